Source: an optimization exercise on an open RTL-to-GDS flow (aim: small area, a short achievable clock period and few clock cycles per item). Production flows keep margins and buffers that such runs may drop.
At most, simulation tests tie the RTL to the original design; equivalence was not proved.
The runs stand in the order in which they began. Some may have run side by side, so a run need not build on the results above it, and the first need not be the original design.
The series may have gaps, and a smaller design here may also do less where the tests do not look.
The RTL of runs 3, 4 and 6 to 10 was laid out without a check of its function.
Power and IR drop assume default switching activity.

`flow/run.sh`:
```
#!/bin/bash
# synth_recipe.tcl (not shown) runs the flow's synth.tcl, then flattens the netlist and writes it again
# the make line also repeats each setting of config.mk as NAME=value (left out here)
make -C /OpenROAD-flow-scripts/flow DESIGN_CONFIG=/design/flow/config.mk WORK_HOME=/design/flow/orfs CLKGATE_MAP_FILE= SYNTH_SCRIPT=/design/flow/synth_recipe.tcl finish
```
`flow/config.mk`:
```
export PLATFORM = sky130hd
export DESIGN_NAME = sorter_top
export DESIGN_NICKNAME = sorter_top
export VERILOG_FILES = /design/flow/design.v
export SDC_FILE = /design/flow/constraint.sdc
export NUM_CORES = 4
export LEC_CHECK = 0
export CAP_MARGIN = 20
export CORE_MARGIN = 2
export CORE_UTILIZATION = 40
export SLEW_MARGIN = 20
```
`flow/design.v`:
```
module sort_node_act #(
    parameter WIDTH = 16,
    parameter IDX_W = 5
)(
    input  logic             clk,
    input  logic             keep,       
    input  logic             ins,        
    input  logic             shift,      
    input  logic [WIDTH-1:0] new_val,
    input  logic [IDX_W-1:0] new_idx,
    input  logic [WIDTH-1:0] left_val,
    input  logic [IDX_W-1:0] left_idx,
    output logic [WIDTH-1:0] val,
    output logic [IDX_W-1:0] idx
);
    always_ff @(posedge clk) begin
        val <= ({WIDTH{keep}}  & val)
             | ({WIDTH{ins}}   & new_val)
             | ({WIDTH{shift}} & left_val);
        idx <= ({IDX_W{keep}}  & idx)
             | ({IDX_W{ins}}   & new_idx)
             | ({IDX_W{shift}} & left_idx);
    end
endmodule
module serial_sorter #(
    parameter WIDTH = 16,
    parameter NUM_NODES = 32
)(
    input  wire             clk,
    input  wire             rst_n,
    input  wire             load_en,
    input  wire [WIDTH-1:0] data_in,
    input  wire             clear,
    output wire             out_vld,
    output wire [NUM_NODES-1:0][WIDTH-1:0] data_out,
    output wire [NUM_NODES-1:0][$clog2(NUM_NODES)-1:0] idx_out
);
    localparam IDX_W = $clog2(NUM_NODES);
    logic [WIDTH-1:0] d1, d2;
    logic             l1, l2;
    logic [IDX_W:0]   cnt;           
    logic [NUM_NODES-1:0] c;         
    logic [NUM_NODES-1:0] cn;        
    logic [NUM_NODES-1:0] a;         
    logic             b;             
    assign out_vld = cnt[IDX_W];
    always_ff @(posedge clk or negedge rst_n) begin
        if (!rst_n) begin
            l1  <= 1'b0;
            l2  <= 1'b0;
            cnt <= '0;
        end else begin
            l1 <= load_en;
            l2 <= l1 & ~clear;
            if (clear)   cnt <= '0;
            else if (l2) cnt <= cnt + 1'b1;
        end
    end
    always_ff @(posedge clk) begin
        d1 <= data_in;
        d2 <= d1;
        c  <= (l1 & ~clear) ? cn : '1;
    end
    assign b = d2 < d1;
    genvar i;
    generate
        for (i = 0; i < NUM_NODES; i = i + 1) begin : nodes
            wire c_left = (i == 0) ? 1'b1 : c[i-1];
            wire a_left = (i == 0) ? 1'b0 : a[i-1];
            assign a[i]  = (cnt > i) & (data_out[i] < d1);
            assign cn[i] = c[i] ? a[i] : (c_left ? b : a_left);
            sort_node_act #(.WIDTH(WIDTH), .IDX_W(IDX_W)) node (
                .clk      (clk),
                .keep     (c[i]),
                .ins      (c_left & ~c[i]),
                .shift    (~c_left),
                .new_val  (d2),
                .new_idx  (cnt[IDX_W-1:0]),
                .left_val ((i == 0) ? d2 : data_out[i-1]),
                .left_idx ((i == 0) ? cnt[IDX_W-1:0] : idx_out[i-1]),
                .val      (data_out[i]),
                .idx      (idx_out[i])
            );
        end
    endgenerate
endmodule
module sorter_top (
    input  wire          clk,
    input  wire          rst_n,
    input  wire          load_en,
    input  wire [15:0]   data_in,
    input  wire          clear,
    output wire          out_vld,
    output wire [511:0]  data_out,
    output wire [159:0]  idx_out
);
    localparam WIDTH     = 16;
    localparam NUM_NODES = 32;
    localparam IDX_W     = $clog2(NUM_NODES);
    wire [NUM_NODES-1:0][WIDTH-1:0] data_arr;
    wire [NUM_NODES-1:0][IDX_W-1:0] idx_arr;
    serial_sorter #(
        .WIDTH(WIDTH),
        .NUM_NODES(NUM_NODES)
    ) u_sorter (
        .clk(clk),
        .rst_n(rst_n),
        .load_en(load_en),
        .data_in(data_in),
        .clear(clear),
        .out_vld(out_vld),
        .data_out(data_arr),
        .idx_out(idx_arr)
    );
    assign data_out = data_arr;
    assign idx_out  = idx_arr;
endmodule
```
`flow/constraint.sdc`:
```
create_clock -name core_clock -period 4.0 [get_ports {clk}]
set_input_delay 0.8000 -clock core_clock [delete_from_list [all_inputs] [get_ports {clk}]]
set_output_delay 0.8000 -clock core_clock [all_outputs]
set_load 0.01 [all_outputs]
```
==> results of run 1 <==
## state kept, by name, summed over array words and instances, names as in the netlist, named ones only
name,flops
u_sorter.d2,16
u_sorter.l1,1
u_sorter.l2,1
u_sorter.nodes.node.idx,155
u_sorter.cnt,6
u_sorter.c,32
u_sorter.nodes.node.val,496
u_sorter.d1,16
## Yosys cell counts, types with 18 or more instances
cell	count
dfxtp_1	715
nor2b_1	640
a221o_1	600
ha_1	499
clkbuf_1	242
nand2_1	223
a21oi_1	133
nor2_1	96
o21ai_0	74
a22oi_1	59
a21o_1	51
nand3_1	46
buf_1	41
nand4_1	33
nor3_1	31
inv_1	29
a211oi_1	28
a221oi_1	24
nand2b_1	23
a211o_1	21
edfxtp_1	21
a31oi_1	19
nor4_1	18
## cell families (layout without fill, tap and decap cells)
family                     count (synthesis)  count (layout)
and+or+nand+nor                         1158            1158
AOI/OAI and AO/OA                       1124            1124
DFF                                      744             744
adders and majority gates                499             499
buffers and inverters                    331            1004
xor gates and xnor gates                   5               5
muxes                                      2               2
## layer usage
metal / wire length (um) / vias to the layer above
met5: 0 / -
met4: 7290 / 0
met3: 13200 / 312
met2: 77400 / 1589
met1: 71200 / 17582
li1: - / 16146
## through the flow
step	total power (uW)	worst slack [ns]	hold WS (ns)	area [um^2]	util
5_1_grt	43500	0.835	0.361	50000	0.520
3_5_place_dp	32800	0.780	0.346	47100	0.489
6_report	41400	0.957	0.354	50000	0.520
4_1_cts	41300	1.02	0.354	50000	0.520
3_3_place_gp	32600	0.835	0.343	47100	0.489
2_1_floorplan	22500	1.45	0.331	38700	-
## path summary, 6_finish.rpt
kind                                 start         endpoint  slack, ns  cells past startpoint
setup reg to reg           u_sorter.d1[10]   u_sorter.c[30]       0.96                      8
hold reg to reg            u_sorter.d1[13]  u_sorter.d2[13]       0.35                      0
min in group asynchronous            rst_n  u_sorter.cnt[3]       0.46                      1
max in group asynchronous            rst_n  u_sorter.cnt[4]       3.17                      1
setup / recovery           u_sorter.d1[10]   u_sorter.c[30]       0.96                      8
hold / removal             u_sorter.d1[13]  u_sorter.d2[13]       0.35                      0
## cell type report
class | count | area [um^2]
clock buffers | 119 | 2480
clock inverters | 44 | 515
fillers | 8760 | 46200
inverters | 31 | 116
multi-input cells | 2788 | 22300
flip-flops and latches | 744 | 15200
well taps | 1276 | 1600
repair buffers | 810 | 7840
## power breakdown
group	internal [uW]	total, uW	switching, uW
Sequential	10600	15100	4500
Clock	4950	8430	3480
Combinational	10100	17900	7790
Total	25600	41400	15800
## critical path: stages (launching register included)
cell       delay, ns
dfxtp_1         0.31
inv_2           0.63
ha_1            0.40
and4_1          0.19
a2111oi_0       0.54
nor3_1          0.12
a311oi_1        0.40
nor4_1          0.09
a211oi_1        0.25
==> impl_results.md, run 1 <==
* IO Pins at 693
* Initial DRC count at between 3000 and 4000
* Leak pwr at 0.0204 uW
* Final Max Tran Viols at 0
* Die X at 315 um
* Largest family of logic cells by synthesized area: compound AO/OA/AOI/OAI gates
* Die extent in y at about 320 um
* Netlist cell types at 78
* H-tree levels at 3
* Post-synthesis compound-gate area fraction at 0.248
* Final hold vios at 0
* CP arrival at 3.62 ns
* Full die area at between 90000 and 100000 um^2
* Worst EP required at 4.58 ns
* Peak fanout along the critical path at 19
* Postcts setup bufs at 0
* PortBufs at 692
* DRT antenna net count at 0
* PostCTS Resize Cnt at 0
* Synth Cell Area at 38700 um^2
* Most common cell after layout, fill and taps aside: dfxtp_1
* Commonest cells after routing, fill and taps aside: dfxtp_1 (698), clkdlybuf4s50_1 (692), nor2b_1 (640)
* Hold Path Class: reg -> reg
* Simple-gate area share of the yosys netlist at 0.165
* Synthesized area per cell at 10.0 um^2
* Number of global-route vias before repair at 33520
* Clock slew at reported path FFs at about 0.06 ns
* Synth top area cells: dfxtp_1 (37%), ha_1 (16%), a221o_1 (16%), nor2b_1 (10%), clkbuf_1 (2.3%)
* Vias per cell at around 6.1
* CTS tree: yes
* Status: finished clean
* Clk root buf: clkbuf_16
* Yosys warnings at 2
* DR WL/cell at 29.1 um
* Post-Syn Nets at between 4000 and 5000
* Std-Cell Rows at 114
* GRT Total Usage at 0.327
* Area added between synthesis and finish at 29.2%
* Core box area at 96300 um^2
* TritonCTS buffer count at 87
* Worst-margin pin slew at 1.12 ns
* Setup Skew at 0.0192 ns
* Post-synth EDFFs at 21
* Met2 GRT Util at 0.526
* Mux share of post-synthesis cell area at 0.000549
* Clock buffer depth at 3
* Cell taking the most area after synthesis: dfxtp_1
* Post-synthesis sequential area ratio at 0.391
* Crit Path Category: reg -> reg
* First-pass GRT wire length at approximately 240 mm
* Initial antenna violation count at 2
* Post-Synth XOR/XNOR Area at 0.00113
* Clock net sink count at ~740
* # nets final at 4981
* VDD IR max at about 0.00043 V
* Synth Flop Type: dfxtp_1
* Slew margin rel. at 0.254
* Inst Count DP at 5649
* Yosys reg bits at 744
* Met1 Use GR at 0.427
* Setup TNS at 0 ns
* Adder-cell share of the synthesized area at 0.161
* Share of layout cells above drive strength 1 at 0.0705
* Setup-failing EPs final at 0
* Shortest period the worst path allows at 3.04 ns
* Fmax at 329 MHz
* Placer Congestion at 0.874
* Hpwl dp at about 120 mm
* Met3 Usage GRT at 0.0634
* Max-Cap Viols at 0
* Synth Instances at 3863
* Most crowded layer after global routing: met2
* Grt total ovfl at 0
* Share of the synthesized area in the top cell type at 0.369
* Diode count at 0
* Initial Utilization at 0.402
* Non-filler cells, final at 5812
* Skew-Pair Late Insertion Delay at 0.68 ns
* Critical Path Source Type: flip-flop
* Pin count of the biggest net entering global routing at 48
* Drt drc at 0
* Drt first pass iters at 5
* Final WL at ~170 mm
* Post-CTS Hold Fix Bufs at 0
* RSZ-0062 raised after global routing: false
* CP endpoint kind: flip-flop
* Fin crit share at 0.761
* PwrDens at 826 nW/um^2
* Ys async rst share at 0.0108
* Vias at roughly 36000
Testbench counts, summed over its fixed seeds: cycles 13,816, items 12,288.
==> inputs of run 2 (changes only) <==
--- a/flow/config.mk
+++ b/flow/config.mk
@@ -8,4 +8,5 @@
 export CAP_MARGIN = 20
 export CORE_MARGIN = 2
 export CORE_UTILIZATION = 40
+export SETUP_SLACK_MARGIN = 1.6
 export SLEW_MARGIN = 20
==> run 2 against run 1 <==
Effect of this change:
- still clean
- cell count is 1.1% higher
- register-to-register slack better by 0.47 ns
- clock-buffer cell count is 13 higher
- critical path type unchanged
- critical endpoint is now u_sorter.c[9]
==> impl_results.md, run 2 <==
* Status: finished clean
* Initial antenna violation count at 10
* Most frequent cell after synthesis: dfxtp_1
* IO Pins at 693
* PortBufs at around 690
* Pin count of the biggest net entering global routing at 48
* Post-synth EDFFs at 21
* Reg-to-Reg Start: u_sorter.d1[11]
* Synth Instances at 3863
* Clk root buf: clkbuf_16
* Max-Cap Viols at 0
* Number of global-route vias before repair at 33869
* Share of the synthesized area in the top cell type at 0.369
* Crit path max-delay family: compound AO/OA/AOI/OAI gates
* Slew margin rel. at 0.322
* RSZ-0062 raised after global routing: true
* Multi-input logic area at 23300 um^2
* Largest registers: u_sorter.nodes.node.val (496), u_sorter.nodes.node.idx (155), u_sorter.c (32)
* Synth top area cells: dfxtp_1 (37%), ha_1 (16%), a221o_1 (16%), nor2b_1 (10%), clkbuf_1 (2.3%)
* Critical Path Source Type: flip-flop
* Critical R2R Capture: u_sorter.c[9]
* TritonCTS buffer count at 86
* Inst Count DP at 5650
* Met1 Use GR at 0.446
* Synth top cells by count: dfxtp_1 (715), nor2b_1 (640), a221o_1 (600), ha_1 (499), clkbuf_1 (242)
* CTS tree: yes
* Sequential Power Share at 0.380
* Drt first pass iters at 6
* Final Max Tran Viols at 0
* Initial Utilization at 0.402
* Hold Path Origin: u_sorter.d1[8]
* CP arrival at 3.15 ns
* Cell taking the most area after synthesis: dfxtp_1
* DRT antenna net count at 0
* Filler cells at between 8000 and 9000
* Commonest cells after routing, fill and taps aside: dlygate4sd2_1 (661), nor2b_1 (638), a221o_1 (600)
* # nets final at about 5000
* Most frequent CP cell: buf_12
* Crit path largest cell delay at 0.41 ns
* DR WL/cell at 29.9 um
* Clock power share at 0.204
* Vias at 36344
* Grt total ovfl at 0
* Worst Reg-to-Reg Cells at 11
* Setup-failing EPs final at 0
* Peak fanout along the critical path at 6
* Vias per cell at 6.19
* Final WL at 175 mm
* Die extent in y at approximately 320 um
* Total power at 40100 uW
* H-tree levels at 3
* Synth Flop Type: dfxtp_1
* Setup TNS at 0 ns
* Hold Path Class: reg -> reg
* Placer Congestion at 0.864
* Post-synthesis sequential area ratio at 0.391
* Core box area at 96300 um^2
* Drt drc at 0
* Gate power share at 0.416
* First-pass GRT wire length at 246 mm
* GRT Total Usage at 0.335
* Initial DRC count at 3851
* Shortest period the worst path allows at 2.57 ns
* Setup Skew at 0.0295 ns
* Clock slew at reported path FFs at about 0.060 ns
* VDD IR max at 0.000396 V
* Most crowded layer after global routing: met2
* Hpwl dp at roughly 120 mm
* CP Cell Sequence: clkinvlp_4 > buf_12 > buf_12 > buf_4 > ha_4 > and3_4 > a211oi_2 > a21oi_2 > a311oi_2 > nor4_2 > a221oi_1
* Storage cell area at 15500 um^2
* CP bufs+invs at 4
* Worst-margin pin slew at 1.02 ns
* Share of layout cells above drive strength 1 at 0.161
* Crit Path Category: reg -> reg
* Yosys warnings at 2
* Max reg flops at 496
* Met2 GRT Util at 0.530
* Std-Cell Rows at 114
* Hold endpoint: u_sorter.d2[8]
* Sw Share at 0.398
* Area added between synthesis and finish at 33.0%
* Leak pwr at 0.0223 uW
* FF-to-FF setup slack at ~1.4 ns
* Worst EP required at 4.57 ns
* Pint at 24100 uW
* Switching pwr at approximately 16000 uW
* Skew-Pair Late Insertion Delay at 0.68 ns
* Full die area at 99400 um^2
* Clock net sink count at 744
* Hold Path Depth at 0
* PwrDens at 778 nW/um^2
* Post-Syn Nets at 4382
* Clock buffer depth at 3
* Slowest-stage cell, CP: a311oi_2
* Ys async rst share at 0.0108
* Fmax at 389 MHz
* Met3 Usage GRT at 0.0694
* Die X at 315 um
* CP endpoint kind: flip-flop
* Yosys reg bits at ~740
* Synthesized area per cell at ~10 um^2
* Register name with the most flops: u_sorter.nodes.node.val
* Post-CTS Hold Fix Bufs at 0
* Final hold vios at 0
* Synth Cell Area at about 39000 um^2
* Final hold slack at 0.357 ns
* Most common cell after layout, fill and taps aside: dlygate4sd2_1
* Non-filler cells, final at 5875
* Netlist cell types at 78
* Fin crit share at 0.643
==> run 2: cell counts after synthesis <==
No cell type changed its count.
==> run 2: worst max-delay path by stage <==
stage                                end  depth (start not counted)  slack [ns]            start
after floorplan           u_sorter.c[31]                          7        1.48  u_sorter.d1[15]
after global placement    u_sorter.c[19]                          9        0.72            clear
after detailed placement  u_sorter.c[19]                          9        0.69            clear
after CTS                  u_sorter.c[5]                         10        1.45  u_sorter.d1[10]
after global routing       u_sorter.c[9]                         11        1.35  u_sorter.d1[11]
final                      u_sorter.c[9]                         11        1.43  u_sorter.d1[11]
==> run 2: repair_timing <==
| item | in CTS | in global routing |
|---|---|---|
| buffers inserted | 36 | 20 |
| setup endpoints to repair | 697 | 42 |
| resized for setup | 1051 | 135 |
| pin swaps | 46 | 75 |
| gates cloned | 3 | 4 |
==> run 2: through the flow <==
stage                     setup WS [ns]  instance area [um^2]  utilization
after floorplan                    1.48                 38900            -
after CTS                          1.45                 50600        0.525
final                              1.43                 51500        0.535
after global placement            0.720                 47100        0.490
after global routing               1.35                 51500        0.535
after detailed placement          0.690                 47100        0.490
==> run 2: cell families after synthesis <==
kind of cell,after synthesis,share of synthesized area
AO/OA/AOI/OAI,1124,0.248
adder cells (fa/ha/maj),499,0.161
AND/OR/NAND/NOR,1158,0.165
multiplexers,2,0.000549
buffers and inverters,331,0.0332
XOR/XNOR,5,0.00113
flip-flops,744,0.391
==> run 2: layout make-up <==
class                      instances  area share
multi-input combinational       2788       0.453
sequential                       744       0.301
timing repair buffer             874       0.156
clock buffer                     132      0.0506
tap                             1276      0.0310
clock inverter                    25     0.00558
inverter                          31     0.00337
antenna                            5    0.000243
==> run 2: layer usage <==
metal	part of all wire	routed length, um
met1	0.42	74100
met2	0.45	78600
met3	0.088	15500
met4	0.041	7190
met5	0.00012	21
==> run 2: power by group through the flow <==
stage	Sequential, uW	Clock, uW	Combinational [uW]
finish	15300	8170	16700
global route	15500	8570	18100
CTS	15100	8290	16300
detailed placement	15000	0	17800
global placement	15100	0	17500
floorplan	14400	0	8200
==> inputs of run 3 (changes only) <==
--- a/flow/design.v
+++ b/flow/design.v
@@ -37,12 +37,25 @@
 );
     localparam IDX_W = $clog2(NUM_NODES);
     logic [WIDTH-1:0] d1, d2;
+    logic [WIDTH-1:0] d1e, d1n, d1ne;
     logic             l1, l2;
     logic [IDX_W:0]   cnt;           
     logic [NUM_NODES-1:0] c;         
     logic [NUM_NODES-1:0] cn;        
     logic [NUM_NODES-1:0] a;         
     logic             b;             
+    function automatic logic lt(input logic [WIDTH-1:0] x, input logic [WIDTH-1:0] y);
+        logic [WIDTH-1:0] l, e;
+        integer w, k;
+        l = ~x & y;
+        e = ~(x ^ y);
+        for (w = 1; w < WIDTH; w = w * 2)
+            for (k = 0; k + w < WIDTH; k = k + 2 * w) begin
+                l[k] = l[k + w] | (e[k + w] & l[k]);
+                e[k] = e[k + w] & e[k];
+            end
+        lt = l[0];
+    endfunction
     assign out_vld = cnt[IDX_W];
     always_ff @(posedge clk or negedge rst_n) begin
         if (!rst_n) begin
@@ -57,17 +70,25 @@
         end
     end
     always_ff @(posedge clk) begin
-        d1 <= data_in;
+        d1  <= data_in;
+        d1n <= ~data_in;
+        if (load_en) begin
+            d1e  <= data_in;
+            d1ne <= ~data_in;
+        end
         d2 <= d1;
         c  <= (l1 & ~clear) ? cn : '1;
     end
-    assign b = d2 < d1;
+    assign b = lt(d2, d1);
     genvar i;
     generate
         for (i = 0; i < NUM_NODES; i = i + 1) begin : nodes
             wire c_left = (i == 0) ? 1'b1 : c[i-1];
             wire a_left = (i == 0) ? 1'b0 : a[i-1];
-            assign a[i]  = (cnt > i) & (data_out[i] < d1);
+            wire [WIDTH-1:0] dc = (i < 8)  ? d1 :
+                                  (i < 16) ? ~d1n :
+                                  (i < 24) ? d1e : ~d1ne;
+            assign a[i]  = (cnt > i) & lt(data_out[i], dc);
             assign cn[i] = c[i] ? a[i] : (c_left ? b : a_left);
             sort_node_act #(.WIDTH(WIDTH), .IDX_W(IDX_W)) node (
                 .clk      (clk),
==> flow/flow/run.sh (new file) <==
#!/bin/bash
set -o pipefail
export BUFFER_PORTS_ARGS="-buffer_cell sky130_fd_sc_hd__buf_1"
export CTS_CLUSTER_SIZE=40
export CTS_CLUSTER_DIAMETER=80
bash standard.sh > standard.log 2>&1
==> flow/standard.sh (new file) <==
#!/bin/bash
# synth_recipe.tcl (not shown) runs the flow's synth.tcl, then flattens the netlist and writes it again
# the make line also repeats each setting of config.mk as NAME=value (left out here)
make -C /OpenROAD-flow-scripts/flow DESIGN_CONFIG=/design/flow/config.mk WORK_HOME=/design/flow/orfs CLKGATE_MAP_FILE= SYNTH_SCRIPT=/design/flow/synth_recipe.tcl "${@:-finish}"
--- a/flow/config.mk
+++ b/flow/config.mk
@@ -8,5 +8,5 @@
 export CAP_MARGIN = 20
 export CORE_MARGIN = 2
 export CORE_UTILIZATION = 40
-export SETUP_SLACK_MARGIN = 1.6
+export SETUP_SLACK_MARGIN = 1.9
 export SLEW_MARGIN = 20
removed: flow/run.sh
==> run 3 against run 2 <==
Effect of this change:
- synthesized cell count up 16%
- sequential cell count up 48
- still clean on timing, DRC and antenna
- maximum frequency up 11%
- first-iteration DRC count up 6.7%
- utilization down 4.7 points
==> impl_results.md, run 3 <==
* Status: finished clean
* Commonest cells after routing, fill and taps aside: inv_1 (524), buf_1 (494), dfxtp_1 (486)
* Final worst slack at 1.69 ns
* Ys async rst share at 0.0101
* Netlist cell types at around 70
* Total power at 30400 uW
* Worst Setup SP: u_sorter.d1[4]
* Pint at ~18000 uW
* Post-CTS Hold Fix Bufs at 0
* CP bufs+invs at 3
* Clock power share at 0.198
* Slowest-stage cell, CP: dfxtp_2
* Final Max Tran Viols at 0
* Initial antenna violation count at 11
* Critical Path Source Type: flip-flop
* Setup Skew at 0.0438 ns
* First-pass GRT wire length at 253 mm
* Synth Instances at 4499
* Fmax at 432 MHz
* DRT antenna net count at 0
* Crit Path Category: reg -> reg
* Synthesized area per cell at 9.05 um^2
* Core box area at just over 100000 um^2
* CP arrival at between 2 and 3 ns
* Yosys warnings at 2
* FF-to-FF setup slack at 1.69 ns
* Initial DRC count at between 4000 and 5000
* VDD IR max at 0.000335 V
* Synth top cells by count: dfxtp_1 (731), inv_1 (553), ha_1 (499), a221o_1 (449), nand2_1 (444)
* Pre-CTS setup slack at approximately 1.2 ns
* Post-route cell area at 49600 um^2
* Leak pwr at roughly 0.022 uW
* Synth top area cells: dfxtp_1 (36%), ha_1 (15%), a221o_1 (11%), inv_1 (5.1%), nand2_1 (4.1%)
* Most common cell after layout, fill and taps aside: inv_1
* DR WL/cell at 27.1 um
* Setup-failing EPs final at 0
* Max reg flops at slightly below 500
* Synth Flop Type: dfxtp_1
* TritonCTS buffer count at 47
* Area added between synthesis and finish at 21.7%
* Vias per cell at 5.85
* PwrDens at 614 nW/um^2
* Skew-Pair Late Insertion Delay at 0.69 ns
* Initial Utilization at 0.401
* Worst Reg-to-Reg Cells at 10
* Clock slew at reported path FFs at roughly 0.12 ns
* Die X at 323 um
* Cell taking the most area after synthesis: dfxtp_1
* Number of global-route vias before repair at 36599
* Gate power share at 0.380
* Post-synthesis sequential area ratio at 0.403
* Shortest period the worst path allows at 2.31 ns
* Slew margin rel. at 0.283
* Largest registers: u_sorter.nodes.node.val (496), u_sorter.nodes.node.idx (155), u_sorter.c (32)
* Drt drc at 0
* Setup TNS at 0 ns
* Clock buffer depth at 3
* H-tree levels at 2
* Clk root buf: clkbuf_16
* Storage cell area at 16800 um^2
* Worst-margin pin slew at 1.07 ns
* Register name with the most flops: u_sorter.nodes.node.val
* Pin count of the biggest net entering global routing at 49
* Synth Cell Area at between 40000 and 50000 um^2
* Sequential Power Share at 0.422
* PortBufs at 692
* Critical R2R Capture: u_sorter.c[18]
* CTS tree: yes
* Core Util, Final at 0.489
* Drt first pass iters at 6
* CP endpoint kind: flip-flop
* Full die area at roughly 100000 um^2
* Crit path largest cell delay at 0.34 ns
* Share of layout cells above drive strength 1 at 0.180
* Share of the synthesized area in the top cell type at 0.359
* Filler cells at 9768
* CP Cell Sequence: buf_6 > ha_4 > a21o_1 > a21o_1 > a221oi_2 > o311ai_4 > buf_6 > buf_12 > a32o_2 > a211o_1
* Std-Cell Rows at about 120
* Die extent in y at 323 um
* Placer Congestion at approximately 0.90
* GRT Total Usage at 0.327
* Crit path max-delay family: compound AO/OA/AOI/OAI gates
* Post-Syn Nets at 5018
* Final hold vios at 0
* Hold Path Class: in -> async
* Worst EP required at between 4 and 5 ns
* Post-synth EDFFs at 53
* Most frequent cell after synthesis: dfxtp_1
* Fin crit share at 0.578
* Yosys reg bits at 792
* Switching pwr at between 10000 and 15000 uW
* Final WL at about 180 mm
* IO Pins at 693
* Grt total ovfl at 0
* Max-Cap Viols at 0
* Hpwl dp at about 120 mm
* Peak fanout along the critical path at 8
* Reg-to-Reg Start: u_sorter.d1[4]
* Placed cell area at 44800 um^2
* Clock net sink count at just under 800
* Multi-input logic area at about 22000 um^2
* # nets final at 5704
* RSZ-0062 raised after global routing: true
* Vias at 38553
* Sw Share at 0.418
==> run 3: cell types whose count changed in the layout (fill, tap and decap cells not counted), moves of 43 or more <==
| cell | before | now |
|---|---|---|
| inv_1 | 14 | 524 |
| o221ai_1 | 4 | 90 |
| buf_1 | 0 | 494 |
| a21oi_1 | 121 | 182 |
| nand2_1 | 218 | 443 |
| nor2_1 | 91 | 380 |
| clkbuf_16 | 91 | 48 |
| a221o_1 | 600 | 449 |
| buf_4 | 120 | 202 |
| nor2b_1 | 638 | 175 |
| clkbuf_2 | 0 | 48 |
| buf_2 | 0 | 137 |
| a22oi_1 | 59 | 113 |
| dlygate4sd2_1 | 661 | 0 |
==> run 3: area by class of cell <==
type	instances	share of cell area
Multi-Input combinational cell	2853	0.443
Sequential cell	792	0.339
Timing Repair Buffer	935	0.104
Inverter	556	0.0441
Tap cell	1368	0.0345
Clock buffer	50	0.0246
Clock inverter	36	0.0104
Antenna cell	2	0.000101
==> run 3: worst max path at each step <==
| stage | endpoint | cells after the start | slack, ns |
|---|---|---|---|
| after floorplan | u_sorter.c[31] | 10 | 1.86 |
| after global placement | u_sorter.c[9] | 8 | 1.29 |
| after detailed placement | u_sorter.c[9] | 8 | 1.23 |
| after CTS | u_sorter.c[18] | 10 | 1.67 |
| after global routing | u_sorter.c[18] | 10 | 1.61 |
| final | u_sorter.c[18] | 10 | 1.69 |
==> run 3: power by group through the flow <==
stage / Sequential [uW] / Clock (uW) / Combinational (uW)
after floorplan: 12800 / 0 / 5920
after global placement: 12800 / 0 / 10500
after detailed placement: 12800 / 0 / 10600
after CTS: 12700 / 6080 / 11300
after global routing: 13000 / 6320 / 12800
final: 12800 / 6010 / 11600
==> run 3: per-layer routing <==
layer | up-vias | share of wire | global-route usage | wire length (um)
li1 | 17629 | - | - | -
met1 | 18761 | 0.42 | 0.429 | 74700
met2 | 1796 | 0.46 | 0.528 | 81400
met3 | 357 | 0.082 | 0.0644 | 14700
met4 | 10 | 0.043 | 0.130 | 7710
met5 | - | 0.00039 | 0 | 69
==> run 3: cells by family (layout without fill, tap and decap cells) <==
kind of cell | after synthesis | in the layout | share of synthesized area
muxes | 1 | 1 | 0.000246
AOI/OAI and AO/OA | 1162 | 1162 | 0.230
xor gates and xnor gates | 3 | 3 | 0.000645
adders and majority gates | 499 | 499 | 0.153
other | 0 | 2 | 0
and+or+nand+nor | 1188 | 1188 | 0.133
DFF | 792 | 792 | 0.403
buffers and inverters | 854 | 1577 | 0.0789
==> run 3: timing repair <==
item                                    4_1_cts  5_1_grt
hold endpoints to repair                      0        0
setup buffers                               124       11
endpoints found under the setup margin      319      207
resized for setup                           480      190
cloned                                        3        0
pin swaps                                    72       45
==> run 3: per-stage QoR <==
step                      hold slack (ns)  instances
final                              0.0496       6592
after global routing               0.0437       6590
after CTS                          0.0187       6579
after detailed placement            0.478       6366
after global placement              0.463       6366
after floorplan                     0.326       4499
==> inputs of run 4 (changes only) <==
==> flow/flow/run.sh (replaced) <==
#!/bin/bash
set -o pipefail
export BUFFER_PORTS_ARGS="-buffer_cell sky130_fd_sc_hd__buf_2"
bash standard.sh > standard.log 2>&1
==> run 4 against run 3 <==
Effect of this change:
- still clean
- global-route usage increased by 0.38 points
- register-to-register slack improved by 0.02 ns
- critical path depth decreased by 2
- final area up 4.4%
- via count grew 1.3%
- hold slack better by 0.28 ns
- maximum frequency increased by 0.92%
- cell count up 1.2%
- sequential power is essentially flat
- first-iteration DRC count down 3.8%
- combinational power increased by 4%
==> impl_results.md, run 4 <==
* Hpwl dp at 121 mm
* Number of global-route vias before repair at 36609
* Hold Path Depth at 1
* Cell taking the most area after synthesis: dfxtp_1
* Final Max Tran Viols at 0
* Clock slew at reported path FFs at 0.06 ns
* Vias at 39057
* Hold endpoint: u_sorter.d1[0]
* Worst EP required at 4.55 ns
* Fmax at 436 MHz
* Initial Utilization at 0.401
* Peak fanout along the critical path at 23
* Synth Instances at 4499
* # nets final at 5742
* Worst-margin pin slew at 1.03 ns
* CP arrival at 2.85 ns
* Max reg flops at 496
* TritonCTS buffer count at 92
* VDD IR max at 0.000344 V
* Ys async rst share at 0.0101
* Status: finished clean
* Post-synth EDFFs at 53
* CTS tree: yes
* Largest registers: u_sorter.nodes.node.val (496), u_sorter.nodes.node.idx (155), u_sorter.c (32)
* Share of layout cells above drive strength 1 at 0.271
* Final hold vios at 0
* Shortest period the worst path allows at 2.29 ns
* Vias per cell at a little under 6
* Worst Reg-to-Reg Cells at 8
* Std-Cell Rows at 117
* Post-Syn Nets at between 5000 and 6000
* First-pass GRT wire length at 256 mm
* Netlist cell types at just under 70
* Slew margin rel. at 0.311
* Yosys warnings at 2
* Share of the synthesized area in the top cell type at 0.359
* Clock buffer depth at 3
* Reg-to-Reg Start: u_sorter.d1[5]
* Synth top area cells: dfxtp_1 (36%), ha_1 (15%), a221o_1 (11%), inv_1 (5.1%), nand2_1 (4.1%)
* GRT Total Usage at 0.331
* Most common cell after layout, fill and taps aside: buf_2
* DRT antenna net count at 0
* Crit Path Category: reg -> reg
* Max-Cap Viols at 0
* Initial DRC count at 3953
* Synth Flop Type: dfxtp_1
* Die extent in y at about 320 um
* Fin crit share at 0.573
* Initial antenna violation count at 8
* Synth Cell Area at 40700 um^2
* Setup TNS at 0 ns
* Skew-Pair Late Insertion Delay at 0.68 ns
* IO Pins at roughly 690
* Area added between synthesis and finish at 27.1%
* Clock net sink count at 792
* H-tree levels at 3
* Placer Congestion at 0.894
* Hold Path Class: in -> reg
* Register name with the most flops: u_sorter.nodes.node.val
* Die X at about 320 um
* PortBufs at 692
* Core box area at 101000 um^2
* Synthesized area per cell at 9.05 um^2
* Full die area at 104000 um^2
* Drt first pass iters at 5
* FF-to-FF setup slack at 1.71 ns
* Non-filler cells, final at 6671
* Clk root buf: clkbuf_16
* CP endpoint kind: flip-flop
* Inst Count DP at about 6400
* RSZ-0062 raised after global routing: true
* Setup-failing EPs final at 0
* Grt total ovfl at 0
* Final hold slack at 0.330 ns
* DR WL/cell at 27.0 um
* Yosys reg bits at approximately 790
* Post-synthesis sequential area ratio at 0.403
* Commonest cells after routing, fill and taps aside: buf_2 (683), dfxtp_1 (577), inv_1 (519)
* Setup Skew at 0.0231 ns
* Leak pwr at 0.0245 uW
* Most frequent cell after synthesis: dfxtp_1
* Critical R2R Capture: u_sorter.c[19]
* Drt drc at 0
* Synth top cells by count: dfxtp_1 (731), inv_1 (553), ha_1 (499), a221o_1 (449), nand2_1 (444)
* Pin count of the biggest net entering global routing at 49
* Critical Path Source Type: flip-flop
* Hold Path Origin: data_in[0]
* PwrDens at 649 nW/um^2
* Final WL at 180 mm
run 4: cell counts after synthesis:
No cell type changed its count.
run 4: what timing repair did:
item | 4_1_cts | 5_1_grt
hold buffers | 1 | 0
gates cloned | 0 | 1
resized for setup | 312 | 109
endpoints found under the hold margin | 8 | 0
buffers inserted | 121 | 17
pin swaps | 74 | 48
endpoints found under the setup margin | 154 | 125
run 4: kinds of logic after synthesis:
family	count (synthesis)	share of synthesized area
muxes	1	0.000246
xor gates and xnor gates	3	0.000645
buffers and inverters	854	0.0789
and+or+nand+nor	1188	0.133
adders and majority gates	499	0.153
DFF	792	0.403
AOI/OAI and AO/OA	1162	0.230
run 4: per-layer routing:
metal | wire [um] | track usage
met3 | 15500 | 0.0660
met5 | 23 | 0
met4 | 6970 | 0.128
met2 | 82100 | 0.530
met1 | 75600 | 0.438
run 4: how the worst max path moves through the flow:
stage	cells after the start	from	endpoint	slack [ns]
detailed placement	5	u_sorter.cnt[3]	u_sorter.c[13]	1.08
CTS	8	u_sorter.d1ne[13]	u_sorter.c[25]	1.76
finish	8	u_sorter.d1[5]	u_sorter.c[19]	1.71
global placement	5	u_sorter.cnt[3]	u_sorter.c[13]	1.0
floorplan	10	u_sorter.d2[5]	u_sorter.c[31]	1.86
global route	8	u_sorter.d1e[6]	u_sorter.c[24]	1.61
run 4: power breakdown:
| group | switching, uW | internal (uW) |
|---|---|---|
| Combinational | 6840 | 5240 |
| Clock | 3690 | 5020 |
| Sequential | 2500 | 10300 |
| Total | 13000 | 20500 |
run 4: final cells by class:
type	instances	area, um^2
timing repair buffer	928	5810
fill	9575	49700
multi-input combinational	2853	22300
inverter	556	2190
sequential	792	16700
clock inverter	46	433
tap	1368	1710
clock buffer	125	2630
antenna	3	7.51
run 4: worst max-delay path, cell delays in order, from the launching register on:
cell	delay, ns
dfxtp_4	0.37
ha_4	0.25
a21o_1	0.18
a21o_1	0.16
a221oi_2	0.33
o311ai_4	0.16
buf_12	0.20
a32o_1	0.23
a211o_1	0.26
run 4: per-stage QoR:
stage                     power [uW]   util  area (um^2)  setup WS, ns
after global placement         23700  0.450        45600         0.999
after floorplan                18700      -        40900          1.86
after global routing           35400  0.510        51700          1.61
after detailed placement       23900  0.450        45600          1.08
after CTS                      33300  0.503        51100          1.76
final                          33600  0.510        51800          1.71
==> inputs of run 5 (changes only) <==
--- a/flow/design.v
+++ b/flow/design.v
@@ -13,13 +13,17 @@
     output logic [WIDTH-1:0] val,
     output logic [IDX_W-1:0] idx
 );
+    logic [WIDTH-1:0] val_n;
+    logic [IDX_W-1:0] idx_n;
+    assign val = ~val_n;
+    assign idx = ~idx_n;
     always_ff @(posedge clk) begin
-        val <= ({WIDTH{keep}}  & val)
-             | ({WIDTH{ins}}   & new_val)
-             | ({WIDTH{shift}} & left_val);
-        idx <= ({IDX_W{keep}}  & idx)
-             | ({IDX_W{ins}}   & new_idx)
-             | ({IDX_W{shift}} & left_idx);
+        val_n <= ~(({WIDTH{keep}}  & val)
+                 | ({WIDTH{ins}}   & new_val)
+                 | ({WIDTH{shift}} & left_val));
+        idx_n <= ~(({IDX_W{keep}}  & idx)
+                 | ({IDX_W{ins}}   & new_idx)
+                 | ({IDX_W{shift}} & left_idx));
     end
 endmodule
 module serial_sorter #(
@@ -37,7 +41,6 @@
 );
     localparam IDX_W = $clog2(NUM_NODES);
     logic [WIDTH-1:0] d1, d2;
-    logic [WIDTH-1:0] d1e, d1n, d1ne;
     logic             l1, l2;
     logic [IDX_W:0]   cnt;           
     logic [NUM_NODES-1:0] c;         
@@ -70,12 +73,7 @@
         end
     end
     always_ff @(posedge clk) begin
-        d1  <= data_in;
-        d1n <= ~data_in;
-        if (load_en) begin
-            d1e  <= data_in;
-            d1ne <= ~data_in;
-        end
+        d1 <= data_in;
         d2 <= d1;
         c  <= (l1 & ~clear) ? cn : '1;
     end
@@ -85,10 +83,7 @@
         for (i = 0; i < NUM_NODES; i = i + 1) begin : nodes
             wire c_left = (i == 0) ? 1'b1 : c[i-1];
             wire a_left = (i == 0) ? 1'b0 : a[i-1];
-            wire [WIDTH-1:0] dc = (i < 8)  ? d1 :
-                                  (i < 16) ? ~d1n :
-                                  (i < 24) ? d1e : ~d1ne;
-            assign a[i]  = (cnt > i) & lt(data_out[i], dc);
+            assign a[i]  = (cnt > i) & lt(data_out[i], d1);
             assign cn[i] = c[i] ? a[i] : (c_left ? b : a_left);
             sort_node_act #(.WIDTH(WIDTH), .IDX_W(IDX_W)) node (
                 .clk      (clk),
--- a/flow/config.mk
+++ b/flow/config.mk
@@ -8,5 +8,5 @@
 export CAP_MARGIN = 20
 export CORE_MARGIN = 2
 export CORE_UTILIZATION = 40
-export SETUP_SLACK_MARGIN = 1.9
+export SETUP_SLACK_MARGIN = 1.6
 export SLEW_MARGIN = 20
==> run 5 against run 4 <==
Effect of this change:
- sequential share of layout area rose by 0.31 points
- non-clock buffer count down 56
- clock-buffer cell count fell by 4
- critical path type unchanged
- still clean on timing, DRC and antenna
- maximum frequency down 3.2%
- setup slack got worse by 0.075 ns
==> impl_results.md, run 5 <==
* First-pass GRT wire length at 248 mm
* Cell taking the most area after synthesis: dfxtp_1
* Inst Count DP at 6309
* Largest registers: u_sorter.nodes.node.val_n (496), u_sorter.nodes.node.idx_n (155), u_sorter.c (32)
* Synth Cell Area at 38100 um^2
* Std-Cell Rows at between 100 and 150
* Yosys warnings at 2
* Crit Path Category: reg -> reg
* Crit path max-delay family: compound AO/OA/AOI/OAI gates
* Most common cell after layout, fill and taps aside: a21oi_1
* GRT Total Usage at 0.340
* Die extent in y at approximately 310 um
* IO Pins at 693
* CP arrival at 2.85 ns
* CP endpoint kind: flip-flop
* Vias per cell at 6.09
* CTS tree: yes
* Vias at 39685
* Initial Utilization at 0.402
* Number of global-route vias before repair at 36508
* Post-synth EDFFs at 21
* Storage cell area at 15200 um^2
* Drt first pass iters at 6
* Crit path largest cell delay at 0.40 ns
* PwrDens at 677 nW/um^2
* Slowest-stage cell, CP: dfxtp_4
* Commonest cells after routing, fill and taps aside: a21oi_1 (839), inv_1 (735), buf_2 (692)
* Full die area at 97700 um^2
* Grt total ovfl at 0
* Post-route cell area at 46800 um^2
* DRT antenna net count at 0
* Multi-input logic area at between 15000 and 20000 um^2
* RSZ-0062 raised after global routing: true
* Leak pwr at roughly 0.023 uW
* Setup TNS at 0 ns
* Register name with the most flops: u_sorter.nodes.node.val_n
* Clk root buf: clkbuf_16
* Initial DRC count at 5067
* Clock slew at reported path FFs at roughly 0.060 ns
* VDD IR max at a little under 0.0004 V
* Final Max Tran Viols at 0
* Hpwl dp at 121 mm
* Synth top area cells: dfxtp_1 (38%), ha_1 (16%), a21oi_1 (11%), o22ai_1 (11%), inv_1 (7.3%)
* Setup-failing EPs final at 0
* Yosys reg bits at 744
* Clock net sink count at 744
* Synth top cells by count: a21oi_1 (843), inv_1 (737), dfxtp_1 (715), o22ai_1 (654), ha_1 (499)
* Status: finished clean
* Max-Cap Viols at 0
* Shortest period the worst path allows at 2.37 ns
* Placer Congestion at 0.919
* Filler cells at just over 9000
* Slew margin rel. at 0.322
* Worst-margin pin slew at 1.02 ns
* Drt drc at 0
* PortBufs at between 600 and 700
* Non-filler cells, final at around 6500
* Die X at 313 um
* Netlist cell types at 76
* Initial antenna violation count at 9
* Post-synthesis sequential area ratio at 0.398
* DR WL/cell at between 20 and 30 um
* Core box area at 94700 um^2
* Ys async rst share at 0.0108
* Area added between synthesis and finish at 23.0%
* Most frequent CP cell: buf_4
* Setup Skew at 0.0264 ns
* Synth Flop Type: dfxtp_1
* Placed cell area at between 40000 and 50000 um^2
* Share of the synthesized area in the top cell type at 0.376
* H-tree levels at 3
* TritonCTS buffer count at 84
* # nets final at approximately 5700
* CP bufs+invs at 2
* Skew-Pair Late Insertion Delay at 0.64 ns
* Post-Syn Nets at 5037
* Fmax at around 420 MHz
* CP Cell Sequence: buf_4 > buf_4 > ha_1 > a21oi_1 > nor2_1 > a211oi_1 > o21ai_0 > a221oi_1 > o311ai_1
* Fin crit share at 0.592
* Most frequent cell after synthesis: a21oi_1
* Peak fanout along the critical path at 9
* Clock buffer depth at 3
* Max reg flops at roughly 500
* Core Util, Final at 0.494
* Synth Instances at 4518
* Critical Path Source Type: flip-flop
* Share of layout cells above drive strength 1 at 0.211
* Synthesized area per cell at about 8.4 um^2
* Hold Path Class: in -> async
* Final WL at 175 mm
* Worst EP required at 4.48 ns
* Pin count of the biggest net entering global routing at 40
* Final hold vios at 0
## run 5: cell types whose count changed after synthesis, sizes merged, moves of 88 or more
cell,previous run,this run
o22ai,3,654
nor2b,178,5
inv,555,737
a221o,449,2
a22oi,115,4
a21oi,189,843
nor2,388,106
o221ai,90,2
nand2,444,132
## run 5: cell families after synthesis
| kind of cell | share of synthesized area |
|---|---|
| and+or+nand+nor | 0.0512 |
| AOI/OAI and AO/OA | 0.283 |
| muxes | 0.000263 |
| adders and majority gates | 0.164 |
| buffers and inverters | 0.103 |
| xor gates and xnor gates | 0.000690 |
| DFF | 0.398 |
## run 5: stage by stage
stage | hold WS, ns | setup slack, ns | total power (uW)
finish | 0.0518 | 1.63 | 31700
global route | 0.0411 | 1.55 | 33300
CTS | 0.0110 | 1.60 | 31400
detailed placement | 0.467 | 1.05 | 23200
global placement | 0.465 | 1.13 | 22900
floorplan | 0.423 | 1.62 | 17800
## run 5: worst paths after layout
| check | start | endpoint | slack, ns | cells past startpoint |
|---|---|---|---|---|
| max | u_sorter.d1[9] | u_sorter.c[4] | 1.63 | 9 |
| min | rst_n | u_sorter.l1 | 0.05 | 1 |
| max reg2reg | u_sorter.d1[9] | u_sorter.c[4] | 1.63 | 9 |
| min reg2reg | u_sorter.d1[7] | u_sorter.d2[7] | 0.42 | 0 |
| max in group asynchronous | rst_n | u_sorter.cnt[3] | 3.65 | 1 |
| min in group core_clock | load_en | u_sorter.l1 | 0.27 | 1 |
## run 5: timing repair
| item | 4_1_cts | 5_1_grt |
|---|---|---|
| setup buffers | 29 | 17 |
| hold buffers | 0 | 0 |
| pin swaps | 5 | 13 |
| cloned | 3 | 0 |
| gates resized for setup | 47 | 43 |
| setup endpoints to repair | 32 | 51 |
## run 5: layout make-up
class	count	share of cell area
Timing Repair inverter	1	0.000107
Antenna cell	4	0.000214
Clock inverter	33	0.00828
Inverter	739	0.0593
Sequential cell	744	0.325
Clock buffer	121	0.0535
Multi-Input combinational cell	2737	0.411
Tap cell	1265	0.0338
Timing Repair Buffer	872	0.109
## run 5: routing by layer
metal	vias up	wire length [um]	GRT usage
li1	17645	-	-
met4	4	8680	0.158
met5	-	25	0
met2	2427	77500	0.527
met1	19189	71600	0.454
met3	420	17500	0.0694
## run 5: power breakdown
| part | internal [uW] | switching (uW) |
|---|---|---|
| Sequential | 9610 | 3270 |
| Combinational | 4400 | 6250 |
| Clock | 4820 | 3340 |
## run 5: worst reg2reg max path, delay by kind of cell (launching register included)
kind | cells | cell delay [ns]
AOI/OAI and AO/OA | 5 | 1.02
DFF | 1 | 0.40
buffers and inverters | 2 | 0.40
adders and majority gates | 1 | 0.32
and+or+nand+nor | 1 | 0.06
Testbench counts for the RTL of run 5, summed over its fixed seeds: cycles 13,816, items 12,288.
==> inputs of run 6 (changes only) <==
--- a/flow/design.v
+++ b/flow/design.v
@@ -13,17 +13,13 @@
     output logic [WIDTH-1:0] val,
     output logic [IDX_W-1:0] idx
 );
-    logic [WIDTH-1:0] val_n;
-    logic [IDX_W-1:0] idx_n;
-    assign val = ~val_n;
-    assign idx = ~idx_n;
     always_ff @(posedge clk) begin
-        val_n <= ~(({WIDTH{keep}}  & val)
-                 | ({WIDTH{ins}}   & new_val)
-                 | ({WIDTH{shift}} & left_val));
-        idx_n <= ~(({IDX_W{keep}}  & idx)
-                 | ({IDX_W{ins}}   & new_idx)
-                 | ({IDX_W{shift}} & left_idx));
+        val <= ({WIDTH{keep}}  & val)
+             | ({WIDTH{ins}}   & new_val)
+             | ({WIDTH{shift}} & left_val);
+        idx <= ({IDX_W{keep}}  & idx)
+             | ({IDX_W{ins}}   & new_idx)
+             | ({IDX_W{shift}} & left_idx);
     end
 endmodule
 module serial_sorter #(
@@ -41,6 +37,7 @@
 );
     localparam IDX_W = $clog2(NUM_NODES);
     logic [WIDTH-1:0] d1, d2;
+    logic [WIDTH-1:0] d1n;
     logic             l1, l2;
     logic [IDX_W:0]   cnt;           
     logic [NUM_NODES-1:0] c;         
@@ -73,17 +70,19 @@
         end
     end
     always_ff @(posedge clk) begin
-        d1 <= data_in;
+        d1  <= data_in;
+        d1n <= ~data_in;
+        b   <= lt(d1, data_in);
         d2 <= d1;
         c  <= (l1 & ~clear) ? cn : '1;
     end
-    assign b = lt(d2, d1);
     genvar i;
     generate
         for (i = 0; i < NUM_NODES; i = i + 1) begin : nodes
             wire c_left = (i == 0) ? 1'b1 : c[i-1];
             wire a_left = (i == 0) ? 1'b0 : a[i-1];
-            assign a[i]  = (cnt > i) & lt(data_out[i], d1);
+            wire [WIDTH-1:0] dc = (i < NUM_NODES / 2) ? d1 : ~d1n;
+            assign a[i]  = (cnt > i) & lt(data_out[i], dc);
             assign cn[i] = c[i] ? a[i] : (c_left ? b : a_left);
             sort_node_act #(.WIDTH(WIDTH), .IDX_W(IDX_W)) node (
                 .clk      (clk),
==> flow/flow/run.sh (replaced) <==
#!/bin/bash
set -o pipefail
export BUFFER_PORTS_ARGS="-buffer_cell sky130_fd_sc_hd__buf_1"
export CTS_CLUSTER_SIZE=30
export CTS_CLUSTER_DIAMETER=60
bash standard.sh > standard.log 2>&1
--- a/flow/config.mk
+++ b/flow/config.mk
@@ -8,5 +8,5 @@
 export CAP_MARGIN = 20
 export CORE_MARGIN = 2
 export CORE_UTILIZATION = 40
-export SETUP_SLACK_MARGIN = 1.6
+export SETUP_SLACK_MARGIN = 1.8
 export SLEW_MARGIN = 20
==> run 6 against run 5 <==
Effect of this change:
- cell count is 0.77% lower
- clock-buffer cell count shrank 30
- maximum frequency increased by 3.9%
- still clean
- utilization barely moved
- combinational power grew 16%
- final area grew 3.8%
==> impl_results.md, run 6 <==
* IO Pins at 693
* GRT Total Usage at 0.333
* Ys async rst share at 0.0105
* Worst Setup SP: u_sorter.d1n[1]
* Pre-CTS setup slack at ~1.2 ns
* Reg-to-Reg Start: u_sorter.d1n[1]
* Shortest period the worst path allows at 2.28 ns
* Synth top area cells: dfxtp_1 (37%), ha_1 (16%), a221o_1 (12%), inv_1 (5.2%), nor2_1 (3.9%)
* Hpwl dp at 128 mm
* DR WL/cell at about 27 um
* Synth Cell Area at 39600 um^2
* Critical R2R Capture: u_sorter.c[30]
* Vias at ~39000
* Clk root buf: clkbuf_16
* Worst Reg-to-Reg Cells at 10
* Fmax at between 400 and 500 MHz
* Die extent in y at 319 um
* PortBufs at 692
* Largest registers: u_sorter.nodes.node.val (496), u_sorter.nodes.node.idx (155), u_sorter.c (32)
* Non-filler cells, final at 6466
* Crit Path Category: reg -> reg
* Max reg flops at 496
* Synth Flop Type: dfxtp_1
* Worst setup endpoint: u_sorter.c[30]
* Inst Count DP at between 6000 and 7000
* Post-route cell area at about 49000 um^2
* Final WL at 177 mm
* Max-Cap Viols at 0
* Most frequent cell after synthesis: dfxtp_1
* Worst-margin pin slew at about 1.0 ns
* Clock net sink count at 761
* Register name with the most flops: u_sorter.nodes.node.val
* Share of the synthesized area in the top cell type at 0.370
* CP endpoint kind: flip-flop
* Skew-Pair Late Insertion Delay at 0.67 ns
* Placed cell area at 43700 um^2
* TritonCTS buffer count at 82
* Commonest cells after routing, fill and taps aside: dfxtp_1 (684), buf_1 (675), inv_1 (532)
* Initial DRC count at between 3000 and 4000
* Cell taking the most area after synthesis: dfxtp_1
* Post-synthesis sequential area ratio at 0.391
* Vias per cell at approximately 6
* FF-to-FF setup slack at 1.72 ns
* Drt first pass iters at 7
* Std-Cell Rows at 115
* Status: finished clean
* RSZ-0062 raised after global routing: true
* Slew margin rel. at 0.314
* Area added between synthesis and finish at 22.9%
* Hold Path Class: in -> reg
* Die X at between 300 and 400 um
* Synth Instances at about 4400
* CP arrival at about 2.8 ns
* Setup Skew at 0.0214 ns
* CTS tree: yes
* Most common cell after layout, fill and taps aside: dfxtp_1
* Leak pwr at 0.0215 uW
* Post-CTS Hold Fix Bufs at 0
* Final hold vios at 0
* Share of layout cells above drive strength 1 at 0.109
* Yosys warnings at 2
* Fin crit share at 0.569
* Peak fanout along the critical path at 5
* # nets final at 5625
* Core box area at 98300 um^2
* Critical Path Source Type: flip-flop
* Synth top cells by count: dfxtp_1 (732), inv_1 (549), ha_1 (499), a221o_1 (468), nor2_1 (411)
* First-pass GRT wire length at roughly 250 mm
* Yosys reg bits at roughly 760
* Number of global-route vias before repair at about 36000
* Initial antenna violation count at 8
* Final Max Tran Viols at 0
* DRT antenna net count at 0
* Grt total ovfl at 0
* Post-synth EDFFs at 21
* Netlist cell types at 72
* Pin count of the biggest net entering global routing at between 40 and 50
* Setup-failing EPs final at 0
* Initial Utilization at 0.403
* Clock buffer depth at 3
* Setup TNS at 0 ns
* Full die area at 101000 um^2
* Drt drc at 0
* H-tree levels at 3
* Placer Congestion at 0.925
* Clock slew at reported path FFs at 0.09 ns
* Filler cells at 9481
* VDD IR max at 0.000379 V
* Synthesized area per cell at between 8 and 9 um^2
* Worst EP required at 4.50 ns
* Post-Syn Nets at roughly 4900
* PwrDens at roughly 700 nW/um^2
* Final worst slack at about 1.7 ns
[run 6: changes by cell type in the layout (fill, tap and decap cells not counted), sizes merged, moves of 52 or more]
cell,previous run,this run
nor2b,5,159
a21oi,843,208
o22ai,654,8
o221ai,2,138
a22oi,4,56
nand2,134,382
nor2,106,411
a221o,2,468
inv,741,570
[run 6: worst min-delay path by stage]
stage / start / endpoint / slack [ns] / cells after the start
global placement: u_sorter.d2[2] / u_sorter.nodes[14].node.val[2] / 0.46 / 1
finish: load_en / u_sorter.l1 / 0.22 / 1
global route: load_en / u_sorter.l1 / 0.21 / 1
CTS: load_en / u_sorter.l1 / 0.18 / 1
detailed placement: u_sorter.d2[2] / u_sorter.nodes[14].node.val[2] / 0.47 / 1
floorplan: u_sorter.d1[0] / u_sorter.d2[0] / 0.33 / 0
[run 6: layout make-up]
| class | instances | area [um^2] | share of cell area |
|---|---|---|---|
| sequential | 761 | 15600 | 0.321 |
| tap | 1287 | 1610 | 0.0331 |
| timing repair buffer | 894 | 4510 | 0.0927 |
| clock inverter | 62 | 837 | 0.0172 |
| clock buffer | 91 | 2230 | 0.0459 |
| antenna | 4 | 10.0 | 0.000206 |
| timing repair inverter | 2 | 10.0 | 0.000206 |
| multi-input combinational | 2814 | 21700 | 0.446 |
| inverter | 551 | 2130 | 0.0438 |
[run 6: repair_timing]
| action | in CTS | in global routing |
|---|---|---|
| buffers inserted | 46 | 17 |
| gates resized for setup | 154 | 120 |
| cloned | 0 | 2 |
| pin swaps | 48 | 69 |
| endpoints found under the setup margin | 67 | 97 |
| endpoints found under the hold margin | 0 | 0 |
[run 6: logic make-up (layout without fill, tap and decap cells)]
logic type,Yosys count,after routing,share of synthesized area
AO/OA/AOI/OAI,1160,1160,0.236
XOR/XNOR,3,3,0.000664
adder cells (fa/ha/maj),499,499,0.158
buffers and inverters,852,1600,0.0814
flip-flops,761,761,0.391
multiplexers,6,6,0.00152
other,0,4,0
AND/OR/NAND/NOR,1146,1146,0.131
[run 6: stage by stage]
step,total power (uW),util,hold slack (ns)
floorplan,19100,-,0.330
global placement,24100,0.445,0.462
detailed placement,24300,0.445,0.471
CTS,33200,0.487,0.180
global route,35300,0.495,0.214
finish,33500,0.495,0.221
[run 6: power breakdown]
group | internal [uW] | switching [uW]
Clock | 4510 | 4110
Combinational | 4860 | 7480
Sequential | 10000 | 2550
Total | 19400 | 14100
[run 6: metal layers]
metal,wire length (um),global-route usage,vias to the layer above
met4,9250,0.159,4
met1,71400,0.417,18657
met3,16100,0.0766,407
met5,27,0,-
li1,-,-,17496
met2,80400,0.540,1991
[run 6: worst max-delay path: stages (launching register included)]
cell and delay (ns):
dfxtp_2 0.34, clkinvlp_4 0.12, buf_12 0.16, buf_6 0.11, ha_4 0.19, nor4bb_4 0.15, a2111o_1 0.37, a221oi_2 0.28
a21oi_2 0.11, o211ai_1 0.20, a32oi_1 0.08
==> inputs of run 7 (changes only) <==
--- a/flow/design.v
+++ b/flow/design.v
@@ -36,14 +36,14 @@
     output wire [NUM_NODES-1:0][$clog2(NUM_NODES)-1:0] idx_out
 );
     localparam IDX_W = $clog2(NUM_NODES);
-    logic [WIDTH-1:0] d1, d2;
-    logic [WIDTH-1:0] d1n;
-    logic             l1, l2;
+    logic [WIDTH-1:0] d2;
+    logic [WIDTH-1:0] d2n;           
+    logic             l2;
     logic [IDX_W:0]   cnt;           
     logic [NUM_NODES-1:0] c;         
     logic [NUM_NODES-1:0] cn;        
     logic [NUM_NODES-1:0] a;         
-    logic             b;             
+    logic             b, bh;         
     function automatic logic lt(input logic [WIDTH-1:0] x, input logic [WIDTH-1:0] y);
         logic [WIDTH-1:0] l, e;
         integer w, k;
@@ -59,39 +59,41 @@
     assign out_vld = cnt[IDX_W];
     always_ff @(posedge clk or negedge rst_n) begin
         if (!rst_n) begin
-            l1  <= 1'b0;
             l2  <= 1'b0;
             cnt <= '0;
         end else begin
-            l1 <= load_en;
-            l2 <= l1 & ~clear;
+            l2 <= load_en;
             if (clear)   cnt <= '0;
             else if (l2) cnt <= cnt + 1'b1;
         end
     end
+    always_ff @(posedge clk or negedge rst_n) begin
+        if (!rst_n) c <= '1;
+        else        c <= load_en ? cn : '1;
+    end
     always_ff @(posedge clk) begin
-        d1  <= data_in;
-        d1n <= ~data_in;
-        b   <= lt(d1, data_in);
-        d2 <= d1;
-        c  <= (l1 & ~clear) ? cn : '1;
+        d2  <= data_in;
+        d2n <= ~data_in;
     end
+    assign b  = lt(d2, data_in);
+    assign bh = lt(~d2n, data_in);
     genvar i;
     generate
         for (i = 0; i < NUM_NODES; i = i + 1) begin : nodes
             wire c_left = (i == 0) ? 1'b1 : c[i-1];
             wire a_left = (i == 0) ? 1'b0 : a[i-1];
-            wire [WIDTH-1:0] dc = (i < NUM_NODES / 2) ? d1 : ~d1n;
-            assign a[i]  = (cnt > i) & lt(data_out[i], dc);
-            assign cn[i] = c[i] ? a[i] : (c_left ? b : a_left);
+            assign a[i]  = (cnt > i) & lt(data_out[i], data_in);
+            wire             bi = (i < NUM_NODES / 2) ? b : bh;
+            wire [WIDTH-1:0] vi = (i < NUM_NODES / 2) ? d2 : ~d2n;
+            assign cn[i] = c[i] ? a[i] : (c_left ? bi : a_left);
             sort_node_act #(.WIDTH(WIDTH), .IDX_W(IDX_W)) node (
                 .clk      (clk),
                 .keep     (c[i]),
                 .ins      (c_left & ~c[i]),
                 .shift    (~c_left),
-                .new_val  (d2),
+                .new_val  (vi),
                 .new_idx  (cnt[IDX_W-1:0]),
-                .left_val ((i == 0) ? d2 : data_out[i-1]),
+                .left_val ((i == 0) ? vi : data_out[i-1]),
                 .left_idx ((i == 0) ? cnt[IDX_W-1:0] : idx_out[i-1]),
                 .val      (data_out[i]),
                 .idx      (idx_out[i])
==> run 7 against run 6 <==
Effect of this change:
- still clean on timing, DRC and antenna
- cell count is 0.56% higher
- power is 40% higher
- global-route usage is 3.8 points higher
- final area is 0.99% higher
- synthesized cell count is 0.38% higher
- area after synthesis is 0.37% lower
- clock power is 4.3% lower
- clock skew is 0.0088 ns higher
- critical endpoint is now u_sorter.c[23]
==> impl_results.md, run 7 <==
* Status: finished clean
* Final WL at approximately 200 mm
* Number of global-route vias before repair at 37956
* Grt total ovfl at 0
* Core Util, Final at 0.501
* Fmax at 441 MHz
* Share of the synthesized area in the top cell type at 0.347
* Final hold slack at 0.293 ns
* Initial antenna violation count at 9
* Initial DRC count at 4561
* Synth Cell Area at 39400 um^2
* Post-Syn Nets at 4978
* H-tree levels at 3
* Met2 wire len at 89.0 mm
* Post-synth EDFFs at 21
* CTS tree: yes
* Yosys reg bits at 743
* GRT Total Usage at 0.371
* Skew-Pair Late Insertion Delay at 0.68 ns
* Shortest period the worst path allows at 2.27 ns
* Worst Reg-to-Reg Cells at 7
* Met3 WL at 22.3 mm
* First-pass GRT wire length at ~270 mm
* Max reg flops at 496
* Synth top area cells: dfxtp_1 (35%), ha_1 (16%), a22oi_1 (6.8%), a221o_1 (5.4%), inv_1 (5.2%)
* Clock slew at reported path FFs at approximately 0.070 ns
* Clk root buf: clkbuf_16
* PwrDens at 959 nW/um^2
* Vias per cell at 6.19
* PortBufs at roughly 700
* Drt drc at 0
* Worst-margin pin slew at 1.16 ns
* Setup-failing EPs final at 0
* Cell taking the most area after synthesis: dfxtp_1
* Synth top cells by count: dfxtp_1 (683), inv_1 (551), ha_1 (514), o21ai_0 (388), a22oi_1 (356)
* Synth Flop Type: dfxtp_1
* Setup TNS at 0 ns
* VDD IR max at 0.000482 V
* CP endpoint kind: flip-flop
* Fin crit share at 0.566
* Die X at between 300 and 400 um
* IO Pins at slightly below 700
* Share of layout cells above drive strength 1 at 0.131
* Commonest cells after routing, fill and taps aside: buf_1 (632), dfxtp_1 (624), inv_1 (544)
* RSZ-0062 raised after global routing: true
* Most common cell after layout, fill and taps aside: buf_1
* Yosys warnings at 2
* Inst Count DP at 6272
* Final Max Tran Viols at 0
* Synth Instances at 4444
* Vias at 40247
* Worst EP required at 4.54 ns
* Final hold vios at 0
* FF-to-FF setup slack at 1.74 ns
* Std-Cell Rows at 115
* Ys async rst share at 0.0525
* Netlist cell types at 74
* Initial Utilization at 0.402
* Post-synthesis sequential area ratio at 0.389
* Critical R2R Capture: u_sorter.c[23]
* Non-filler cells, final at about 6500
* # nets final at around 5700
* Register name with the most flops: u_sorter.nodes.node.val
* Core box area at approximately 100000 um^2
* Hold Path Class: in -> async
* Die extent in y at 318 um
* Clock buffer depth at 3
* Drt first pass iters at 8
* Slew margin rel. at 0.225
* Max-Cap Viols at 0
* Setup Skew at 0.0302 ns
* CP arrival at 2.81 ns
* Synthesized area per cell at 8.87 um^2
* TritonCTS buffer count at 79
* DR WL/cell at 30.6 um
* Critical Path Source Type: input pin
* Hpwl dp at 137 mm
* DRT antenna net count at 0
* Leak pwr at 0.0221 uW
* Peak fanout along the critical path at 7
* Crit Path Category: in -> reg
* M1 WL at between 70 and 80 mm
* Reg-to-Reg Start: u_sorter.cnt[1]
* Placer Congestion at 0.955
* Largest registers: u_sorter.nodes.node.val (496), u_sorter.nodes.node.idx (155), u_sorter.c (32)
* Clock net sink count at 743
* Pin count of the biggest net entering global routing at between 40 and 50
* Area added between synthesis and finish at 24.5%
* Most frequent cell after synthesis: dfxtp_1
* Full die area at 101000 um^2
* Highest routed layer: met5
## run 7: cell types whose count changed after synthesis, sizes merged, moves of 21 or more
| cell | change |
|---|---|
| nor2b | -62 |
| nand2 | -49 |
| nor2 | -198 |
| dfxtp | -49 |
| a21oi | -25 |
| o221ai | -46 |
| o21ai | +284 |
| a21o | +34 |
| clkbuf | +21 |
| buf | -25 |
| a22oi | +300 |
| a221o | -256 |
| dfstp | +32 |
## run 7: repair_timing
action,in CTS,in global routing
gates cloned,6,5
setup endpoints to repair,121,146
resized for setup,174,184
hold endpoints to repair,0,0
hold buffers,0,0
pin swaps,19,62
setup buffers,38,33
## run 7: routing by layer
| layer | up-vias | track usage |
|---|---|---|
| met5 | - | 0 |
| met3 | 579 | 0.109 |
| met1 | 19500 | 0.446 |
| li1 | 17654 | - |
| met2 | 2510 | 0.588 |
| met4 | 4 | 0.215 |
## run 7: power by group
group	switching, uW	internal [uW]	leakage, uW	total (uW)
combinational	13700	8220	0.0144	22000
clock	3860	4390	0.00139	8250
sequential	5500	11400	0.00637	16900
total	23100	24000	0.0221	47100
## run 7: logic make-up (layout without fill, tap and decap cells)
kind of cell / after synthesis / count (layout) / synth area share
compound gates: 1466 / 1466 / 0.262
xor+xnor: 3 / 3 / 0.000666
fa+ha+maj: 514 / 514 / 0.163
buf+inv: 861 / 1630 / 0.0828
flops: 743 / 743 / 0.389
mux: 4 / 4 / 0.00102
other cells: 0 / 2 / 0
simple gates: 853 / 853 / 0.102
## run 7: worst max-delay path, stage by stage
cell and delay (ns):
buf_12 0.12, buf_16 0.16, buf_12 0.14, buf_4 0.13, ha_4 0.21, a211oi_2 0.20
a211oi_2 0.10, a211o_1 0.27, a221o_1 0.33, o32ai_2 0.23, a41oi_1 0.08
## run 7: worst max path at each step
stage / start / to / slack (ns) / cells after the start
floorplan: data_in[13] / u_sorter.c[20] / 1.68 / 7
global placement: data_in[1] / u_sorter.c[0] / 0.63 / 9
detailed placement: data_in[1] / u_sorter.c[0] / 0.58 / 9
CTS: data_in[2] / u_sorter.c[14] / 1.70 / 10
global route: data_in[14] / u_sorter.c[12] / 1.69 / 10
finish: data_in[2] / u_sorter.c[23] / 1.73 / 11
## run 7: cell type report
class                           count  area, um^2
Antenna cell                        2        5.00
Clock buffer                       88        2120
Clock inverter                     58         762
Fill cell                        9465       48900
Inverter                          564        2130
Multi-Input combinational cell   2840       21900
Sequential cell                   743       15400
Tap cell                         1287        1610
Timing Repair Buffer              918        5200
Timing Repair inverter              2        10.0
## run 7: stage by stage
stage | power, uW | instance area [um^2] | worst slack, ns
2_1_floorplan | 27500 | 39900 | 1.68
3_3_place_gp | 37000 | 44100 | 0.629
3_5_place_dp | 37400 | 44100 | 0.583
4_1_cts | 46000 | 48100 | 1.70
5_1_grt | 49600 | 49100 | 1.69
6_report | 47100 | 49100 | 1.73
==> inputs of run 8 (changes only) <==
--- a/flow/config.mk
+++ b/flow/config.mk
@@ -7,6 +7,6 @@
 export LEC_CHECK = 0
 export CAP_MARGIN = 20
 export CORE_MARGIN = 2
-export CORE_UTILIZATION = 40
+export CORE_UTILIZATION = 60
 export SETUP_SLACK_MARGIN = 1.8
 export SLEW_MARGIN = 20
==> run 8 against run 7 <==
Effect of this change:
- clock-buffer cell count decreased by 35
- clock power decreased by 28%
- combinational power decreased by 5%
- via count increased by 2.5%
- routed wire length decreased by 12%
- sequential share of layout area increased by 1.3 points
- sequential cell count unchanged
- still clean
- power decreased by 7.0%
- first-iteration DRC count increased by 61%
==> impl_results.md, run 8 <==
* Switching pwr at 21500 uW
* PortBufs at 692
* Hold Path Class: in -> async
* Clock buffer depth at 3
* Shortest period the worst path allows at 2.29 ns
* CP endpoint kind: flip-flop
* Max reg flops at about 500
* Share of the synthesized area in the top cell type at 0.347
* Setup Skew at 0.0314 ns
* TritonCTS buffer count at 49
* Initial Utilization at 0.609
* FF-to-FF setup slack at 1.71 ns
* Yosys reg bits at roughly 740
* Ys async rst share at 0.0525
* Critical Path Source Type: flip-flop
* Final hold vios at 0
* Core box area at 64700 um^2
* Synth Flop Type: dfxtp_1
* Full die area at 67800 um^2
* Clock power share at 0.137
* Setup-failing EPs final at 0
* Yosys warnings at 2
* Largest registers: u_sorter.nodes.node.val (496), u_sorter.nodes.node.idx (155), u_sorter.c (32)
* Post-CTS Hold Fix Bufs at 0
* Synth Instances at 4444
* Skew-Pair Late Insertion Delay at around 0.65 ns
* Crit Path Category: reg -> reg
* Initial DRC count at 7350
* Core Util, Final at 0.727
* Placed cell area at 43400 um^2
* RSZ-0062 raised after global routing: true
* Worst EP required at 4.54 ns
* Final hold slack at 0.213 ns
* Mux share of post-synthesis cell area at 0.00102
* CTS tree: yes
* Netlist cell types at 74
* Sequential Power Share at 0.388
* Post-Synth XOR/XNOR Area at 0.000666
* Std-Cell Rows at 93
* Status: finished clean
* Initial antenna violation count at 3
* Sw Share at 0.492
* Final WL at 176 mm
* Commonest cells after routing, fill and taps aside: buf_1 (666), dfxtp_1 (650), inv_1 (542)
* Clock net sink count at 743
* Max-Cap Viols at 0
* Most common cell after layout, fill and taps aside: buf_1
* Pin count of the biggest net entering global routing at 48
* Grt total ovfl at 0
* Fmax at roughly 440 MHz
* Slew margin rel. at 0.268
* Hpwl dp at 119 mm
* Post-route cell area at around 47000 um^2
* GRT Total Usage at 0.486
* Simple-gate area share of the yosys netlist at 0.102
* Drt drc at 0
* Post-synthesis compound-gate area fraction at 0.262
* Area added between synthesis and finish at 19.3%
* Gate power share at 0.475
* Post-synth EDFFs at 21
* Most frequent cell after synthesis: dfxtp_1
* Clk root buf: clkbuf_16
* Synthesized area per cell at 8.87 um^2
* VDD IR max at roughly 0.0007 V
* Adder-cell share of the synthesized area at 0.163
* Leak pwr at 0.0213 uW
* Post-synthesis sequential area ratio at 0.389
* Synth top area cells: dfxtp_1 (35%), ha_1 (16%), a22oi_1 (6.8%), a221o_1 (5.4%), inv_1 (5.2%)
* Total power at about 44000 uW
* Number of global-route vias before repair at 36257
* Cell taking the most area after synthesis: dfxtp_1
* Setup TNS at 0 ns
* Pint at 22200 uW
* Vias per cell at 6.89
* Drt first pass iters at 8
* Fin crit share at 0.573
* Worst-margin pin slew at 1.09 ns
* IO Pins at approximately 700
* PwrDens at between 900 and 1000 nW/um^2
* Register name with the most flops: u_sorter.nodes.node.val
* # nets final at 5624
* Die extent in y at between 200 and 300 um
* DRT antenna net count at 0
* Synth top cells by count: dfxtp_1 (683), inv_1 (551), ha_1 (514), o21ai_0 (388), a22oi_1 (356)
* Synth Cell Area at 39400 um^2
* Largest family of logic cells by synthesized area: compound AO/OA/AOI/OAI gates
* Die X at 260 um
* Final Max Tran Viols at 0
* First-pass GRT wire length at between 200 and 250 mm
* CP arrival at between 2 and 3 ns
* Clock slew at reported path FFs at roughly 0.1 ns
* Peak fanout along the critical path at 4
* Vias at 41262
* Placer Congestion at 1.00
* Post-Syn Nets at 4978
* Share of layout cells above drive strength 1 at 0.104
* DR WL/cell at roughly 29 um
* H-tree levels at 2
-- run 8: cell counts after synthesis --
Identical to the previous run, type by type.
-- run 8: through the flow --
| step | worst slack, ns | std cells |
|---|---|---|
| after floorplan | 1.68 | 4444 |
| final | 1.71 | 5990 |
| after global routing | 1.65 | 5986 |
| after CTS | 1.70 | 5934 |
| after detailed placement | 0.707 | 5821 |
| after global placement | 0.712 | 5821 |
-- run 8: per-layer routing --
layer / global-route usage / part of all wire / routed length, um / up-vias
li1: - / - / - / 17488
met2: 0.676 / 0.41 / 71400 / 3537
met4: 0.257 / 0.061 / 10800 / 6
met5: 0 / 0.00023 / 41 / -
met1: 0.670 / 0.37 / 65500 / 19599
met3: 0.150 / 0.16 / 28500 / 632
-- run 8: area by class of cell --
type | instances | area (um^2)
multi-input combinational | 2840 | 21700
tap | 855 | 1070
clock inverter | 39 | 498
fill | 5270 | 17700
inverter | 564 | 2130
antenna | 4 | 10.0
sequential | 743 | 15400
clock buffer | 53 | 1320
timing repair buffer | 892 | 4940
-- run 8: kinds of logic (layout without fill, tap and decap cells) --
group / count (synthesis) / after routing
other: 0 / 4
AO/OA/AOI/OAI: 1466 / 1466
flip-flops: 743 / 743
XOR/XNOR: 3 / 3
adder cells (fa/ha/maj): 514 / 514
multiplexers: 4 / 4
AND/OR/NAND/NOR: 853 / 853
buffers and inverters: 861 / 1548
-- run 8: power by group through the flow --
stage / registers, uW / clock network (uW) / logic [uW]
floorplan: 15400 / 0 / 12100
global placement: 16500 / 0 / 19200
detailed placement: 16500 / 0 / 19700
CTS: 16400 / 5940 / 20000
global route: 17100 / 6190 / 22800
finish: 17000 / 5980 / 20800
-- run 8: final timing paths --
kind,from,endpoint,cells past startpoint
min,rst_n,u_sorter.l2,1
min reg2reg,u_sorter.nodes[31].node.idx[3],u_sorter.nodes[31].node.idx[3],2
max reg2reg,u_sorter.nodes[18].node.val[5],u_sorter.c[18],9
max in group asynchronous,rst_n,u_sorter.c[14],2
max,u_sorter.nodes[18].node.val[5],u_sorter.c[18],9
min in group core_clock,data_in[11],u_sorter.d2n[11],2
-- run 8: critical path, cell delays in order (launching register included) --
cell	delay, ns
dfxtp_1	0.59
inv_1	0.09
ha_1	0.31
nand3_1	0.11
a21boi_0	0.10
o311ai_0	0.38
a21oi_1	0.13
buf_4	0.18
o32ai_1	0.22
a41oi_1	0.08
-- run 8: timing repair --
| item | in CTS | in global routing |
|---|---|---|
| pin swaps | 7 | 29 |
| buffers inserted | 17 | 46 |
| gates resized for setup | 106 | 186 |
| gates cloned | 4 | 6 |
| endpoints found under the setup margin | 81 | 102 |
==> inputs of run 9 (changes only) <==
--- a/flow/design.v
+++ b/flow/design.v
@@ -45,16 +45,17 @@
     logic [NUM_NODES-1:0] a;         
     logic             b, bh;         
     function automatic logic lt(input logic [WIDTH-1:0] x, input logic [WIDTH-1:0] y);
-        logic [WIDTH-1:0] l, e;
+        logic [WIDTH-1:0] g, e;
         integer w, k;
-        l = ~x & y;
+        g = x & ~y;
         e = ~(x ^ y);
+        g[0] = x[0] | ~y[0];          
         for (w = 1; w < WIDTH; w = w * 2)
             for (k = 0; k + w < WIDTH; k = k + 2 * w) begin
-                l[k] = l[k + w] | (e[k + w] & l[k]);
+                g[k] = g[k + w] | (e[k + w] & g[k]);
                 e[k] = e[k + w] & e[k];
             end
-        lt = l[0];
+        lt = ~g[0];
     endfunction
     assign out_vld = cnt[IDX_W];
     always_ff @(posedge clk or negedge rst_n) begin
--- a/flow/config.mk
+++ b/flow/config.mk
@@ -7,6 +7,6 @@
 export LEC_CHECK = 0
 export CAP_MARGIN = 20
 export CORE_MARGIN = 2
-export CORE_UTILIZATION = 60
+export CORE_UTILIZATION = 40
 export SETUP_SLACK_MARGIN = 1.8
 export SLEW_MARGIN = 20
==> run 9 against run 8 <==
Effect of this change:
- cell count barely moved
- final area rose by 3.4%
- sequential power rose by 2%
- utilization is 21 points lower
- clock power grew 37%
- setup slack worse by 0.14 ns
- non-clock buffer count increased by 57
- die area is 43% higher
- hold slack gained 0.049 ns
- area after synthesis shrank 3.9%
- sequential share of layout area down 1.0 points
- critical path type is now in -> reg
==> impl_results.md, run 9 <==
* Initial DRC count at 4663
* Netlist cell types at 80
* Final Max Tran Viols at 0
* Clk root buf: clkbuf_16
* DRT antenna net count at 0
* Critical Path Source Type: input pin
* Clock net sink count at 743
* Max-Cap Viols at 0
* Worst-margin pin slew at 1.12 ns
* Register name with the most flops: u_sorter.nodes.node.val
* Core box area at between 90000 and 100000 um^2
* Full die area at approximately 97000 um^2
* Ys async rst share at 0.0525
* Worst EP required at 4.58 ns
* Drt first pass iters at 6
* Fin crit share at 0.607
* Synth Instances at ~3900
* Cell taking the most area after synthesis: dfxtp_1
* Most crowded layer after global routing: met2
* Die extent in y at 312 um
* Yosys warnings at 2
* Vias per cell at 6.38
* Met3 Usage GRT at 0.0822
* Inst Count DP at 5707
* CTS tree: yes
* Vias at between 30000 and 40000
* Non-filler cells, final at 5987
* Setup TNS at 0 ns
* Reg-to-Reg Start: u_sorter.d2[14]
* Grt total ovfl at 0
* Fmax at 412 MHz
* Most frequent cell after synthesis: dfxtp_1
* Post-route cell area at between 40000 and 50000 um^2
* GRT Total Usage at 0.366
* Die X at around 310 um
* First-pass GRT wire length at 263 mm
* Placed cell area at around 42000 um^2
* H-tree levels at 3
* Final hold slack at 0.262 ns
* Synth top cells by count: dfxtp_1 (683), ha_1 (514), o21ai_0 (473), a22oi_1 (398), nor2b_1 (283)
* # nets final at 5206
* CP endpoint kind: flip-flop
* Pin count of the biggest net entering global routing at 49
* VDD IR max at 0.000457 V
* Final hold vios at 0
* Post-synthesis sequential area ratio at 0.404
* Skew-Pair Late Insertion Delay at ~0.7 ns
* Share of layout cells above drive strength 1 at 0.163
* Synth top area cells: dfxtp_1 (36%), ha_1 (17%), a22oi_1 (7.9%), a221o_1 (6.9%), o21ai_0 (6.2%)
* Clock buffer depth at 3
* DR WL/cell at 31.6 um
* Setup-failing EPs final at 0
* PwrDens at 904 nW/um^2
* Diode count at 0
* Commonest cells after routing, fill and taps aside: dfxtp_1 (642), buf_1 (640), ha_1 (463)
* Shortest period the worst path allows at 2.43 ns
* Largest registers: u_sorter.nodes.node.val (496), u_sorter.nodes.node.idx (155), u_sorter.c (32)
* Synthesized area per cell at between 9 and 10 um^2
* Drt drc at 0
* Worst Setup SP: data_in[11]
* RSZ-0062 raised after global routing: true
* Hold Path Origin: data_in[10]
* IO Pins at a little under 700
* Crit Path Category: in -> reg
* Area added between synthesis and finish at 28.4%
* Number of global-route vias before repair at between 30000 and 40000
* Met2 GRT Util at 0.579
* Final worst slack at 1.57 ns
* Hold Path Class: in -> reg
* Setup Skew at 0.0388 ns
* Post-synth EDFFs at 21
* Synth Flop Type: dfxtp_1
* Initial antenna violation count at 5
* Share of the synthesized area in the top cell type at 0.361
* Placer Congestion at 0.939
* PortBufs at 692
* Slew margin rel. at 0.249
* Clock slew at reported path FFs at 0.07 ns
* Pre-CTS setup slack at 0.353 ns
* Most common cell after layout, fill and taps aside: dfxtp_1
* Leak pwr at 0.0197 uW
* Initial Utilization at 0.405
* CP arrival at 3.01 ns
* Status: finished clean
* Peak fanout along the critical path at 10
* Met1 Use GR at 0.474
* Std-Cell Rows at 112
* TritonCTS buffer count at 77
* Synth Cell Area at 37900 um^2
* Yosys reg bits at 743
* Final WL at 189 mm
* Post-Syn Nets at about 4400
* Hpwl dp at 125 mm
* Max reg flops at 496
[run 9: cell families after synthesis]
logic type | after synthesis | share of synthesized area
AO/OA/AOI/OAI | 1513 | 0.279
XOR/XNOR | 4 | 0.000925
adder cells (fa/ha/maj) | 514 | 0.170
buffers and inverters | 355 | 0.0359
flip-flops | 743 | 0.404
multiplexers | 8 | 0.00215
AND/OR/NAND/NOR | 772 | 0.108
[run 9: path summary, 6_finish.rpt]
kind / to / slack (ns) / cells past startpoint
worst min-delay path: u_sorter.d2[10] / 0.26 / 1
max in group asynchronous: u_sorter.cnt[2] / 3.22 / 2
min in group asynchronous: u_sorter.cnt[5] / 0.27 / 2
worst min register to register: u_sorter.nodes[31].node.idx[4] / 0.48 / 2
worst max register to register: u_sorter.c[15] / 1.63 / 9
worst max-delay path: u_sorter.c[15] / 1.57 / 11
[run 9: power breakdown]
group	switching (uW)	leakage, uW	internal (uW)	total, uW
Combinational	10500	0.0120	7810	18300
Clock	3970	0.00139	4240	8210
Sequential	6220	0.00636	11200	17400
Total	20700	0.0197	23300	44000
[run 9: per-layer routing]
layer,up-vias,part of all wire
met5,-,0.00014
met4,4,0.050
met3,419,0.097
met2,2218,0.45
met1,18893,0.40
li1,16634,-
[run 9: repair_timing]
action,in CTS,in global routing
pin swaps,71,65
cloned,16,8
hold endpoints to repair,0,0
hold buffers,0,0
resized for setup,317,156
buffers inserted,91,25
endpoints found under the setup margin,252,239
[run 9: layout make-up]
| class | count | area (um^2) |
|---|---|---|
| repair buffers | 949 | 5710 |
| inverters | 82 | 393 |
| fillers | 8804 | 45000 |
| repair inverters | 7 | 42.5 |
| clock inverters | 55 | 787 |
| well taps | 1254 | 1570 |
| clock buffers | 85 | 2080 |
| multi-input cells | 2812 | 22700 |
| flip-flops and latches | 743 | 15400 |
[run 9: worst max-delay path, cell delays in order]
cell and delay (ns):
buf_2 0.11, clkinvlp_4 0.09, buf_12 0.16, ha_4 0.30
nand3_2 0.07, or4_1 0.52, a211oi_2 0.19, nor3_2 0.07
buf_6 0.18, nand2b_4 0.19, a221o_1 0.31
[run 9: stage by stage]
step / util / power, uW
6_report: 0.520 / 44000
5_1_grt: 0.520 / 46300
3_3_place_gp: 0.451 / 33500
2_1_floorplan: - / 25500
4_1_cts: 0.509 / 43000
3_5_place_dp: 0.451 / 33900
==> inputs of run 10 (changes only) <==
--- a/flow/design.v
+++ b/flow/design.v
@@ -37,13 +37,13 @@
 );
     localparam IDX_W = $clog2(NUM_NODES);
     logic [WIDTH-1:0] d2;
-    logic [WIDTH-1:0] d2n;           
+    logic [WIDTH-1:0] d2n, d2e, d2ne;
     logic             l2;
     logic [IDX_W:0]   cnt;           
     logic [NUM_NODES-1:0] c;         
     logic [NUM_NODES-1:0] cn;        
     logic [NUM_NODES-1:0] a;         
-    logic             b, bh;         
+    logic [3:0]       bq;            
     function automatic logic lt(input logic [WIDTH-1:0] x, input logic [WIDTH-1:0] y);
         logic [WIDTH-1:0] g, e;
         integer w, k;
@@ -75,17 +75,24 @@
     always_ff @(posedge clk) begin
         d2  <= data_in;
         d2n <= ~data_in;
+        if (load_en) begin
+            d2e  <= data_in;
+            d2ne <= ~data_in;
+        end
     end
-    assign b  = lt(d2, data_in);
-    assign bh = lt(~d2n, data_in);
+    wire [3:0][WIDTH-1:0] dq = {~d2ne, d2e, ~d2n, d2};
+    assign bq[0] = lt(d2, data_in);
+    assign bq[1] = lt(~d2n, data_in);
+    assign bq[2] = lt(d2e, data_in);
+    assign bq[3] = lt(~d2ne, data_in);
     genvar i;
     generate
         for (i = 0; i < NUM_NODES; i = i + 1) begin : nodes
             wire c_left = (i == 0) ? 1'b1 : c[i-1];
             wire a_left = (i == 0) ? 1'b0 : a[i-1];
             assign a[i]  = (cnt > i) & lt(data_out[i], data_in);
-            wire             bi = (i < NUM_NODES / 2) ? b : bh;
-            wire [WIDTH-1:0] vi = (i < NUM_NODES / 2) ? d2 : ~d2n;
+            wire             bi = bq[i * 4 / NUM_NODES];
+            wire [WIDTH-1:0] vi = dq[i * 4 / NUM_NODES];
             assign cn[i] = c[i] ? a[i] : (c_left ? bi : a_left);
             sort_node_act #(.WIDTH(WIDTH), .IDX_W(IDX_W)) node (
                 .clk      (clk),
==> run 10 against run 9 <==
Effect of this change:
- still clean on timing, DRC and antenna
- sequential share of layout area down 0.15 points
- area after synthesis is 4.9% higher
- sequential power grew 5%
- clock-buffer cell count is 5 higher
- die area rose by 4.8%
- via count up 3.0%
- hold slack worse by 0.031 ns
==> impl_results.md, run 10 <==
* Status: finished clean
* DRT antenna net count at 0
* Yosys reg bits at 775
* Worst setup endpoint: u_sorter.c[22]
* Grt total ovfl at 0
* Non-filler cells, final at 6234
* Initial DRC count at about 4500
* Worst EP required at 4.61 ns
* Number of global-route vias before repair at around 37000
* Synth Instances at 4037
* Total power at 46200 uW
* H-tree levels at 3
* CP bufs+invs at 1
* Ys async rst share at 0.0503
* Slew margin rel. at 0.312
* Clock slew at reported path FFs at 0.08 ns
* FF-to-FF setup slack at 1.62 ns
* Placed cell area at 44200 um^2
* Post-synth EDFFs at 53
* Clock net sink count at 775
* Clock power share at 0.180
* Max-Cap Viols at 0
* Max reg flops at between 400 and 500
* Std-Cell Rows at between 100 and 150
* Crit path largest cell delay at about 0.52 ns
* Worst-margin pin slew at around 1.0 ns
* Slowest-stage cell, CP: or4b_1
* Synth top cells by count: dfxtp_1 (683), ha_1 (544), o21ai_0 (419), a22oi_1 (338), nor2b_1 (330)
* Pin count of the biggest net entering global routing at 49
* Critical Path Source Type: flip-flop
* Peak fanout along the critical path at 8
* Gate power share at 0.426
* Synth Flop Type: dfxtp_1
* Synth top area cells: dfxtp_1 (34%), ha_1 (17%), a221o_1 (7.5%), a22oi_1 (6.4%), o21ai_0 (5.3%)
* Post-synthesis sequential area ratio at 0.410
* RSZ-0062 raised after global routing: true
* Core box area at 98400 um^2
* Fin crit share at 0.596
* Crit. path cell count at 8
* Full die area at 102000 um^2
* Register name with the most flops: u_sorter.nodes.node.val
* Switching pwr at 21600 uW
* Inst Count DP at roughly 6000
* Post-Syn Nets at 4601
* Synth Cell Area at 39700 um^2
* TritonCTS buffer count at 80
* Setup-failing EPs final at 0
* IO Pins at 693
* Sw Share at 0.468
* Placer Congestion at 0.926
* DR WL/cell at 31.4 um
* CTS tree: yes
* Sequential Power Share at 0.394
* Drt first pass iters at 6
* Final WL at 196 mm
* Share of the synthesized area in the top cell type at 0.344
* # nets final at 5442
* Vias per cell at 6.31
* Crit path max-delay family: simple AND/OR/NAND/NOR gates
* Die X at 319 um
* GRT Total Usage at 0.361
* Critical R2R Capture: u_sorter.c[22]
* Worst Reg-to-Reg Cells at 8
* Commonest cells after routing, fill and taps aside: buf_1 (626), dfxtp_1 (603), ha_1 (445)
* Die extent in y at 319 um
* Vias at 39327
* First-pass GRT wire length at around 270 mm
* Initial Utilization at 0.404
* Setup Skew at around 0.05 ns
* Core Util, Final at 0.529
* Setup TNS at 0 ns
* Reg-to-Reg Start: u_sorter.d2e[6]
* Cell taking the most area after synthesis: dfxtp_1
* Synthesized area per cell at 9.85 um^2
* CP endpoint kind: flip-flop
* Yosys warnings at 2
* Filler cells at 9115
* Clk root buf: clkbuf_16
* Final Max Tran Viols at 0
* Share of layout cells above drive strength 1 at 0.193
* Clock buffer depth at 3
* Leak pwr at roughly 0.021 uW
* Post-CTS Hold Fix Bufs at 0
* Area added between synthesis and finish at 31.1%
* Pint at between 20000 and 25000 uW
* Skew-Pair Late Insertion Delay at between 0.6 and 0.7 ns
* PortBufs at just under 700
* Hpwl dp at 130 mm
* Fmax at about 420 MHz
* Netlist cell types at 77
* Largest registers: u_sorter.nodes.node.val (496), u_sorter.nodes.node.idx (155), u_sorter.c (32)
* PwrDens at just under 900 nW/um^2
* CP Cell Sequence: buf_12 > ha_4 > nand4_1 > or4b_1 > o31a_1 > o211ai_4 > nand3_1 > and3_1
* Post-route cell area at about 52000 um^2
* Worst Setup SP: u_sorter.d2e[6]
* Shortest period the worst path allows at ~2.4 ns
* Drt drc at 0
* Crit Path Category: reg -> reg
* Initial antenna violation count at 6
* Hold Path Class: in -> reg
* VDD IR max at 0.000520 V
* CP arrival at 3.00 ns
* Final hold vios at 0
* Most frequent cell after synthesis: dfxtp_1
* Most common cell after layout, fill and taps aside: buf_1
## run 10: cell types whose count changed in the layout (fill, tap and decap cells not counted), moves of 28 or more
| cell | before | now |
|---|---|---|
| dfxtp_1 | 642 | 603 |
| edfxtp_1 | 21 | 53 |
| nor2b_1 | 278 | 329 |
| a22oi_1 | 397 | 338 |
| a21oi_1 | 123 | 151 |
| ha_4 | 50 | 98 |
| o21ai_0 | 432 | 396 |
| dfxtp_2 | 41 | 80 |
| buf_4 | 166 | 217 |
| a221o_1 | 260 | 299 |
## run 10: how the worst min path moves through the flow
| stage | cells after the start | start | end |
|---|---|---|---|
| finish | 1 | data_in[2] | u_sorter.d2[2] |
| global route | 1 | data_in[2] | u_sorter.d2[2] |
| CTS | 1 | data_in[2] | u_sorter.d2[2] |
| detailed placement | 2 | u_sorter.nodes[31].node.idx[4] | u_sorter.nodes[31].node.idx[4] |
| global placement | 2 | u_sorter.nodes[31].node.idx[4] | u_sorter.nodes[31].node.idx[4] |
| floorplan | 0 | u_sorter.d2[0] | flip-flop |
## run 10: metrics by stage
step,hold WS [ns],setup slack (ns)
floorplan,0.406,0.902
CTS,0.204,1.65
global route,0.218,1.57
finish,0.231,1.62
detailed placement,0.461,0.341
global placement,0.456,0.383
## run 10: worst reg2reg max path: stages (launching register included)
cell,delay [ns]
edfxtp_1,0.44
buf_12,0.17
ha_4,0.27
nand4_1,0.11
or4b_1,0.52
o31a_1,0.28
o211ai_4,0.19
nand3_1,0.13
and3_1,0.21
## run 10: power groups by stage
stage | sequential, uW | combinational, uW | clock, uW
final | 18200 | 19700 | 8320
after global routing | 18400 | 21700 | 8700
after CTS | 17800 | 18700 | 8360
after detailed placement | 17900 | 17700 | 0
after global placement | 17900 | 17300 | 0
after floorplan | 16100 | 10700 | 0
## run 10: cell families after synthesis
family / Yosys count / synth area share
simple gates: 828 / 0.113
mux: 2 / 0.000535
buf+inv: 375 / 0.0359
xor+xnor: 5 / 0.00110
fa+ha+maj: 544 / 0.171
flops: 775 / 0.410
compound gates: 1508 / 0.268
## run 10: layout make-up
type / count / area (um^2) / area share
Antenna cell: 3 / 7.51 / 0.000144
Inverter: 109 / 487 / 0.00934
Sequential cell: 775 / 16400 / 0.315
Timing Repair Buffer: 1021 / 6540 / 0.125
Timing Repair inverter: 4 / 20.0 / 0.000384
Multi-Input combinational cell: 2887 / 24100 / 0.463
Tap cell: 1287 / 1610 / 0.0309
Clock buffer: 90 / 2150 / 0.0413
Clock inverter: 58 / 753 / 0.0145
## run 10: per-layer routing
metal,up-vias,part of all wire,wire length [um],global-route usage
li1,17350,-,-,-
met1,19366,0.38,74200,0.435
met2,2134,0.46,90600,0.584
met3,475,0.10,20300,0.107
met4,2,0.054,10500,0.177
met5,-,0.000056,11,0
## run 10: repair_timing
item | CTS | global route
buffers inserted | 137 | 58
pin swaps | 90 | 97
setup endpoints to repair | 193 | 151
gates resized for setup | 379 | 246
cloned | 12 | 4
==> inputs of run 11 (changes only) <==
--- a/flow/design.v
+++ b/flow/design.v
@@ -45,17 +45,16 @@
     logic [NUM_NODES-1:0] a;         
     logic [3:0]       bq;            
     function automatic logic lt(input logic [WIDTH-1:0] x, input logic [WIDTH-1:0] y);
-        logic [WIDTH-1:0] g, e;
+        logic [WIDTH-1:0] l, e;
         integer w, k;
-        g = x & ~y;
+        l = ~x & y;
         e = ~(x ^ y);
-        g[0] = x[0] | ~y[0];          
         for (w = 1; w < WIDTH; w = w * 2)
             for (k = 0; k + w < WIDTH; k = k + 2 * w) begin
-                g[k] = g[k + w] | (e[k + w] & g[k]);
+                l[k] = l[k + w] | (e[k + w] & l[k]);
                 e[k] = e[k + w] & e[k];
             end
-        lt = ~g[0];
+        lt = l[0];
     endfunction
     assign out_vld = cnt[IDX_W];
     always_ff @(posedge clk or negedge rst_n) begin
==> run 11 against run 10 <==
Effect of this change:
- non-clock buffer count fell by 158
- routed wire length fell by 7.6%
- sequential share of layout area rose by 1.7 points
- via count rose by 1.4%
- first-iteration DRC count fell by 7.5%
- hold slack improved by 0.10 ns
- register-to-register slack improved by 0.20 ns
- global-route usage fell by 3.0 points
- combinational power fell by 9%
- critical endpoint is now idx_out[22]
- highest routed layer unchanged
==> impl_results.md, run 11 <==
* Post-synthesis sequential area ratio at 0.399
* Grt total ovfl at 0
* Fmax at around 460 MHz
* First-pass GRT wire length at approximately 260 mm
* RSZ-0062 raised after global routing: true
* Gate power share at 0.419
* Max-Cap Viols at 0
* Most frequent cell after synthesis: dfxtp_1
* Cell taking the most area after synthesis: dfxtp_1
* CP arrival at 1.38 ns
* Hold Path Origin: data_in[5]
* Skew-Pair Late Insertion Delay at 0.69 ns
* DR WL/cell at 27.0 um
* Worst Setup SP: u_sorter.nodes[4].node.idx[2]
* Setup Skew at 0.0271 ns
* Netlist cell types at 65
* Leak pwr at 0.0224 uW
* Final WL at roughly 180 mm
* Clock net sink count at 775
* Yosys warnings at 2
* Final worst slack at around 1.8 ns
* Full die area at 104000 um^2
* Drt drc at 0
* Yosys reg bits at 775
* Synth top area cells: dfxtp_1 (34%), ha_1 (17%), a22oi_1 (7.2%), inv_1 (5.2%), o21ai_0 (4.6%)
* Initial Utilization at 0.402
* Pin count of the biggest net entering global routing at 48
* Number of global-route vias before repair at 36941
* Drt first pass iters at 6
* Sw Share at 0.464
* Sequential Power Share at 0.378
* Synth Instances at between 4000 and 5000
* Initial DRC count at roughly 4200
* Clock buffer depth at 3
* Area added between synthesis and finish at 21.3%
* Synthesized area per cell at 8.94 um^2
* Fin crit share at 0.545
* Setup TNS at 0 ns
* DRT antenna net count at 0
* Peak fanout along the critical path at 3
* VDD IR max at approximately 0.00046 V
* Critical Path Source Type: flip-flop
* Status: finished clean
* Vias per cell at just under 6
* Die X at approximately 320 um
* Setup-failing EPs final at 0
* Clock power share at 0.204
* Die extent in y at 323 um
* Crit path max-delay family: flip-flops
* Initial antenna violation count at 4
* Hpwl dp at approximately 130 mm
* CP Cell Sequence: buf_1
* CTS tree: yes
* TritonCTS buffer count at 86
* Post-synth EDFFs at between 50 and 60
* Clk root buf: clkbuf_16
* Vias at ~40000
* Synth Cell Area at 40800 um^2
* IO Pins at 693
* Reg-to-Reg Start: u_sorter.d2[5]
* PwrDens at 865 nW/um^2
* Slew margin rel. at 0.313
* Clock slew at reported path FFs at 0.06 ns
* CP endpoint kind: output port
* CP bufs+invs at 1
* Pre-CTS setup slack at 0.732 ns
* Shortest period the worst path allows at 2.18 ns
* Share of layout cells above drive strength 1 at 0.109
* Std-Cell Rows at 117
* Largest registers: u_sorter.nodes.node.val (496), u_sorter.nodes.node.idx (155), u_sorter.c (32)
* Ys async rst share at 0.0503
* Slowest-stage cell, CP: dfxtp_2
* Final Max Tran Viols at 0
* Synth Flop Type: dfxtp_1
* Switching pwr at 19800 uW
* Synth top cells by count: dfxtp_1 (683), inv_1 (565), ha_1 (544), nand2_1 (482), a22oi_1 (393)
* Core box area at 101000 um^2
* Final hold vios at 0
* Commonest cells after routing, fill and taps aside: buf_1 (630), dfxtp_1 (629), inv_1 (555)
* Hold Path Class: in -> reg
* Post-Syn Nets at 5124
* Register name with the most flops: u_sorter.nodes.node.val
* Share of the synthesized area in the top cell type at 0.336
* Most common cell after layout, fill and taps aside: buf_1
* Crit Path Category: reg -> out
* Max reg flops at 496
* # nets final at slightly below 6000
* H-tree levels at 3
* Worst EP required at ~3.2 ns
* Worst-margin pin slew at 1.03 ns
* Crit path largest cell delay at 0.45 ns
* PortBufs at around 690
* GRT Total Usage at 0.331
* Placer Congestion at 0.907
* Pint at roughly 23000 uW
==> run 11: cell types whose count changed after synthesis, moves of 42 or more <==
cell      delta
a22oi_1     +55
o21ai_0     -42
o221ai_1   +127
nor2b_1    -264
a221o_1    -178
inv_1      +461
nor2_1      +74
nand2_1    +322
==> run 11: worst paths after layout <==
kind / to / slack, ns / depth (start not counted)
setup / recovery: idx_out[22] / 1.82 / 1
hold / removal: u_sorter.d2[5] / 0.33 / 1
setup reg to reg: u_sorter.c[6] / 1.82 / 9
hold reg to reg: u_sorter.nodes[31].node.idx[2] / 0.48 / 2
max in group asynchronous: u_sorter.c[13] / 2.99 / 2
min in group asynchronous: u_sorter.c[16] / 0.46 / 1
==> run 11: cell families after synthesis <==
logic type      Yosys count  synth area share
compound gates         1485             0.254
simple gates            906             0.100
buf+inv                 842            0.0777
flops                   775             0.399
fa+ha+maj               544             0.167
mux                       5           0.00126
xor+xnor                  3          0.000645
==> run 11: through the flow <==
step	hold slack (ns)	instances	cell area [um^2]	power, uW	utilization
after detailed placement	0.464	6453	45100	33300	0.444
final	0.334	6691	49400	42800	0.487
after global routing	0.318	6689	49400	45400	0.487
after floorplan	0.406	4560	40900	25300	-
after global placement	0.457	6453	45100	32900	0.444
after CTS	0.350	6664	48900	42300	0.482
==> run 11: layout make-up <==
| cell class | count | area, um^2 |
|---|---|---|
| diodes | 3 | 7.51 |
| clock buffers | 90 | 2200 |
| clock inverters | 70 | 865 |
| fillers | 9703 | 52000 |
| inverters | 572 | 2180 |
| multi-input cells | 2943 | 21700 |
| flip-flops and latches | 775 | 16400 |
| well taps | 1368 | 1710 |
| repair buffers | 863 | 4310 |
| repair inverters | 7 | 45.0 |
==> run 11: timing repair <==
| action | in CTS | in global routing |
|---|---|---|
| hold buffers | 0 | 0 |
| gates cloned | 4 | 4 |
| gates resized for setup | 141 | 115 |
| endpoints found under the setup margin | 295 | 262 |
| setup buffers | 47 | 20 |
| pin swaps | 5 | 9 |
==> run 11: metal layers <==
| metal | global-route usage | vias up | share of wire |
|---|---|---|---|
| met4 | 0.160 | 2 | 0.053 |
| met2 | 0.523 | 2090 | 0.45 |
| met3 | 0.0656 | 421 | 0.091 |
| met1 | 0.432 | 19342 | 0.41 |
| li1 | - | 18017 | - |
| met5 | 0 | - | 0.000066 |
==> run 11: power groups by stage <==
stage	sequential [uW]	clock, uW	combinational, uW
global route	16400	9090	20000
global placement	16100	0	16800
detailed placement	16100	0	17100
floorplan	15200	0	10000
finish	16200	8710	17900
CTS	15900	8770	17500
Testbench counts for the RTL of run 11, summed over its fixed seeds: cycles 13,432, items 12,288.
==> inputs of run 12 (changes only) <==
--- a/flow/config.mk
+++ b/flow/config.mk
@@ -7,6 +7,6 @@
 export LEC_CHECK = 0
 export CAP_MARGIN = 20
 export CORE_MARGIN = 2
-export CORE_UTILIZATION = 40
+export CORE_UTILIZATION = 60
 export SETUP_SLACK_MARGIN = 1.8
 export SLEW_MARGIN = 20
==> run 12 against run 11 <==
Effect of this change:
- global-route usage grew 13 points
- clock-buffer cell count shrank 30
- via count grew 3.1%
- largest power group unchanged
- combinational power shrank 2%
- sequential share of layout area grew 1.0 points
- utilization grew 23 points
- highest routed layer unchanged
==> impl_results.md, run 12 <==
* H-tree levels at 2
* RSZ-0062 raised after global routing: true
* Post-synthesis sequential area ratio at 0.399
* Ys async rst share at 0.0503
* Final Max Tran Viols at 0
* Skew-Pair Late Insertion Delay at about 0.67 ns
* Commonest cells after routing, fill and taps aside: buf_1 (667), dfxtp_1 (646), inv_1 (558)
* Initial DRC count at 5418
* M1 WL at 63.0 mm
* Shortest period the worst path allows at between 2 and 2.5 ns
* Pre-CTS setup slack at 0.701 ns
* TritonCTS buffer count at 55
* CP endpoint kind: flip-flop
* Drt drc at 0
* Full die area at between 70000 and 80000 um^2
* Critical R2R Capture: u_sorter.c[24]
* Grt total ovfl at 0
* Netlist cell types at 65
* Largest registers: u_sorter.nodes.node.val (496), u_sorter.nodes.node.idx (155), u_sorter.c (32)
* First-pass GRT wire length at between 200 and 250 mm
* Most frequent cell after synthesis: dfxtp_1
* DR WL/cell at roughly 27 um
* Worst Reg-to-Reg Cells at 6
* Largest family of logic cells by synthesized area: compound AO/OA/AOI/OAI gates
* CTS tree: yes
* Vias at 41110
* Post-CTS Hold Fix Bufs at 0
* Pin count of the biggest net entering global routing at 48
* Filler cells at 5406
* Drt first pass iters at 6
* Die X at approximately 260 um
* Synthesized area per cell at just under 9 um^2
* Max reg flops at approximately 500
* IO Pins at between 600 and 700
* Worst EP required at between 4 and 5 ns
* Max-Cap Viols at 0
* VDD IR max at 0.000565 V
* Post-synth EDFFs at 53
* Leak pwr at 0.0219 uW
* Clock slew at reported path FFs at 0.09 ns
* Initial Utilization at 0.607
* Core box area at around 67000 um^2
* Clock buffer depth at 3
* Mux share of post-synthesis cell area at 0.00126
* Fin crit share at 0.554
* Hold Path Class: in -> async
* Synth top cells by count: dfxtp_1 (683), inv_1 (565), ha_1 (544), nand2_1 (482), a22oi_1 (393)
* Final worst slack at about 1.8 ns
* Vias per cell at around 6.7
* Slew margin rel. at 0.391
* Area added between synthesis and finish at 17.5%
* Synth Cell Area at 40800 um^2
* Setup Skew at 0.0283 ns
* Met3 WL at 21.4 mm
* Post-synthesis compound-gate area fraction at 0.254
* Yosys reg bits at 775
* Final hold vios at 0
* Final hold slack at 0.273 ns
* Met2 wire len at 72.4 mm
* Peak fanout along the critical path at 11
* Post-Synth XOR/XNOR Area at 0.000645
* Status: finished clean
* Fmax at 451 MHz
* Share of the synthesized area in the top cell type at 0.336
* Placer Congestion at 0.963
* Hpwl dp at between 100 and 150 mm
* Final WL at 168 mm
* Synth top area cells: dfxtp_1 (34%), ha_1 (17%), a22oi_1 (7.2%), inv_1 (5.2%), o21ai_0 (4.6%)
* Register name with the most flops: u_sorter.nodes.node.val
* Initial antenna violation count at 7
* Post-Syn Nets at 5124
* Total power at 40200 uW
* Placed cell area at between 40000 and 50000 um^2
* PwrDens at 840 nW/um^2
* Setup-failing EPs final at 0
* Clk root buf: clkbuf_16
* Adder-cell share of the synthesized area at 0.167
* Crit Path Category: reg -> reg
* Worst-margin pin slew at 0.914 ns
* Critical Path Source Type: flip-flop
* GRT Total Usage at 0.460
* DRT antenna net count at 0
* Std-Cell Rows at 95
* Clock net sink count at 775
* Die extent in y at 265 um
* # nets final at 5794
* Setup TNS at 0 ns
* Yosys warnings at 2
* Cell taking the most area after synthesis: dfxtp_1
* Highest routed layer: met5
* CP arrival at between 2 and 3 ns
* PortBufs at 692
* Reg-to-Reg Start: u_sorter.d2ne[0]
* Post-route cell area at roughly 48000 um^2
* Simple-gate area share of the yosys netlist at 0.100
* Number of global-route vias before repair at 37763
* Synth Instances at roughly 4600
* FF-to-FF setup slack at approximately 1.8 ns
* Most common cell after layout, fill and taps aside: buf_1
* Share of layout cells above drive strength 1 at 0.0904
* Synth Flop Type: dfxtp_1
run 12: cell counts after synthesis:
Identical to the previous run, type by type.
run 12: layout make-up:
type,instances,area (um^2),area share
inverter,572,2170,0.0454
clock buffer,60,1440,0.0300
multi-input combinational,2943,21700,0.453
tap,873,1090,0.0228
sequential,775,16400,0.342
timing repair inverter,4,22.5,0.000470
clock inverter,43,573,0.0120
timing repair buffer,879,4510,0.0941
antenna,5,12.5,0.000261
run 12: cells by family after synthesis:
family	count (synthesis)
mux	5
fa+ha+maj	544
simple gates	906
compound gates	1485
xor+xnor	3
buf+inv	842
flops	775
run 12: critical path, stage by stage, from the launching register on:
cell and delay, ns:
edfxtp_1 0.92, a311oi_1 0.22, o21ai_1 0.20, o2111a_2 0.25, nor3_4 0.06, buf_6 0.15, a311oi_1 0.29
run 12: how the worst max path moves through the flow:
stage                     start                         endpoint  slack, ns  depth (start not counted)
2_1_floorplan        data_in[5]                    u_sorter.c[6]       1.57                          7
3_3_place_gp        data_in[13]                   u_sorter.c[22]       0.73                          9
3_5_place_dp        data_in[13]                   u_sorter.c[22]       0.70                          9
4_1_cts          u_sorter.c[25]  u_sorter.nodes[26].node.val[11]       1.76                          3
5_1_grt         u_sorter.cnt[1]                   u_sorter.c[26]       1.70                          9
6_report       u_sorter.d2ne[0]                   u_sorter.c[24]       1.78                          6
run 12: power by group:
group	switching, uW	internal [uW]
sequential	4940	11400
clock	3410	3010
combinational	10700	6790
total	19000	21200
run 12: what timing repair did:
item	4_1_cts	5_1_grt
gates resized for setup	106	110
hold endpoints to repair	0	0
buffers inserted	52	33
cloned	4	3
endpoints found under the setup margin	188	135
pin swaps	9	23
run 12: through the flow:
stage	util	std cells
final	0.713	6154
after global routing	0.713	6149
after floorplan	-	4560
after CTS	0.703	6113
after detailed placement	0.661	5954
after global placement	0.661	5954
run 12: routing by layer:
layer / global-route usage / up-vias
li1: - / 17961
met1: 0.593 / 19630
met2: 0.695 / 2919
met3: 0.116 / 598
met4: 0.276 / 2
met5: 0 / -
==> inputs of run 13 (changes only) <==
--- a/flow/config.mk
+++ b/flow/config.mk
@@ -8,5 +8,5 @@
 export CAP_MARGIN = 20
 export CORE_MARGIN = 2
 export CORE_UTILIZATION = 60
-export SETUP_SLACK_MARGIN = 1.8
+export SETUP_SLACK_MARGIN = 2.0
 export SLEW_MARGIN = 20
==> run 13 against run 12 <==
Effect of this change:
- sequential cell count unchanged
- sequential power increased by 4%
- area after synthesis unchanged
- first-iteration DRC count increased by 34%
- hold slack better by 0.034 ns
- utilization rose by 12 points
- routed wire length increased by 14%
- combinational power up 37%
- power grew 19%
- via count increased by 9.3%
- setup slack got worse by 0.012 ns
- largest power group unchanged
==> impl_results.md, run 13 <==
* Status: finished clean
* Clock buffer depth at 3
* TritonCTS buffer count at slightly below 60
* CP arrival at ~2.8 ns
* Clock net sink count at 775
* H-tree levels at 2
* Drt first pass iters at 11
* RSZ-0062 raised after global routing: true
* Synth top area cells: dfxtp_1 (34%), ha_1 (17%), a22oi_1 (7.2%), inv_1 (5.2%), o21ai_0 (4.6%)
* Setup TNS at 0 ns
* Core box area at ~67000 um^2
* Peak fanout along the critical path at 21
* Netlist cell types at 65
* VDD IR max at 0.000760 V
* Sw Share at 0.445
* Total power at about 48000 uW
* Crit path largest cell delay at 0.51 ns
* Ys async rst share at 0.0503
* Sequential Power Share at 0.355
* GRT Total Usage at 0.504
* Largest registers: u_sorter.nodes.node.val (496), u_sorter.nodes.node.idx (155), u_sorter.c (32)
* Initial DRC count at 7273
* Number of global-route vias before repair at between 40000 and 50000
* Setup-failing EPs final at 0
* DR WL/cell at 29.6 um
* Full die area at 70000 um^2
* Yosys warnings at 2
* Pint at 26500 uW
* Skew-Pair Late Insertion Delay at 0.70 ns
* Clk root buf: clkbuf_16
* Final hold vios at 0
* Fmax at approximately 450 MHz
* Gate power share at 0.500
* Clock slew at reported path FFs at 0.10 ns
* Filler cells at 4078
* Drt drc at 0
* Final worst slack at ~1.8 ns
* Hpwl dp at approximately 120 mm
* PwrDens at approximately 860 nW/um^2
* Share of layout cells above drive strength 1 at 0.396
* Slew margin rel. at 0.412
* PortBufs at 692
* Critical Path Source Type: input pin
* Register name with the most flops: u_sorter.nodes.node.val
* Die X at 265 um
* Vias at 44942
* # nets final at around 6100
* Hold Path Class: in -> reg
* Final Max Tran Viols at 0
* Post-synth EDFFs at 53
* Core Util, Final at 0.830
* Synth Cell Area at 40800 um^2
* Fin crit share at 0.557
* CP endpoint kind: flip-flop
* Max reg flops at 496
* Worst EP required at 4.60 ns
* CP Cell Sequence: buf_16 > clkbuf_16 > ha_1 > nor2_1 > a211oi_2 > a211oi_2 > o21ai_2 > a211oi_1 > a311oi_1
* Leak pwr at 0.0264 uW
* Post-synthesis sequential area ratio at 0.399
* Most frequent cell after synthesis: dfxtp_1
* Setup Skew at 0.0304 ns
* Shortest period the worst path allows at 2.23 ns
* Commonest cells after routing, fill and taps aside: inv_1 (548), buf_4 (497), ha_1 (489)
* Most frequent CP cell: a211oi_2
* Area added between synthesis and finish at 36.8%
* DRT antenna net count at 0
* CTS tree: yes
* Initial Utilization at 0.607
* Synthesized area per cell at roughly 8.9 um^2
* Initial antenna violation count at 15
* IO Pins at around 700
* Die extent in y at ~260 um
* Post-Syn Nets at 5124
* Grt total ovfl at 0
* Pin count of the biggest net entering global routing at 49
* Most common cell after layout, fill and taps aside: inv_1
* Synth top cells by count: dfxtp_1 (683), inv_1 (565), ha_1 (544), nand2_1 (482), a22oi_1 (393)
* First-pass GRT wire length at 266 mm
* Synth Instances at 4560
* Vias per cell at between 6 and 7
* Max-Cap Viols at 0
* Share of the synthesized area in the top cell type at 0.336
* Clock power share at 0.145
* Placer Congestion at 0.968
* Std-Cell Rows at 95
* Pre-CTS setup slack at 0.700 ns
* Worst-margin pin slew at 0.882 ns
* Slowest-stage cell, CP: a211oi_1
* Synth Flop Type: dfxtp_1
* Final WL at 193 mm
* Cell taking the most area after synthesis: dfxtp_1
* Crit Path Category: in -> reg
* Switching pwr at 21300 uW
* Yosys reg bits at 775
## run 13: cells by family (layout without fill, tap and decap cells)
logic type,after synthesis,count (layout),synth area share
compound gates,1485,1485,0.254
buf+inv,842,1908,0.0777
xor+xnor,3,3,0.000645
fa+ha+maj,544,544,0.167
other cells,0,11,0
flops,775,775,0.399
mux,5,5,0.00126
simple gates,906,907,0.100
## run 13: repair_timing
action                                  in CTS  in global routing
endpoints found under the setup margin     956                476
pin swaps                                   33                 82
hold buffers                                 0                  0
buffers inserted                           333                 87
gates resized for setup                   1776                380
cloned                                      17                  6
## run 13: layer usage
layer | wire, um | up-vias | global-route usage
met3 | 29000 | 1164 | 0.168
met2 | 79300 | 3905 | 0.741
met4 | 18700 | 8 | 0.371
met5 | 53 | - | 0
met1 | 65600 | 21197 | 0.614
li1 | - | 18668 | -
## run 13: cell type report
type	instances	area, um^2	share of cell area
Timing Repair Buffer	1217	9510	0.171
Antenna cell	11	27.5	0.000494
Clock inverter	46	654	0.0117
Clock buffer	66	1560	0.0279
Inverter	572	2200	0.0395
Tap cell	873	1090	0.0196
Multi-Input combinational cell	2944	22900	0.410
Sequential cell	775	17800	0.319
Timing Repair inverter	7	50.0	0.000898
## run 13: path summary, 6_finish.rpt
check / slack (ns) / endpoint / from / cells after the start
min in group asynchronous: 0.57 / u_sorter.c[3] / rst_n / 1
max: 1.77 / u_sorter.c[12] / data_in[3] / 9
max in group asynchronous: 2.97 / u_sorter.c[22] / rst_n / 2
max reg2reg: 1.81 / u_sorter.c[12] / u_sorter.nodes[12].node.val[6] / 8
min reg2reg: 0.48 / u_sorter.nodes[4].node.idx[3] / u_sorter.nodes[4].node.idx[3] / 2
min: 0.31 / u_sorter.d2[1] / data_in[1] / 1
## run 13: stage by stage
step,cells,hold WS (ns),cell area [um^2]
6_report,6511,0.307,55800
5_1_grt,6503,0.292,55700
4_1_cts,6407,0.314,53400
3_5_place_dp,5945,0.452,44900
3_3_place_gp,5943,0.453,44800
2_1_floorplan,4560,0.406,41400
## run 13: power by group through the flow
stage,combinational (uW),clock (uW),sequential (uW)
floorplan,10300,0,15200
global placement,16400,0,16200
detailed placement,16800,0,16200
CTS,21500,6830,16300
global route,25600,7130,17000
finish,23900,6910,17000
## run 13: worst max-delay path, delay by kind of cell
kind	cells	cell delay (ns)
compound gates	5	1.12
fa+ha+maj	1	0.31
buf+inv	2	0.41
simple gates	1	0.17
==> inputs of run 14 (changes only) <==
==> flow/flow/run.sh (replaced) <==
#!/bin/bash
set -o pipefail
export BUFFER_PORTS_ARGS="-buffer_cell sky130_fd_sc_hd__buf_1"
export CTS_CLUSTER_SIZE=40
export CTS_CLUSTER_DIAMETER=70
bash standard.sh > standard.log 2>&1
--- a/flow/config.mk
+++ b/flow/config.mk
@@ -8,5 +8,5 @@
 export CAP_MARGIN = 20
 export CORE_MARGIN = 2
 export CORE_UTILIZATION = 60
-export SETUP_SLACK_MARGIN = 2.0
+export SETUP_SLACK_MARGIN = 1.9
 export SLEW_MARGIN = 20
==> run 14 against run 13 <==
Effect of this change:
- critical endpoint is now u_sorter.c[29]
- clock power shrank 15%
- still clean on timing, DRC and antenna
- cell count shrank 5.5%
- register-to-register slack gained 0.02 ns
- critical path depth shrank 2
- setup slack gained 0.060 ns
- clock skew grew 0.0047 ns
- power shrank 16%
- synthesized cell count is the same
- critical path type is now reg -> reg
- combinational power shrank 25%
- sequential power shrank 4%
==> impl_results.md, run 14 <==
* Grt total ovfl at 0
* VDD IR max at between 0.0005 and 0.0006 V
* Yosys warnings at 2
* RSZ-0062 raised after global routing: true
* Max-Cap Viols at 0
* Std-Cell Rows at 95
* Drt first pass iters at 6
* First-pass GRT wire length at 242 mm
* Yosys reg bits at 775
* Initial Utilization at 0.607
* TritonCTS buffer count at 46
* FF-to-FF setup slack at 1.83 ns
* Initial DRC count at 5813
* # nets final at 5809
* Post-route cell area at 48800 um^2
* Commonest cells after routing, fill and taps aside: buf_1 (605), inv_1 (552), ha_1 (517)
* Vias per cell at 6.68
* Final WL at approximately 170 mm
* Pin count of the biggest net entering global routing at 49
* Clk root buf: clkbuf_16
* Synthesized area per cell at a little under 9 um^2
* Reg-to-Reg Start: u_sorter.d2ne[13]
* Vias at 41100
* Critical Path Source Type: flip-flop
* CP endpoint kind: flip-flop
* Multi-input logic area at 22200 um^2
* PwrDens at a little over 800 nW/um^2
* Worst Setup SP: u_sorter.d2ne[13]
* Synth Instances at between 4000 and 5000
* Clock net sink count at 775
* Storage cell area at 16600 um^2
* DR WL/cell at 27.4 um
* Clock slew at reported path FFs at 0.10 ns
* Shortest period the worst path allows at about 2.2 ns
* Full die area at 70000 um^2
* Synth top area cells: dfxtp_1 (34%), ha_1 (17%), a22oi_1 (7.2%), inv_1 (5.2%), o21ai_0 (4.6%)
* Register name with the most flops: u_sorter.nodes.node.val
* Share of the synthesized area in the top cell type at 0.336
* Post-synthesis sequential area ratio at 0.399
* Placed cell area at 44500 um^2
* Number of global-route vias before repair at about 38000
* Setup-failing EPs final at 0
* H-tree levels at 2
* Share of layout cells above drive strength 1 at 0.151
* Worst-margin pin slew at 0.917 ns
* IO Pins at 693
* Placer Congestion at slightly below 1
* Skew-Pair Late Insertion Delay at 0.67 ns
* Final hold vios at 0
* Fmax at 461 MHz
* CTS tree: yes
* Post-CTS Hold Fix Bufs at 0
* Fin crit share at 0.542
* CP arrival at around 2.7 ns
* Core Util, Final at 0.727
* Post-Syn Nets at 5124
* Hold Path Origin: data_in[14]
* Cell taking the most area after synthesis: dfxtp_1
* Hold Path Class: in -> reg
* Ys async rst share at 0.0503
* Hpwl dp at 117 mm
* Setup Skew at 0.0351 ns
* Status: finished clean
* Most frequent cell after synthesis: dfxtp_1
* Worst EP required at about 4.6 ns
* Synth Cell Area at between 40000 and 50000 um^2
* Leak pwr at 0.0221 uW
* Drt drc at 0
* Die X at 265 um
* Die extent in y at 265 um
* Initial antenna violation count at 5
* Most common cell after layout, fill and taps aside: buf_1
* Crit Path Category: reg -> reg
* Peak fanout along the critical path at 4
* Largest registers: u_sorter.nodes.node.val (496), u_sorter.nodes.node.idx (155), u_sorter.c (32)
* Slew margin rel. at 0.388
* Core box area at 67200 um^2
* Synth top cells by count: dfxtp_1 (683), inv_1 (565), ha_1 (544), nand2_1 (482), a22oi_1 (393)
* Filler cells at about 5300
* Netlist cell types at between 60 and 70
* DRT antenna net count at 0
* Max reg flops at around 500
* Diode count at 0
* Synth Flop Type: dfxtp_1
* Setup TNS at 0 ns
* Final Max Tran Viols at 0
* PortBufs at 692
* Clock buffer depth at 3
* GRT Total Usage at 0.455
* Area added between synthesis and finish at 19.7%
* Post-synth EDFFs at 53
run 14: area by class of cell:
class,instances,share of cell area
timing repair inverter,8,0.00103
clock buffer,51,0.0255
tap,873,0.0224
inverter,572,0.0448
multi-input combinational,2943,0.456
timing repair buffer,899,0.100
clock inverter,35,0.0102
sequential,775,0.341
run 14: cell families (layout without fill, tap and decap cells):
kind of cell / count (synthesis) / after routing / synth area share
fa+ha+maj: 544 / 544 / 0.167
mux: 5 / 5 / 0.00126
flops: 775 / 775 / 0.399
buf+inv: 842 / 1565 / 0.0777
compound gates: 1485 / 1485 / 0.254
xor+xnor: 3 / 3 / 0.000645
simple gates: 906 / 906 / 0.100
run 14: repair_timing:
action	CTS	global route
setup endpoints to repair	401	184
cloned	10	6
pin swaps	25	57
buffers inserted	66	39
resized for setup	317	239
run 14: layer usage:
layer | wire (um) | vias to the layer above | part of all wire | track usage
li1 | - | 17994 | - | -
met1 | 63300 | 19528 | 0.38 | 0.600
met2 | 72000 | 2950 | 0.43 | 0.683
met3 | 21100 | 624 | 0.12 | 0.0996
met4 | 12500 | 4 | 0.074 | 0.275
met5 | 31 | - | 0.00018 | 0
run 14: power breakdown:
part	internal, uW	switching (uW)	leakage, uW
registers	11600	4800	0.00669
clock network	2640	3250	0.000840
logic	7100	10900	0.0146
total	21300	19000	0.0221
run 14: path summary, 6_finish.rpt:
| path | to | depth (start not counted) |
|---|---|---|
| worst max-delay path | u_sorter.c[29] | 7 |
| worst min-delay path | u_sorter.d2[14] | 1 |
| worst max register to register | u_sorter.c[29] | 7 |
| worst min register to register | u_sorter.nodes[31].node.idx[4] | 2 |
| max in group asynchronous | u_sorter.c[26] | 2 |
| min in group asynchronous | u_sorter.c[2] | 1 |
run 14: worst max-delay path, cell delays in order (launching register included):
cell	delay (ns)
edfxtp_1	0.51
ha_4	0.27
a21o_1	0.16
a21o_1	0.15
a221o_1	0.34
nor3_4	0.33
nor3b_2	0.26
a311oi_2	0.06
run 14: per-stage QoR:
step	std cells	hold slack, ns	power, uW	setup slack [ns]
3_5_place_dp	5949	0.460	32700	0.814
4_1_cts	6111	0.384	39100	1.84
2_1_floorplan	4560	0.406	25300	1.57
3_3_place_gp	5949	0.458	32300	0.849
5_1_grt	6156	0.378	42500	1.78
6_report	6156	0.398	40300	1.83
==> inputs of run 15 (changes only) <==
==> flow/flow/run.sh (replaced) <==
#!/bin/bash
set -o pipefail
export BUFFER_PORTS_ARGS="-buffer_cell sky130_fd_sc_hd__buf_1"
export CTS_CLUSTER_SIZE=30
export CTS_CLUSTER_DIAMETER=60
bash standard.sh > standard.log 2>&1
--- a/flow/config.mk
+++ b/flow/config.mk
@@ -7,6 +7,6 @@
 export LEC_CHECK = 0
 export CAP_MARGIN = 20
 export CORE_MARGIN = 2
-export CORE_UTILIZATION = 60
-export SETUP_SLACK_MARGIN = 1.9
+export CORE_UTILIZATION = 45
+export SETUP_SLACK_MARGIN = 1.75
 export SLEW_MARGIN = 20
==> run 15 against run 14 <==
Effect of this change:
- still clean on timing, DRC and antenna
- first-iteration DRC count down 21%
- power up 2.8%
- cell count up 5.4%
- setup slack worse by 0.13 ns
- area after synthesis unchanged
- critical path depth down 4
- register-to-register slack worse by 0.13 ns
- global-route usage down 9.0 points
- via count down 2.6%
- non-clock buffer count down 11
- highest routed layer is now met4
==> impl_results.md, run 15 <==
* Sw Share at 0.470
* Fmax at 435 MHz
* CP endpoint kind: flip-flop
* Gate power share at 0.428
* Most frequent cell after synthesis: dfxtp_1
* Synth top area cells: dfxtp_1 (34%), ha_1 (17%), a22oi_1 (7.2%), inv_1 (5.2%), o21ai_0 (4.6%)
* Max reg flops at a little under 500
* Max-Cap Viols at 0
* Crit Path Category: reg -> reg
* Leak pwr at approximately 0.022 uW
* Hpwl dp at 128 mm
* VDD IR max at 0.000518 V
* IO Pins at around 690
* Drt first pass iters at 6
* First-pass GRT wire length at between 200 and 300 mm
* Vias at 40041
* Number of global-route vias before repair at between 30000 and 40000
* Sequential Power Share at 0.387
* DRT antenna net count at 0
* Skew-Pair Late Insertion Delay at approximately 0.67 ns
* Die X at 305 um
* Area added between synthesis and finish at 20.0%
* Setup Skew at around 0.032 ns
* Setup TNS at 0 ns
* Pin count of the biggest net entering global routing at 48
* Filler cells at 8453
* PortBufs at 692
* Reg-to-Reg Start: u_sorter.c[24]
* H-tree levels at 3
* Clock buffer depth at 3
* Register name with the most flops: u_sorter.nodes.node.val
* Final WL at 182 mm
* Peak fanout along the critical path at 25
* Switching pwr at 19500 uW
* Synth Flop Type: dfxtp_1
* Share of layout cells above drive strength 1 at 0.0909
* Status: finished clean
* Total power at 41400 uW
* Commonest cells after routing, fill and taps aside: buf_1 (673), dfxtp_1 (659), inv_1 (558)
* Final hold vios at 0
* Share of the synthesized area in the top cell type at 0.336
* # nets final at 5821
* Shortest period the worst path allows at 2.30 ns
* Placer Congestion at 0.935
* Largest registers: u_sorter.nodes.node.val (496), u_sorter.nodes.node.idx (155), u_sorter.c (32)
* Diode count at 0
* Most common cell after layout, fill and taps aside: buf_1
* Worst-margin pin slew at 1.05 ns
* Clock net sink count at 775
* Critical Path Source Type: flip-flop
* Core box area at 89900 um^2
* Cell taking the most area after synthesis: dfxtp_1
* Synth top cells by count: dfxtp_1 (683), inv_1 (565), ha_1 (544), nand2_1 (482), a22oi_1 (393)
* Final Max Tran Viols at 0
* Post-synth EDFFs at 53
* CTS tree: yes
* Clk root buf: clkbuf_16
* TritonCTS buffer count at 72
* Fin crit share at 0.575
* Post-CTS Hold Fix Bufs at 0
* Die extent in y at between 300 and 400 um
* Synth Cell Area at 40800 um^2
* RSZ-0062 raised after global routing: true
* Initial antenna violation count at 6
* Drt drc at 0
* Ys async rst share at 0.0503
* GRT Total Usage at 0.365
* Worst Setup SP: u_sorter.c[24]
* Vias per cell at roughly 6.2
* Std-Cell Rows at between 100 and 150
* Hold Path Class: in -> reg
* Post-Syn Nets at ~5100
* Synthesized area per cell at 8.94 um^2
* Yosys warnings at 2
* Slew margin rel. at 0.302
* Worst EP required at 4.52 ns
* Setup-failing EPs final at 0
* Grt total ovfl at 0
* Yosys reg bits at 775
* Hold Path Origin: data_in[2]
* Synth Instances at between 4000 and 5000
* Full die area at 93000 um^2
* CP arrival at 2.82 ns
* Initial Utilization at 0.453
* Clock power share at 0.185
* PwrDens at about 850 nW/um^2
* Initial DRC count at between 4000 and 5000
* Core Util, Final at 0.544
* Post-synthesis sequential area ratio at 0.399
* DR WL/cell at between 20 and 30 um
* Pint at 21900 uW
* Clock slew at reported path FFs at roughly 0.080 ns
* Netlist cell types at 65
[run 15: critical path, cell delays in order, from the launching register on]
cell	delay (ns)
dfstp_2	0.89
clkinvlp_2	0.78
a22oi_1	0.38
o21ai_0	0.11
[run 15: timing repair]
| item | CTS | global route |
|---|---|---|
| pin swaps | 6 | 22 |
| buffers inserted | 50 | 31 |
| gates cloned | 5 | 9 |
| endpoints found under the setup margin | 147 | 146 |
| resized for setup | 86 | 97 |
[run 15: layout make-up]
cell class,count,area (um^2),area share
Clock buffer,81,1940,0.0397
Clock inverter,51,652,0.0133
Inverter,572,2170,0.0444
Multi-Input combinational cell,2943,21700,0.443
Sequential cell,775,16400,0.335
Tap cell,1176,1470,0.0301
Timing Repair Buffer,888,4620,0.0945
Timing Repair inverter,5,25.0,0.000512
[run 15: kinds of logic (layout without fill, tap and decap cells)]
kind of cell / count (synthesis) / after routing / synth area share
DFF: 775 / 775 / 0.399
muxes: 5 / 5 / 0.00126
xor gates and xnor gates: 3 / 3 / 0.000645
buffers and inverters: 842 / 1597 / 0.0777
adders and majority gates: 544 / 544 / 0.167
AOI/OAI and AO/OA: 1485 / 1485 / 0.254
and+or+nand+nor: 906 / 906 / 0.100
[run 15: routing by layer]
| metal | GRT usage | routed length (um) |
|---|---|---|
| met3 | 0.0702 | 18100 |
| met1 | 0.489 | 74300 |
| met5 | 0 | 0 |
| met4 | 0.172 | 9380 |
| met2 | 0.565 | 79800 |
[run 15: power groups by stage]
| stage | registers, uW | logic (uW) | clock network (uW) |
|---|---|---|---|
| floorplan | 15200 | 10000 | 0 |
| global placement | 16100 | 16700 | 0 |
| detailed placement | 16100 | 17000 | 0 |
| CTS | 15800 | 17300 | 7690 |
| global route | 16300 | 19700 | 8000 |
| finish | 16000 | 17700 | 7660 |
[run 15: metrics by stage]
| step | cells | hold WS [ns] | area (um^2) | worst slack (ns) |
|---|---|---|---|---|
| after CTS | 6451 | 0.390 | 48100 | 1.72 |
| after detailed placement | 6264 | 0.466 | 44800 | 0.716 |
| after global routing | 6491 | 0.356 | 48900 | 1.70 |
| final | 6491 | 0.357 | 48900 | 1.70 |
| after floorplan | 4560 | 0.406 | 40800 | 1.57 |
| after global placement | 6264 | 0.459 | 44800 | 0.695 |
[run 15: worst paths after layout]
check / to / slack (ns) / cells after the start
min in group asynchronous: u_sorter.c[16] / 0.63 / 1
max in group asynchronous: u_sorter.c[17] / 2.80 / 2
hold / removal: u_sorter.d2[2] / 0.36 / 1
setup reg to reg: u_sorter.nodes[25].node.val[14] / 1.70 / 3
hold reg to reg: u_sorter.nodes[31].node.idx[3] / 0.49 / 2
setup / recovery: u_sorter.nodes[25].node.val[14] / 1.70 / 3
==> inputs of run 16 (changes only) <==
==> flow/flow/run.sh (replaced) <==
#!/bin/bash
set -o pipefail
export BUFFER_PORTS_ARGS="-buffer_cell sky130_fd_sc_hd__buf_1"
export CTS_CLUSTER_SIZE=40
export CTS_CLUSTER_DIAMETER=70
bash standard.sh > standard.log 2>&1
--- a/flow/config.mk
+++ b/flow/config.mk
@@ -7,6 +7,6 @@
 export LEC_CHECK = 0
 export CAP_MARGIN = 20
 export CORE_MARGIN = 2
-export CORE_UTILIZATION = 45
-export SETUP_SLACK_MARGIN = 1.75
+export CORE_UTILIZATION = 60
+export SETUP_SLACK_MARGIN = 1.8
 export SLEW_MARGIN = 20
==> run 16 against run 15 <==
Effect of this change:
- clock-buffer cell count fell by 32
- critical endpoint is now idx_out[120]
- synthesized cell count did not move
- setup slack improved by 0.064 ns
- critical path depth fell by 2
- hold slack got worse by 0.11 ns
==> impl_results.md, run 16 <==
* Final Max Tran Viols at 0
* Area added between synthesis and finish at 17.0%
* Share of the synthesized area in the top cell type at 0.336
* VDD IR max at between 0.0005 and 0.0006 V
* Skew-Pair Late Insertion Delay at 0.66 ns
* CP bufs+invs at 1
* CP endpoint kind: output port
* Post-synthesis sequential area ratio at 0.399
* Setup Skew at between 0.03 and 0.04 ns
* Most crowded layer after global routing: met2
* Post-CTS Hold Fix Bufs at 0
* Slew margin rel. at 0.340
* Synth Flop Type: dfxtp_1
* Sequential Power Share at 0.411
* Fin crit share at 0.559
* Setup-failing EPs final at 0
* Peak fanout along the critical path at 3
* Met1 Use GR at 0.598
* Drt drc at 0
* Post-Synth XOR/XNOR Area at 0.000645
* Inst Count DP at 5954
* Ys async rst share at 0.0503
* RSZ-0062 raised after global routing: true
* Leak pwr at between 0.02 and 0.025 uW
* Synth top area cells: dfxtp_1 (34%), ha_1 (17%), a22oi_1 (7.2%), inv_1 (5.2%), o21ai_0 (4.6%)
* CTS tree: yes
* Netlist cell types at 65
* Post-route cell area at roughly 48000 um^2
* Post-synthesis compound-gate area fraction at 0.254
* First-pass GRT wire length at roughly 240 mm
* Most common cell after layout, fill and taps aside: buf_1
* Worst Reg-to-Reg Cells at 2
* Full die area at ~70000 um^2
* Clk root buf: clkbuf_16
* Pin count of the biggest net entering global routing at 48
* Std-Cell Rows at 95
* Grt total ovfl at 0
* Simple-gate area share of the yosys netlist at 0.100
* Synth top cells by count: dfxtp_1 (683), inv_1 (565), ha_1 (544), nand2_1 (482), a22oi_1 (393)
* Yosys warnings at 2
* Core box area at 67200 um^2
* Final hold slack at 0.249 ns
* Share of layout cells above drive strength 1 at 0.0886
* Final hold vios at 0
* Status: finished clean
* GRT Total Usage at 0.459
* Clock buffer depth at 3
* Switching pwr at 18900 uW
* Drt first pass iters at 8
* Crit Path Category: reg -> out
* Core Util, Final at 0.710
* Placed cell area at 44400 um^2
* Clock net sink count at 775
* Worst EP required at 3.20 ns
* FF-to-FF setup slack at 1.83 ns
* Final WL at ~170 mm
* # nets final at ~5800
* Vias at just over 40000
* Gate power share at 0.444
* Initial DRC count at 5578
* IO Pins at approximately 690
* Synthesized area per cell at 8.94 um^2
* Number of global-route vias before repair at approximately 38000
* Shortest period the worst path allows at between 2 and 2.5 ns
* PwrDens at 831 nW/um^2
* Crit path max-delay family: flip-flops
* Register name with the most flops: u_sorter.nodes.node.val
* Met3 Usage GRT at 0.113
* Most frequent cell after synthesis: dfxtp_1
* Hpwl dp at 119 mm
* Hold Path Class: in -> async
* Clock power share at 0.145
* Worst-margin pin slew at slightly below 1 ns
* Critical Path Source Type: flip-flop
* Commonest cells after routing, fill and taps aside: buf_1 (668), dfxtp_1 (645), inv_1 (558)
* Vias per cell at 6.68
* Critical R2R Capture: u_sorter.nodes[26].node.val[6]
* Sw Share at 0.478
* Post-synth EDFFs at 53
* PortBufs at 692
* Synth Cell Area at 40800 um^2
* Initial Utilization at 0.607
* Crit path largest cell delay at 0.56 ns
* DR WL/cell at 27.7 um
* Synth Instances at 4560
* Largest family of logic cells by synthesized area: compound AO/OA/AOI/OAI gates
* Filler cells at 5433
* Yosys reg bits at 775
* Setup TNS at 0 ns
* Reg-to-Reg Start: u_sorter.c[25]
* Fmax at around 450 MHz
* Die extent in y at 265 um
* H-tree levels at 2
* CP Cell Sequence: buf_1
* Mux share of post-synthesis cell area at 0.00126
* CP arrival at 1.44 ns
* Placer Congestion at around 0.96
* Met2 GRT Util at 0.697
* Die X at 265 um
* Initial antenna violation count at 5
* Cell taking the most area after synthesis: dfxtp_1
* Max-Cap Viols at 0
* Pint at between 20000 and 25000 uW
* Largest registers: u_sorter.nodes.node.val (496), u_sorter.nodes.node.idx (155), u_sorter.c (32)
* Post-Syn Nets at 5124
* Clock slew at reported path FFs at 0.12 ns
* Max reg flops at roughly 500
* TritonCTS buffer count at 43
* DRT antenna net count at 0
* Adder-cell share of the synthesized area at 0.167
* Slowest-stage cell, CP: dfxtp_1
* Non-filler cells, final at 6133
## run 16: metal layers
| metal | up-vias | routed length (um) |
|---|---|---|
| met5 | - | 45 |
| met4 | 6 | 11600 |
| met3 | 582 | 21600 |
| met2 | 2820 | 73300 |
| met1 | 19622 | 63100 |
| li1 | 17918 | - |
## run 16: repair_timing
item / in CTS / in global routing
cloned: 4 / 5
pin swaps: 5 / 28
endpoints found under the setup margin: 198 / 133
setup buffers: 55 / 35
resized for setup: 101 / 125
## run 16: power by group through the flow
stage          Clock [uW]  Sequential, uW  Combinational [uW]
2_1_floorplan           0           15200               10000
3_3_place_gp            0           16200               16300
3_5_place_dp            0           16200               16700
4_1_cts              5710           15900               17100
5_1_grt              5960           16400               19500
6_report             5740           16300               17600
## run 16: worst max path at each step
stage,slack [ns],endpoint,start,cells after the start
final,1.76,idx_out[120],u_sorter.nodes[24].node.idx[0],1
after global routing,1.72,u_sorter.c[4],data_in[3],9
after CTS,1.72,u_sorter.nodes[26].node.val[13],u_sorter.c[25],3
after detailed placement,0.70,u_sorter.c[22],data_in[13],9
after global placement,0.73,u_sorter.c[22],data_in[13],9
after floorplan,1.57,u_sorter.c[6],data_in[5],7
## run 16: cells by family after synthesis
kind of cell,after synthesis
AO/OA/AOI/OAI,1485
AND/OR/NAND/NOR,906
multiplexers,5
flip-flops,775
adder cells (fa/ha/maj),544
XOR/XNOR,3
buffers and inverters,842
## run 16: layout make-up
| cell class | instances | area (um^2) | area share |
|---|---|---|---|
| diodes | 1 | 2.50 | 0.0000525 |
| clock buffers | 49 | 1160 | 0.0244 |
| clock inverters | 30 | 477 | 0.0100 |
| inverters | 572 | 2170 | 0.0455 |
| multi-input cells | 2943 | 21800 | 0.457 |
| flip-flops and latches | 775 | 16400 | 0.343 |
| well taps | 873 | 1090 | 0.0229 |
| repair buffers | 886 | 4620 | 0.0969 |
| repair inverters | 4 | 22.5 | 0.000472 |
## run 16: per-stage QoR
stage | total power (uW) | setup slack [ns]
finish | 39600 | 1.76
global route | 41800 | 1.72
CTS | 38700 | 1.72
detailed placement | 32900 | 0.701
global placement | 32500 | 0.726
floorplan | 25300 | 1.57

-- port drivers added, routing unchanged --
Ports are ideal in the flow. The routed layouts listed here were re-timed in OpenROAD.
Step 1: set_driving_cell puts a clkbuf_16 on clk and a buf_2 on each other input, an assumption about the parent block.
Step 2 times the ports against the registers' clock, not the clock port: input delays grow and output delays shrink by t, the midpoint of the rising clock arrivals with the driver on.
Slacks: ideal ports / drivers / drivers and shift; pairs: ideal ports / drivers.
| run | shift t [ns] | setup slack, ns | clock arrival spread, ns | slew at the worst register clock pin (ns) |
|---|---|---|---|---|
| run 1 | 0.742 | 0.957 / 0.957 / 0.685 | 0.022 / 0.022 | 0.07 / 0.07 |
| run 2 | 0.740 | 1.427 / 1.427 / 1.154 | 0.032 / 0.032 | 0.06 / 0.06 |
| run 3 | 0.744 | 1.686 / 1.686 / 1.669 | 0.049 / 0.049 | 0.12 / 0.12 |
| run 4 | 0.746 | 1.707 / 1.707 / 1.506 | 0.027 / 0.027 | 0.07 / 0.07 |
| run 5 | 0.706 | 1.633 / 1.621 / 1.283 | 0.029 / 0.030 | 0.07 / 0.07 |
| run 6 | 0.730 | 1.722 / 1.722 / 1.190 | 0.024 / 0.025 | 0.09 / 0.09 |
| run 7 | 0.737 | 1.735 / 1.726 / 1.019 | 0.035 / 0.036 | 0.09 / 0.09 |
| run 8 | 0.703 | 1.709 / 1.691 / 1.059 | 0.037 / 0.038 | 0.11 / 0.11 |
| run 9 | 0.728 | 1.570 / 1.581 / 0.854 | 0.052 / 0.051 | 0.10 / 0.10 |
| run 10 | 0.746 | 1.616 / 1.616 / 0.885 | 0.053 / 0.053 | 0.10 / 0.10 |
| run 11 | 0.750 | 1.819 / 1.748 / 1.060 | 0.037 / 0.037 | 0.08 / 0.08 |
| run 12 | 0.724 | 1.783 / 1.728 / 1.114 | 0.036 / 0.036 | 0.10 / 0.10 |
| run 13 | 0.752 | 1.771 / 1.593 / 0.841 | 0.033 / 0.034 | 0.10 / 0.10 |
| run 14 | 0.722 | 1.831 / 1.814 / 1.131 | 0.035 / 0.035 | 0.11 / 0.11 |
| run 15 | 0.720 | 1.701 / 1.701 / 1.106 | 0.039 / 0.039 | 0.10 / 0.10 |
| run 16 | 0.720 | 1.764 / 1.690 / 1.115 | 0.041 / 0.040 | 0.12 / 0.12 |
After both steps setup and hold are still met in every run listed. The setup slack of run 13, which loses most, moves by -0.178 ns with the drivers and by -0.930 ns with both steps.
